Background: an optimization exercise with open tools, aiming at a short achievable clock period and few clock cycles. Do not read the settings as production practice.
Where RTL was checked, it was by simulation tests only, not by an equivalence proof against the original.
Order is by start time. A run may have started before the one above it ended, and the first run may already hold edits.
Some runs may be left out. An edit can pass the tests and still lose a function that they never use.
Only the layout flow was run in runs 1 and 2; the RTL was not checked for function there.

<file path="flow/run.sh">
#!/bin/bash
# synth_recipe.tcl (not shown) runs the flow's synth.tcl, then flattens the netlist and writes it again
# the make line also repeats each setting of config.mk as NAME=value (left out here)
make -C /OpenROAD-flow-scripts/flow DESIGN_CONFIG=/design/flow/config.mk WORK_HOME=/design/flow/orfs CLKGATE_MAP_FILE= SYNTH_SCRIPT=/design/flow/synth_recipe.tcl finish
</file>
<file path="flow/config.mk">
export PLATFORM = sky130hd
export DESIGN_NAME = TopLevelProcessor
export DESIGN_NICKNAME = TopLevelProcessor
export VERILOG_FILES = /design/flow/design.v
export SDC_FILE = /design/flow/constraint.sdc
export NUM_CORES = 4
export LEC_CHECK = 0
export CAP_MARGIN = 20
export CORE_MARGIN = 2
export CORE_UTILIZATION = 20
export PLACE_DENSITY = 0.35
export SLEW_MARGIN = 20
</file>
<file path="flow/constraint.sdc">
create_clock -name core_clock -period 27.0 [get_ports {clk}]
set_input_delay 5.4000 -clock core_clock [delete_from_list [all_inputs] [get_ports {clk}]]
set_output_delay 5.4000 -clock core_clock [all_outputs]
set_load 0.01 [all_outputs]
</file>
<file path="flow/design.v">
`timescale 1ns / 1ps
module FullAdder(
    input  wire a,
    input  wire b,
    input  wire cin,
    output reg sum,
    output reg cout
);
    always @(*) begin
        sum = a ^ b ^ cin;
        cout = (a & b) | (a & cin) | (b & cin);
    end
endmodule
`timescale 1ns / 1ps
module ALU (
    input  wire [31:0] A,
    input  wire [31:0] B,
    input  wire [3:0]  ALUControl,
    output reg  [31:0] ALUResult,
    output wire        Zero,
    output wire        blt
);
    localparam AND_OP = 4'b0000;
    localparam OR_OP  = 4'b0001;
    localparam ADD_OP = 4'b0010;
    localparam SUB_OP = 4'b0110;
    localparam XOR_OP = 4'b0100;
    localparam SLL_OP = 4'b1000;
    localparam SRL_OP = 4'b1001;
    localparam SLT_OP = 4'b0111;
    wire [31:0] B_for_adder;
    wire [32:0] carry;
    wire [31:0] add_result;
    reg [31:0] B_temp;
    always @(*) begin
        if (ALUControl == SUB_OP)
            B_temp = ~B;
        else
            B_temp = B;
    end
    assign B_for_adder = B_temp;
    reg cin_lsb;
    always @(*) begin
        if (ALUControl == SUB_OP)
            cin_lsb = 1'b1;
        else
            cin_lsb = 1'b0;
    end
    assign carry[0] = cin_lsb;
    genvar i;
    generate
        for (i = 0; i < 32; i = i + 1) begin : ripple_adder
            FullAdder fa (
                .a   (A[i]),
                .b   (B_for_adder[i]),
                .cin (carry[i]),
                .sum (add_result[i]),
                .cout(carry[i+1])
            );
        end
    endgenerate
    wire [31:0] and_result = A & B;
    wire [31:0] or_result  = A | B;
    wire [31:0] xor_result = A ^ B;
    wire [31:0] sll_result = A << B[4:0];
    wire [31:0] srl_result = A >> B[4:0];
    wire [31:0] slt_result = ($signed(A) < $signed(B)) ? 32'd1 : 32'd0;
    always @(*) begin
        if      (ALUControl == AND_OP)                        ALUResult = and_result;
        else if (ALUControl == OR_OP)                         ALUResult = or_result;
        else if (ALUControl == XOR_OP)                        ALUResult = xor_result;
        else if (ALUControl == ADD_OP || ALUControl == SUB_OP) ALUResult = add_result;
        else if (ALUControl == SLL_OP)                        ALUResult = sll_result;
        else if (ALUControl == SRL_OP)                        ALUResult = srl_result;
        else if (ALUControl == SLT_OP)                        ALUResult = slt_result;
        else                                                   ALUResult = 32'b0;
    end
    assign Zero = (ALUResult == 32'b0);
    assign blt  = ($signed(A) < $signed(B));
endmodule
`timescale 1ns / 1ps
module ALUControl (
    input  wire [1:0] ALUOp,
    input  wire [2:0] funct3,
    input  wire [6:0] funct7,
    output reg  [3:0] ALUControl
);
    always @(*) begin
        case (ALUOp)
            2'b00: ALUControl = 4'b0010;   
            2'b01: ALUControl = 4'b0110;   
            2'b10: begin   
                case (funct3)
                    3'b000: begin
                        if (funct7[5] == 1'b1)
                            ALUControl = 4'b0110;   
                        else
                            ALUControl = 4'b0010;   
                    end
                    3'b001: ALUControl = 4'b1000;   
                    3'b100: ALUControl = 4'b0100;   
                    3'b101: ALUControl = 4'b1001;   
                    3'b110: ALUControl = 4'b0001;   
                    3'b111: ALUControl = 4'b0000;   
                    default: ALUControl = 4'b0010;
                endcase
            end
            2'b11: begin   
                case (funct3)
                    3'b000: ALUControl = 4'b0010;   
                    default: ALUControl = 4'b0010;
                endcase
            end
            default: ALUControl = 4'b0010;
        endcase
    end
endmodule
`timescale 1ns / 1ps
module MainControl (   
    input  wire [6:0] opcode,
    output reg        RegWrite,
    output reg        ALUSrc,
    output reg        MemRead,
    output reg        MemWrite,
    output reg        MemtoReg,
    output reg        Branch,
    output reg [1:0]  ALUOp
);
    localparam R_TYPE  = 7'b0110011;    
    localparam I_ARITH = 7'b0010011;    
    localparam LOAD    = 7'b0000011;    
    localparam STORE   = 7'b0100011;    
    localparam BRANCH  = 7'b1100011;    
    always @(*) begin  
        RegWrite = 1'b0;
        ALUSrc   = 1'b0;
        MemRead  = 1'b0;
        MemWrite = 1'b0;
        MemtoReg = 1'b0;
        Branch   = 1'b0;
        ALUOp    = 2'b00;
        case (opcode)  
            R_TYPE: begin
                RegWrite = 1'b1;
                ALUSrc   = 1'b0;
                MemRead  = 1'b0;
                MemWrite = 1'b0;
                MemtoReg = 1'b0;
                Branch   = 1'b0;
                ALUOp    = 2'b10;
            end  
            I_ARITH: begin  
                RegWrite = 1'b1;
                ALUSrc   = 1'b1;
                MemRead  = 1'b0;
                MemWrite = 1'b0;
                MemtoReg = 1'b0;
                Branch   = 1'b0;
                ALUOp    = 2'b11;
            end
            LOAD: begin    
                RegWrite = 1'b1;
                ALUSrc   = 1'b1;
                MemRead  = 1'b1;
                MemWrite = 1'b0;
                MemtoReg = 1'b1;
                Branch   = 1'b0;
                ALUOp    = 2'b00;
            end
            STORE: begin  
                RegWrite = 1'b0;
                ALUSrc   = 1'b1;
                MemRead  = 1'b0;
                MemWrite = 1'b1;
                MemtoReg = 1'b0;  
                Branch   = 1'b0;
                ALUOp    = 2'b00;
            end
            BRANCH: begin   
                RegWrite = 1'b0;
                ALUSrc   = 1'b0;
                MemRead  = 1'b0;
                MemWrite = 1'b0;
                MemtoReg = 1'b0;  
                Branch   = 1'b1;
                ALUOp    = 2'b01;
            end
            default: begin
                RegWrite = 1'b0;
                ALUSrc   = 1'b0;
                MemRead  = 1'b0;
                MemWrite = 1'b0;
                MemtoReg = 1'b0;
                Branch   = 1'b0;
                ALUOp    = 2'b00;
            end
        endcase
    end
endmodule
`timescale 1ns / 1ps
module RegisterFile (
    input  wire        clk,
    input  wire        rst,
    input  wire        WriteEnable,
    input  wire [4:0]  rs1,
    input  wire [4:0]  rs2,
    input  wire [4:0]  rd,
    input  wire [31:0] WriteData,
    output wire [31:0] ReadData1,    
    output wire [31:0] ReadData2     
);
    reg [31:0] regs [0:31];
    integer i;
    always @(posedge clk or posedge rst) begin
        if (rst) begin
            for (i = 0; i < 32; i = i + 1)
                regs[i] <= 32'b0;
        end
        else begin
            if (WriteEnable == 1'b1) begin
                if (rd != 5'b00000) begin
                    regs[rd] <= WriteData;
                end
            end
        end
    end
    assign ReadData1 = (rs1 == 5'b00000) ? 32'b0 : regs[rs1];
    assign ReadData2 = (rs2 == 5'b00000) ? 32'b0 : regs[rs2];
endmodule
`timescale 1ns / 1ps
module ProgramCounter (
    input  wire        clk,
    input  wire        rst,
    input  wire [31:0] PC_Next,  
    output reg  [31:0] PC    
);
    always @(posedge clk) begin
        if (rst)
            PC <= 32'h00000000;  
        else
            PC <= PC_Next;  
    end
endmodule
`timescale 1ns / 1ps
module pcAdder (
    input  wire [31:0] PC,           
    output wire [31:0] PC_Plus4      
);
    assign PC_Plus4 = PC + 32'd4;
endmodule
`timescale 1ns / 1ps
module immGen (
    input  wire [31:0] instruction,  
    output reg  [31:0] imm_out  
);
    wire [6:0] opcode = instruction[6:0];
    localparam LOAD    = 7'b0000011;  
    localparam I_ARITH = 7'b0010011;  
    localparam JALR    = 7'b1100111;  
    localparam STORE   = 7'b0100011;  
    localparam BRANCH  = 7'b1100011;  
    always @(*) begin
        case (opcode)
            LOAD, I_ARITH, JALR: begin
                imm_out = {{20{instruction[31]}}, instruction[31:20]};
            end
            STORE: begin
                imm_out = {{20{instruction[31]}},
                           instruction[31:25],
                           instruction[11:7]};
            end
            BRANCH: begin
                imm_out = {{20{instruction[31]}},
                           instruction[31],
                           instruction[7],
                           instruction[30:25],
                           instruction[11:8]};
            end
            default: begin
                imm_out = 32'd0;
            end
        endcase
    end
endmodule
`timescale 1ns / 1ps
module branchAdder (
    input  wire [31:0] PC,   
    input  wire [31:0] imm,  
    output wire [31:0] BranchTarget  
);
    assign BranchTarget = PC + (imm << 1);
endmodule
`timescale 1ns / 1ps
module mux2 (
    input  wire sel,  
    input  wire [31:0] in0,   
    input  wire [31:0] in1,  
    output reg  [31:0] out   
);
    always @(*) begin
        if (sel == 1'b0) begin
            out = in0;
        end
        else begin
            out = in1;
        end
    end
endmodule
`timescale 1ns / 1ps
module TopLevelProcessor (
    input  wire        clk,
    input  wire        rst,
    output wire [31:0] imem_addr,
    input  wire [31:0] imem_rdata,
    output wire        dmem_we,
    output wire        dmem_re,
    output wire [31:0] dmem_addr,
    output wire [31:0] dmem_wdata,
    input  wire [31:0] dmem_rdata
);
    wire [31:0] PC;
    wire [31:0] PC_Plus4;
    wire [31:0] BranchTarget;
    wire [31:0] PC_Next;
    wire        PCSrc;
    wire [31:0] instruction;
    wire [6:0]  opcode;
    wire [4:0]  rs1_addr;
    wire [4:0]  rs2_addr;
    wire [4:0]  rd_addr;
    wire [2:0]  funct3;
    wire [6:0]  funct7;
    assign opcode    = instruction[6:0];
    assign rd_addr   = instruction[11:7];
    assign funct3    = instruction[14:12];
    assign rs1_addr  = instruction[19:15];
    assign rs2_addr  = instruction[24:20];
    assign funct7    = instruction[31:25];
    wire        RegWrite;
    wire        ALUSrc;
    wire        MemRead;
    wire        MemWrite;
    wire        MemtoReg;
    wire        Branch;
    wire [1:0]  ALUOp;
    wire [3:0]  ALUControl;
    wire [31:0] ReadData1;
    wire [31:0] ReadData2;
    wire [31:0] WriteData;
    wire [31:0] imm_out;
    wire [31:0] ALU_B;
    wire [31:0] ALUResult;
    wire        Zero;
    wire [31:0] MemReadData;
    assign PCSrc = Branch & Zero;
    ProgramCounter u_pc (
        .clk     (clk),
        .rst     (rst),
        .PC_Next (PC_Next),
        .PC      (PC)
    );
    pcAdder u_pcAdder (
        .PC       (PC),
        .PC_Plus4 (PC_Plus4)
    );
    immGen u_immGen (
        .instruction (instruction),
        .imm_out     (imm_out)
    );
    branchAdder u_branchAdder (
        .PC           (PC),
        .imm          (imm_out),
        .BranchTarget (BranchTarget)
    );
    mux2 u_mux_pc (
        .sel (PCSrc),
        .in0 (PC_Plus4),
        .in1 (BranchTarget),
        .out (PC_Next)
    );
    assign imem_addr   = PC;
    assign instruction = imem_rdata;
    MainControl u_main_ctrl (
        .opcode   (opcode),
        .RegWrite (RegWrite),
        .ALUSrc   (ALUSrc),
        .MemRead  (MemRead),
        .MemWrite (MemWrite),
        .MemtoReg (MemtoReg),
        .Branch   (Branch),
        .ALUOp    (ALUOp)
    );
    ALUControl u_alu_ctrl (
        .ALUOp      (ALUOp),
        .funct3     (funct3),
        .funct7     (funct7),
        .ALUControl (ALUControl)
    );
    RegisterFile u_regfile (
        .clk         (clk),
        .rst         (rst),
        .WriteEnable (RegWrite),
        .rs1         (rs1_addr),
        .rs2         (rs2_addr),
        .rd          (rd_addr),
        .WriteData   (WriteData),
        .ReadData1   (ReadData1),
        .ReadData2   (ReadData2)
    );
    mux2 u_mux_alusrc (
        .sel (ALUSrc),
        .in0 (ReadData2),
        .in1 (imm_out),
        .out (ALU_B)
    );
    ALU u_alu (
        .A          (ReadData1),
        .B          (ALU_B),
        .ALUControl (ALUControl),
        .ALUResult  (ALUResult),
        .Zero       (Zero),
        .blt        ()
    );
    assign dmem_we     = MemWrite;
    assign dmem_re     = MemRead;
    assign dmem_addr   = ALUResult;
    assign dmem_wdata  = ReadData2;
    assign MemReadData = dmem_rdata;
    mux2 u_mux_wb (
        .sel (MemtoReg),
        .in0 (ALUResult),
        .in1 (MemReadData),
        .out (WriteData)
    );
endmodule
</file>
==> impl_metrics.yaml, run 1 <==
synthesis:
  netlist_instances: 6961
  synthArstFlopShare_pct: 97.0
  syn-cell-area_sq_um: 58900
  synth_top_area_share_pct: 42.2
  ys_seq_elements: 1023
  yosys-top-cells-area: "dfrtp_1 42%, nand2_1 9.1%, o21ai_0 9.0%"
  syn-num-nets: 7156
  synth.distinct_cells: 98
  syn_area_per_cell_sq_um: 8.46
  synthFlopType: "dfrtp_1"
  synth_top_area_cell: "dfrtp_1"
  ys_seq_area_share_pct: 43.2
  ys_warn_count: 9
  synth_edf_count: 0
floorplanning:
  fp-row-count: 199
  io_pins: 164
  design.core.area_sq_um: 293000
  die-width_um: 547
  start_util_pct: 20.1
  die_area_sq_um: 299000
  fp.dieH_um: 547
final_layout:
  synthToLayoutAreaGrowth_pct: 24.6
  stdcell_area_sq_um: 73400
  drive_above_1_share_pct: 14.4
  n_fill_cell: 32100
  final_cells: 11300
  nNetsFinal: 7405
routing:
  via_count: 63600
  m1WireLength_um: 187000
  drt_first_pass_iters: 8
  met2_length_um: 187000
  finalWirelength_um: 439000
  drc: 0
  vias_per_cell: 5.65
  met3_length_um: 42100
  top_layer_used: "met5"
  final_antenna_net_count: 0
  first_iter_violations: 9581
  wl_per_cell_um: 39.0
clock_tree:
  numCtsBuffers: 132
  cts.sinks: 1023
  cts.clk_slew.worst_paths_ps: 50
  clockBufferDepth: 3
  insertion_delay_ps: 830
  cts_root_buf: "clkbuf_16"
  htreeDepth: 4
  hold_buffers: 0
  cts_tree: "done"
place:
  dp_cells: 11000
  io_buffers: 162
  dp_hpwl_um: 298000
  place_congestion: 0.993
  placed_area_sq_um: 68600
global_routing:
  grt_antenna_before_repair: 55
  grt_pass1_wl_um: 581000
  grt_pass1_vias: 59900
  grt-ovfl-total: 0
  grt_max_degree: 137
  grt_use_total_pct: 28.5
critical_path:
  reg2reg_slack_ps: 9920
  arrival_ps: 21260
  rr_endpoint: "u_pc.PC[17]"
  critPathCaptureType: "output pin"
  worstSetupPathType: "input pin to output pin"
  crit_path_max_fanout: 11
  r2r-start: "u_regfile.regs[4][0]"
  cp_data_required_time_ps: 21600
  max_stage_delay_ps: 520
  r2r_cells: 52
  crit_slowest_cell: "a221oi_2"
  worst_setup_path_start_kind: "input pin"
  cp_common_cell: "fa_2"
timing:
  slew_headroom_pct: 16.8
  slew_violations: 0
  fmax_mhz: 37.5
  setup_viol: 0
  tightest_slew_ps: 1250
  skew_ps: 69.3
  period_share_pct: 98.7
  finalCriticalPeriod_ps: 26660
  final_hold_viol_count: 0
worst_hold_path:
  holdPathStages: 2
  hold_class: "flop to flop"
  hold-path-endpoint: "u_regfile.regs[8][1]"
  min_from: "u_regfile.regs[8][1]"
run:
  cap_violations: 0
status:
  status: "complete, no violations"
==> cells by family (layout without fill, tap and decap cells) <==
family | Yosys count | in the layout | synth area share (%)
buf+inv | 724 | 1070 | 4.84
compound gates | 2432 | 2432 | 26.3
other cells | 1 | 28 | 0.00637
flops | 1023 | 1023 | 43.2
mux | 162 | 162 | 2.91
xor+xnor | 86 | 86 | 1.28
fa+ha+maj | 129 | 129 | 3.14
simple gates | 2404 | 2404 | 18.4
==> how the worst max path moves through the flow <==
stage,startpoint,to,depth (start not counted)
after global routing,imem_rdata[23],dmem_addr[31],51
after floorplan,imem_rdata[21],dmem_addr[31],50
after global placement,imem_rdata[23],dmem_addr[31],50
final,imem_rdata[23],dmem_addr[31],51
after detailed placement,imem_rdata[23],dmem_addr[31],50
after CTS,imem_rdata[23],dmem_addr[31],48
==> routing by layer <==
layer	global-route usage (%)	up-vias
met5	0.475	-
met4	13.0	22
met3	7.45	1001
met2	42.2	4243
met1	38.4	32400
li1	-	25900
==> flip-flops by register name (all words and copies together) (netlist names) <==
| signal | flops |
|---|---|
| u_pc.PC | 31 |
| u_regfile.regs | 992 |
==> area by class of cell <==
class	instances	area (sq um)	share of cell area (%)
clock buffers	185	3760	5.13
repair buffers	742	6150	8.38
multi-input cells	5214	31900	43.5
diodes	27	67.6	0.0921
flip-flops and latches	1023	25400	34.7
inverters	97	372	0.506
clock inverters	46	766	1.04
well taps	3919	4900	6.68
==> cell usage after synthesis (all sizes together) (11+ instances only) <==
master and number:
nand2 1425, o21ai 1060, dfrtp 992, a22oi 681, clkbuf 530, a21oi 243
nor2 211, and3 187, nand3 167, mux2i 148, nand4 118, ha 98
buf 97, inv 95, nor3 95, a221oi 66, a2111oi 56, a22o 53
nor4 46, xor2 45, xnor2 41, a211oi 35, o22ai 34, a222oi 33
dfxtp 31, fa 31, nor2b 23, nand2b 21, or3 20, a21o 17
a31oi 17, nand3b 17, a32oi 12, and4 12, o211ai 11, or2 11
==> stage by stage <==
stage	utilization (%)	hold WS (ps)	TNS, ps	setup slack (ps)
2_1_floorplan	-	450	0	12.9
3_3_place_gp	23.4	469	-4490	-2010
3_5_place_dp	23.4	475	-4260	-1930
4_1_cts	25.0	487	0	53.1
5_1_grt	25.0	514	-6.49	-6.49
6_report	25.0	485	0	338
==> critical path, delay by kind of cell <==
family                   cells  cell delay [ps]
AND/OR/NAND/NOR              3              660
adder cells (fa/ha/maj)     30            11690
buffers and inverters        8             1490
XOR/XNOR                     4              570
AO/OA/AOI/OAI                6             1430
==> cell usage in the layout, fill, tap and decap left out, drive strengths merged, types with 154 or more instances in the layout <==
cell and n:
a21oi 243, a22oi 681, o21ai 1060, clkdlybuf4s50 154
dfrtp 992, buf 588, nand3 167, and3 187
nand2 1425, nor2 211, clkbuf 185
==> repair_timing <==
action / 4_1_cts / 5_1_grt
buffers inserted: 1 / 0
endpoints found under the setup margin: 4 / 3
hold endpoints to repair: 0 / 0
pin swaps: 17 / 24
gates resized for setup: 30 / 10
Power of run 1 is not shown: the default activity estimate is doubtful for this run.
==> run 2: changes to the inputs <==
==> flow/design.v (replaced) <==
`timescale 1ns / 1ps
module RegisterFile (
    input  wire        clk,
    input  wire        rst,
    input  wire        we,
    input  wire [4:0]  wa,
    input  wire [31:0] wd,
    input  wire [4:0]  ra1,
    input  wire [4:0]  ra2,
    output wire [31:0] rd1,
    output wire [31:0] rd2
);
    wire [31:0] q [0:31];
    assign q[0] = 32'b0;
    genvar i;
    generate
        for (i = 1; i < 32; i = i + 1) begin : g_reg
            reg [31:0] r;
            always @(posedge clk or posedge rst) begin
                if (rst)
                    r <= 32'b0;
                else if (we && wa == i)
                    r <= wd;
            end
            assign q[i] = r;
        end
    endgenerate
    assign rd1 = q[ra1];
    assign rd2 = q[ra2];
endmodule
`timescale 1ns / 1ps
module TopLevelProcessor (
    input  wire        clk,
    input  wire        rst,
    output wire [31:0] imem_addr,
    input  wire [31:0] imem_rdata,
    output wire        dmem_we,
    output wire        dmem_re,
    output wire [31:0] dmem_addr,
    output wire [31:0] dmem_wdata,
    input  wire [31:0] dmem_rdata
);
    reg  [31:0] pc_f;
    reg  [31:0] ir;
    reg  [31:0] pc_x;
    reg         v_x;
    reg         m_we, m_re, m_wen, m_ld;
    reg  [4:0]  m_rd;
    reg  [31:0] m_addr, m_wdata, m_res;
    wire [6:0] opcode = ir[6:0];
    wire [2:0] f3     = ir[14:12];
    wire [4:0] rs1    = ir[19:15];
    wire [4:0] rs2    = ir[24:20];
    wire [4:0] rd     = ir[11:7];
    wire is_op  = (opcode == 7'b0110011);
    wire is_imm = (opcode == 7'b0010011);
    wire is_ld  = (opcode == 7'b0000011);
    wire is_st  = (opcode == 7'b0100011);
    wire is_br  = (opcode == 7'b1100011);
    wire [31:0] imm_i = {{20{ir[31]}}, ir[31:20]};
    wire [31:0] imm_s = {{20{ir[31]}}, ir[31:25], ir[11:7]};
    wire [31:0] imm_b = {{19{ir[31]}}, ir[31], ir[7], ir[30:25], ir[11:8], 1'b0};
    wire use1 = is_op | is_imm | is_ld | is_st | is_br;
    wire use2 = is_op | is_st | is_br;
    wire [31:0] wb_data = m_ld ? dmem_rdata : m_res;
    wire [31:0] rf1, rf2;
    RegisterFile u_rf (
        .clk (clk), .rst (rst),
        .we  (m_wen), .wa (m_rd), .wd (wb_data),
        .ra1 (rs1), .ra2 (rs2),
        .rd1 (rf1), .rd2 (rf2)
    );
    wire hit1 = m_wen && (m_rd == rs1);
    wire hit2 = m_wen && (m_rd == rs2);
    wire stall = v_x && m_ld && ((hit1 && use1) || (hit2 && use2));
    wire [31:0] a = (hit1 && !m_ld) ? m_res : rf1;
    wire [31:0] b = (hit2 && !m_ld) ? m_res : rf2;
    wire        sub     = ir[30] && (f3 == 3'b000);
    wire [31:0] sum_rr  = a + (sub ? ~b : b) + {31'b0, sub};
    wire [31:0] sum_ri  = a + (is_st ? imm_s : imm_i);
    reg  [31:0] op_res;
    always @(*) begin
        case (f3)
            3'b001:  op_res = a << b[4:0];
            3'b100:  op_res = a ^ b;
            3'b101:  op_res = a >> b[4:0];
            3'b110:  op_res = a | b;
            3'b111:  op_res = a & b;
            default: op_res = sum_rr;
        endcase
    end
    wire [31:0] res = is_op ? op_res : sum_ri;
    wire go    = v_x && !stall;
    wire taken = go && is_br && (a == b);
    wire [31:0] target = pc_x + imm_b;
    always @(posedge clk or posedge rst) begin
        if (rst) begin
            pc_f  <= 32'b0;
            v_x   <= 1'b0;
            m_we  <= 1'b0;
            m_re  <= 1'b0;
            m_wen <= 1'b0;
            m_ld  <= 1'b0;
        end else begin
            if (taken)
                pc_f <= target;
            else if (!stall)
                pc_f <= pc_f + 32'd4;
            if (taken)
                v_x <= 1'b0;
            else if (!stall)
                v_x <= 1'b1;
            m_we  <= go && is_st;
            m_re  <= go && is_ld;
            m_wen <= go && (is_op || is_imm || is_ld) && (rd != 5'd0);
            m_ld  <= go && is_ld;
        end
    end
    always @(posedge clk) begin
        if (!stall) begin
            ir   <= imem_rdata;
            pc_x <= pc_f;
        end
        m_rd    <= rd;
        m_addr  <= sum_ri;
        m_wdata <= b;
        m_res   <= res;
    end
    assign imem_addr  = pc_f;
    assign dmem_we    = m_we;
    assign dmem_re    = m_re;
    assign dmem_addr  = m_addr;
    assign dmem_wdata = m_wdata;
endmodule
==> run 2 against run 1 <==
Effect of this change: clock-buffer cell count grew 38; wire length shrank 4.8%; hold slack lost 39 ps; synthesized cell count grew 7.4%.
==> impl_metrics.yaml, run 2 <==
global_routing:
  grt_pass1_vias: 61900
  grt_max_degree: 143
  grt_pass1_wl_um: 559000
  grt_use_total_pct: 24.3
  grt-ovfl-total: 0
  grt_antenna_before_repair: 40
timing:
  fmax_mhz: 112
  period_share_pct: 33.0
  skew_ps: 59.8
  setup_viol: 0
  final_hold_viol_count: 0
  finalSetupTns_ps: 0
  tightest_slew_ps: 1270
  rsz0062_at_grt: "false"
  slew_headroom_pct: 14.5
  finalCriticalPeriod_ps: 8900
  slew_violations: 0
critical_path:
  critPathCaptureType: "flop"
  worstSetupPathType: "flop to flop"
  crit_slowest_cell: "a31oi_1"
  r2r_cells: 23
  worst_setup_path_start_kind: "flop"
  cp_data_required_time_ps: 27760
  reg2reg_slack_ps: 18100
  max_stage_delay_ps: 710
  arrival_ps: 9660
  crit_chain: "buf_4 > nor3b_2 > buf_4 > and2_2 > buf_4 > a22oi_1 > and4_1 > a31oi_1 > a21oi_1 > inv_1 > ha_1 > o21ai_0 > a2111oi_0 > o21ai_0 > a21boi_0 > o211ai_1 > o211ai_1 > nand3_1 > nand3b_1 > xor2_1 > nor2_1 > or4_1 > o211ai_1"
  crit_path_max_fanout: 27
clock_tree:
  cts.sinks: 1193
  hold_buffers: 0
  cts.clk_slew.worst_paths_ps: 70
  clockBufferDepth: 3
  htreeDepth: 4
  cts_tree: "done"
  cts_resized: 0
  cts_root_buf: "clkbuf_16"
  insertion_delay_ps: 860
  numCtsBuffers: 154
  cts_setup_buffers: 0
final_layout:
  n_fill_cell: 35200
  regMostFlops: "u_rf.g.r"
  synthToLayoutAreaGrowth_pct: 20.2
  largest_register_ffs: 992
  layout_commonest_cell: "dfrtp_1"
  nNetsFinal: 7631
  stdcell_area_sq_um: 78700
  mostFrequentLayoutCells: "1027 x dfrtp_1, 812 x a21oi_1, 781 x nor2_1"
  final_util_pct: 24.1
  drive_above_1_share_pct: 10.2
synthesis:
  synth_top_area_cell: "dfrtp_1"
  syn-num-nets: 7699
  syn-cell-area_sq_um: 65500
  synth.distinct_cells: 104
  yosysMostFrequentCell: "dfrtp_1"
  synthFlopType: "dfrtp_1"
  synth_edf_count: 64
  ys_seq_elements: 1193
  netlist_top_cells_count: "1028 x dfrtp_1, 825 x nor2_1, 815 x a21oi_1"
  synth_top_area_share_pct: 39.3
  syn_area_per_cell_sq_um: 8.76
  ys_warn_count: 2
  yosys-top-cells-area: "dfrtp_1 39%, a21oi_1 6.2%, a22oi_1 5.8%"
  synthArstFlopShare_pct: 86.2
  netlist_instances: 7473
  ys_seq_area_share_pct: 45.3
routing:
  via_count: 65700
  final_antenna_net_count: 0
  wl_per_cell_um: 35.1
  first_iter_violations: 9917
  drc: 0
  drt_first_pass_iters: 9
  vias_per_cell: 5.52
  finalWirelength_um: 418000
floorplanning:
  start_util_pct: 20.1
  fp-row-count: 210
  fp.dieH_um: 576
  die-width_um: 576
  design.core.area_sq_um: 327000
  io_pins: 164
  die_area_sq_um: 332000
place:
  place_congestion: 0.917
  dp_hpwl_um: 268000
  io_buffers: 163
  placed_area_sq_um: 73100
worst_hold_path:
  holdPathStages: 2
  hold_class: "flop to flop"
run:
  cap_violations: 0
status:
  status: "complete, no violations"
run 2: metrics by stage:
stage          std cells  hold WS (ps)  setup WS (ps)
2_1_floorplan       7473           382           7430
3_3_place_gp       11600           427          17390
3_5_place_dp       11600           438          17360
4_1_cts            11900           446          18240
5_1_grt            11900           481          17760
6_report           11900           446          18100
run 2: final cells by class:
| class | count | area, sq um | area share (%) |
|---|---|---|---|
| Clock inverter | 65 | 942 | 1.20 |
| Sequential cell | 1193 | 29700 | 37.7 |
| Tap cell | 4346 | 5440 | 6.91 |
| Timing Repair Buffer | 446 | 3910 | 4.97 |
| Multi-Input combinational cell | 5496 | 33700 | 42.9 |
| Inverter | 114 | 437 | 0.555 |
| Clock buffer | 223 | 4510 | 5.73 |
| Antenna cell | 16 | 40.0 | 0.0509 |
run 2: critical path: cells and delay by family (launching register included):
| kind | cells | cell delay (ps) |
|---|---|---|
| AOI/OAI and AO/OA | 10 | 3780 |
| xor gates and xnor gates | 1 | 250 |
| adders and majority gates | 1 | 220 |
| buffers and inverters | 4 | 1780 |
| DFF | 1 | 330 |
| and+or+nand+nor | 7 | 2310 |
run 2: metal layers:
| layer | track usage [%] | up-vias | part of all wire, % |
|---|---|---|---|
| met5 | 0.387 | - | 0.064 |
| met4 | 11.4 | 18 | 5.3 |
| met3 | 5.72 | 856 | 9.1 |
| met2 | 35.4 | 3995 | 42 |
| met1 | 33.7 | 33500 | 44 |
| li1 | - | 27300 | - |
run 2: cells by family after synthesis:
kind of cell / count (synthesis) / synth area share (%)
flops: 1193 / 45.3
fa+ha+maj: 160 / 3.09
simple gates: 2597 / 18.6
compound gates: 2408 / 23.3
buf+inv: 784 / 4.74
mux: 219 / 3.54
xor+xnor: 112 / 1.50
run 2: final timing paths:
| kind | startpoint | end |
|---|---|---|
| hold reg to reg | pc_x[0] | pc_f[0] |
| setup / recovery | ir[19] | m_res[29] |
| setup reg to reg | ir[19] | m_res[29] |
| min in group asynchronous | rst | u_rf.g_reg[7].r[28] |
| hold / removal | pc_x[0] | pc_f[0] |
| max in group asynchronous | rst | u_rf.g_reg[3].r[0] |
Power of run 2 is not shown: the default activity estimate is doubtful for this run.
==> run 3: changes to the inputs <==
==> flow/design.v (replaced) <==
`timescale 1ns / 1ps
module RegisterFile (
    input  wire        clk,
    input  wire        clr,
    input  wire        we,
    input  wire [4:0]  wa,
    input  wire [31:0] wd,
    input  wire [31:1] sel1,
    input  wire [31:1] sel2,
    output reg  [31:0] rd1,
    output reg  [31:0] rd2
);
    reg [31:0] r [1:31];
    integer i;
    always @(posedge clk) begin
        for (i = 1; i < 32; i = i + 1) begin
            if (clr)
                r[i] <= 32'b0;
            else if (we && wa == i)
                r[i] <= wd;
        end
    end
    always @(*) begin
        rd1 = 32'b0;
        rd2 = 32'b0;
        for (i = 1; i < 32; i = i + 1) begin
            rd1 = rd1 | ({32{sel1[i]}} & r[i]);
            rd2 = rd2 | ({32{sel2[i]}} & r[i]);
        end
    end
endmodule
`timescale 1ns / 1ps
module TopLevelProcessor (
    input  wire        clk,
    input  wire        rst,
    output wire [31:0] imem_addr,
    input  wire [31:0] imem_rdata,
    output wire        dmem_we,
    output wire        dmem_re,
    output wire [31:0] dmem_addr,
    output wire [31:0] dmem_wdata,
    input  wire [31:0] dmem_rdata
);
    localparam NB = 4;    
    localparam NW = 2;    
    integer k;
    reg rst_q;
    always @(posedge clk) rst_q <= rst;
    reg  [31:0] pc_f;
    reg  [31:0]   ir;
    reg  [31:0]   pc_x;
    reg           v_x;
    reg           x_op, x_imm, x_ld, x_st, x_br, x_sub, x_wr;
    reg  [31:0]   x_immls;           
    reg  [31:1]   x_s1, x_s2;        
    reg           x_fw1, x_fw2;      
    reg           x_ldh;             
    reg           x_bh;              
    reg  [NW-1:0] x_bi;              
    reg         m_we, m_re, m_wen, m_ld;
    reg  [4:0]  m_rd;
    reg  [31:0] m_addr, m_wdata, m_res;
    reg            bv   [0:NB-1];
    reg  [9:0]     btag [0:NB-1];
    reg  [9:0]     btgt [0:NB-1];
    reg  [NW-1:0]  bptr;
    reg            u_v, u_set;
    reg  [NW-1:0]  u_idx;
    reg  [9:0]     u_tag, u_tgt;
    reg            p_hit;
    reg  [NW-1:0]  p_idx;
    reg  [9:0]     p_low;
    always @(*) begin
        p_hit = 1'b0;
        p_idx = {NW{1'b0}};
        p_low = 10'd0;
        for (k = 0; k < NB; k = k + 1) begin
            if (bv[k] && btag[k] == pc_f[11:2]) begin
                p_hit = 1'b1;
                p_idx = k[NW-1:0];
                p_low = p_low | btgt[k];
            end
        end
    end
    wire [31:0] p_tgt = {pc_f[31:12], p_low, pc_f[1:0]};
    wire [31:0] fi    = imem_rdata;
    wire [6:0]  f_opc = fi[6:0];
    wire [4:0]  f_rs1 = fi[19:15];
    wire [4:0]  f_rs2 = fi[24:20];
    wire f_op  = (f_opc == 7'b0110011);
    wire f_imm = (f_opc == 7'b0010011);
    wire f_ld  = (f_opc == 7'b0000011);
    wire f_st  = (f_opc == 7'b0100011);
    wire f_br  = (f_opc == 7'b1100011);
    wire f_use1 = f_op | f_imm | f_ld | f_st | f_br;
    wire f_use2 = f_op | f_st | f_br;
    wire f_wr  = (f_op | f_imm | f_ld) && (fi[11:7] != 5'd0);
    wire [31:0] f_immls = f_st ? {{20{fi[31]}}, fi[31:25], fi[11:7]}
                               : {{20{fi[31]}}, fi[31:20]};
    wire f_sub = fi[30] && (fi[14:12] == 3'b000);
    reg  [31:1] f_s1, f_s2;
    always @(*) begin
        for (k = 1; k < 32; k = k + 1) begin
            f_s1[k] = (f_rs1 == k);
            f_s2[k] = (f_rs2 == k);
        end
    end
    wire [2:0] f3 = ir[14:12];
    wire [4:0] rd = ir[11:7];
    wire [31:0] imm_b = {{19{ir[31]}}, ir[31], ir[7], ir[30:25], ir[11:8], 1'b0};
    wire [31:0] wb_data = m_ld ? dmem_rdata : m_res;
    wire [31:0] rf1, rf2;
    RegisterFile u_rf (
        .clk  (clk), .clr (rst_q),
        .we   (m_wen), .wa (m_rd), .wd (wb_data),
        .sel1 (x_s1), .sel2 (x_s2),
        .rd1  (rf1), .rd2 (rf2)
    );
    wire stall = v_x && x_ldh;
    wire go    = v_x && !x_ldh;
    wire [31:0] a = x_fw1 ? m_res : rf1;
    wire [31:0] b = x_fw2 ? m_res : rf2;
    wire [31:0] sum_rr = a + (x_sub ? ~b : b) + {31'b0, x_sub};
    wire [31:0] sum_ri = a + x_immls;
    reg  [31:0] op_res;
    always @(*) begin
        case (f3)
            3'b001:  op_res = a << b[4:0];
            3'b100:  op_res = a ^ b;
            3'b101:  op_res = a >> b[4:0];
            3'b110:  op_res = a | b;
            3'b111:  op_res = a & b;
            default: op_res = sum_rr;
        endcase
    end
    wire [31:0] res = x_op ? op_res : sum_ri;
    wire        taken  = x_br && (a == b);
    wire [31:0] target = pc_x + imm_b;
    wire [31:0] pc_x4  = pc_x + 32'd4;
    wire        bad_t  = go && (pc_f != target);    
    wire        bad_n  = go && (pc_f != pc_x4);     
    wire        redir  = taken ? bad_t : bad_n;
    wire [31:0] pred   = p_hit ? p_tgt : pc_f + 32'd4;
    wire [31:0] next_t = bad_t ? target : pred;
    wire [31:0] next_n = bad_n ? pc_x4  : pred;
    always @(posedge clk) begin
        if (rst) begin
            pc_f <= 32'b0;
            v_x  <= 1'b0;
            m_we <= 1'b0;
            m_re <= 1'b0;
            u_v  <= 1'b0;
            bptr <= {NW{1'b0}};
            for (k = 0; k < NB; k = k + 1) bv[k] <= 1'b0;
        end else begin
            if (!stall) begin
                pc_f <= taken ? next_t : next_n;
                v_x  <= !redir;
            end
            m_we <= go && x_st;
            m_re <= go && x_ld;
            u_v  <= redir && (taken || x_bh);
            if (redir && taken && !x_bh)
                bptr <= bptr + 1'b1;
            if (u_v)
                bv[u_idx] <= u_set;
        end
    end
    always @(posedge clk) begin
        u_set <= taken;
        u_idx <= x_bh ? x_bi : bptr;
        u_tag <= pc_x[11:2];
        u_tgt <= target[11:2];
        if (u_v && u_set) begin
            btag[u_idx] <= u_tag;
            btgt[u_idx] <= u_tgt;
        end
        if (!stall) begin
            ir      <= fi;
            pc_x    <= pc_f;
            x_op    <= f_op;
            x_imm   <= f_imm;
            x_ld    <= f_ld;
            x_st    <= f_st;
            x_br    <= f_br;
            x_sub   <= f_sub;
            x_wr    <= f_wr;
            x_immls <= f_immls;
            x_s1    <= f_s1;
            x_s2    <= f_s2;
            x_bh    <= p_hit;
            x_bi    <= p_idx;
        end
        x_fw1 <= go && x_wr && !x_ld && (rd == f_rs1);
        x_fw2 <= go && x_wr && !x_ld && (rd == f_rs2);
        x_ldh <= go && x_wr &&  x_ld && ((rd == f_rs1 && f_use1) || (rd == f_rs2 && f_use2));
        m_wen   <= go && x_wr;
        m_ld    <= go && x_ld;
        m_rd    <= rd;
        m_addr  <= sum_ri;
        m_wdata <= b;
        m_res   <= res;
    end
    assign imem_addr  = pc_f;
    assign dmem_we    = m_we;
    assign dmem_re    = m_re;
    assign dmem_addr  = m_addr;
    assign dmem_wdata = m_wdata;
endmodule
==> flow/flow/run.sh (new file) <==
#!/bin/bash
# The standard layout (standard.sh: standard synthesis, floorplan, place,
# CTS, route, finish), with the timing repair steps asked to leave extra setup
# slack so that they keep optimising the design's real paths. The SDC,
# clock period and every other setting are the standard flow's own.
set -euo pipefail
export SETUP_SLACK_MARGIN=${SETUP_MARGIN_NS:-20.5}
bash standard.sh > standard_flow.log 2>&1
==> flow/standard.sh (new file) <==
#!/bin/bash
# synth_recipe.tcl (not shown) runs the flow's synth.tcl, then flattens the netlist and writes it again
# the make line also repeats each setting of config.mk as NAME=value (left out here)
make -C /OpenROAD-flow-scripts/flow DESIGN_CONFIG=/design/flow/config.mk WORK_HOME=/design/flow/orfs CLKGATE_MAP_FILE= SYNTH_SCRIPT=/design/flow/synth_recipe.tcl "${@:-finish}"
--- a/flow/config.mk
+++ b/flow/config.mk
@@ -7,6 +7,8 @@
 export LEC_CHECK = 0
 export CAP_MARGIN = 20
 export CORE_MARGIN = 2
-export CORE_UTILIZATION = 20
-export PLACE_DENSITY = 0.35
+export CORE_UTILIZATION = 40
+export CTS_CLUSTER_DIAMETER = 100
+export CTS_CLUSTER_SIZE = 20
+export PLACE_DENSITY = 0.6
 export SLEW_MARGIN = 20
removed: flow/run.sh
==> run 3 against run 2 <==
Effect of this change: first-iteration DRC count up 49%; via count up 8.1%; flip-flop and latch count is 174 higher; critical path depth fell by 21; fmax grew 32%; non-clock buffer count is 2 higher; final area fell by 2.1%; hold slack improved by 32 ps; die area is 46% lower; global-route usage is 14 points higher.
==> impl_metrics.yaml, run 3 <==
status:
  status: "complete, no violations"
run:
  cap_violations: 0
final_layout:
  largest_register_ffs: 992
  mostFrequentLayoutCells: "1191 x nor2_1, 1081 x dfxtp_1, 1021 x a211oi_1"
  drive_above_1_share_pct: 9.53
  nNetsFinal: 7846
  regMostFlops: "u_rf.r"
  synthToLayoutAreaGrowth_pct: 9.81
  n_fill_cell: 17100
  layout_commonest_cell: "nor2_1"
  multi_input_area_sq_um: 37700
  reg_top3: "u_rf.r: 992 flops, btag: 40 flops, btgt: 40 flops"
  ff_latch_area_sq_um: 29600
global_routing:
  grt_pass1_wl_um: 495000
  grt_use_total_pct: 38.3
  grt_pass1_vias: 64600
  grt_max_degree: 188
  grt_antenna_before_repair: 16
  grt-ovfl-total: 0
synthesis:
  synth.distinct_cells: 100
  synth_xor_area_share_pct: 3.41
  syn-num-nets: 8085
  synth_top_family_by_area: "compound AO/OA/AOI/OAI gates"
  yosysMostFrequentCell: "nor2_1"
  synth_top_area_share_pct: 33.1
  syn-cell-area_sq_um: 70200
  synth_edf_count: 207
  synthMuxAreaShare_pct: 2.88
  synth_top_area_cell: "dfxtp_1"
  ys_seq_elements: 1367
  ys_warn_count: 3
  ys_seq_area_share_pct: 41.9
  synthArstFlopShare_pct: 0
  synthAdderAreaFrac_pct: 2.90
  synthFlopType: "dfxtp_1"
  syn_area_per_cell_sq_um: 8.93
  synthSimpleGateAreaFrac_pct: 14.0
  netlist_instances: 7858
  yosys-top-cells-area: "dfxtp_1 33%, a211oi_1 11%, edfxtp_1 8.9%"
  netlist_top_cells_count: "1224 x nor2_1, 1160 x dfxtp_1, 1021 x a211oi_1"
  synth-compound-area-share_pct: 29.9
critical_path:
  worst_setup_path_start_kind: "flop"
  crit_path_max_fanout: 2
  critPathCaptureType: "output pin"
  arrival_ps: 1330
  cp_data_required_time_ps: 21600
  worstSetupPathType: "flop to output pin"
  reg2reg_slack_ps: 20330
clock_tree:
  cts_tree: "done"
  hold_buffers: 0
  insertion_delay_ps: 780
  clockBufferDepth: 3
  cts.clk_slew.worst_paths_ps: 90
  numCtsBuffers: 82
  cts_root_buf: "clkbuf_16"
  htreeDepth: 3
  cts.sinks: 1367
routing:
  first_iter_violations: 14800
  final_antenna_net_count: 0
  wl_per_cell_um: 35.9
  finalWirelength_um: 359000
  vias_per_cell: 7.11
  via_count: 71000
  drt_first_pass_iters: 12
  drc: 0
floorplanning:
  die-width_um: 423
  start_util_pct: 40.3
  fp-row-count: 153
  fp.dieH_um: 423
  design.core.area_sq_um: 174000
  io_pins: 164
  die_area_sq_um: 179000
timing:
  fmax_mhz: 149
  tightest_slew_ps: 1260
  setup_viol: 0
  final_hold_viol_count: 0
  period_share_pct: 24.9
  finalSetupTns_ps: 0
  skew_ps: 70.2
  rsz0062_at_grt: "true"
  slew_violations: 0
  finalCriticalPeriod_ps: 6730
  slew_headroom_pct: 15.7
place:
  place_congestion: 1.00
  io_buffers: 163
  dp_hpwl_um: 212000
worst_hold_path:
  hold_class: "flop to flop"
[run 3: changes by cell type after synthesis, moves of 370 or more]
cell      before   now
a21oi_1      815   248
o21ai_0      529   159
a211oi_1      37  1021
dfrtp_1     1028     0
dfxtp_1      101  1160
nor2_1       825  1224
[run 3: repair_timing]
| item | CTS | global route |
|---|---|---|
| hold endpoints to repair | 0 | 0 |
| setup buffers | 39 | 7 |
| gates cloned | 0 | 1 |
| endpoints found under the setup margin | 132 | 125 |
| gates resized for setup | 545 | 61 |
| pin swaps | 0 | 1 |
[run 3: final timing paths]
| check | endpoint | startpoint | depth (start not counted) |
|---|---|---|---|
| worst max-delay path | imem_addr[22] | pc_f[22] | 2 |
| worst min-delay path | u_idx[0] | x_bi[0] | 2 |
| worst max register to register | pc_f[22] | x_s1[23] | 13 |
| worst min register to register | u_idx[0] | x_bi[0] | 2 |
[run 3: kinds of logic (layout without fill, tap and decap cells)]
group                      after synthesis  count (layout)
AOI/OAI and AO/OA                     2782            2782
and+or+nand+nor                       2188            2188
DFF                                   1367            1367
buffers and inverters                  902             696
xor gates and xnor gates               259             259
muxes                                  199             199
adders and majority gates              161             161
other                                    0              18
[run 3: critical path, stage by stage (launching register included)]
cell     delay [ps]
dfxtp_2         330
buf_8           120
buf_6           110
[run 3: metal layers]
layer / track usage [%] / share of wire [%] / vias to the layer above
met1: 49.2 / 37 / 33700
li1: - / - / 29400
met3: 15.1 / 16 / 1697
met4: 25.4 / 8.5 / 25
met2: 52.4 / 39 / 6269
met5: 0.591 / 0.11 / -
[run 3: final cells by class]
class                      count  share of cell area [%]
timing repair buffer         448                    5.04
antenna                       18                  0.0584
tap                         2325                    3.77
clock buffer                 104                    2.89
sequential                  1367                    38.4
inverter                     130                   0.653
clock inverter                13                   0.214
timing repair inverter         1                 0.00649
multi-input combinational   5589                    48.9
[run 3: through the flow]
stage | cell area (sq um) | hold WS (ps) | util (%) | worst slack, ps | cells
floorplan | 70200 | 371 | - | 20460 | 7858
global placement | 74000 | 429 | 42.5 | 19680 | 9812
detailed placement | 74000 | 452 | 42.5 | 19670 | 9812
CTS | 76700 | 481 | 44.0 | 20230 | 9968
global route | 77000 | 500 | 44.2 | 20230 | 9982
finish | 77100 | 478 | 44.2 | 20270 | 9995
Testbench counts for the RTL of run 3, summed over its fixed seeds: cycles 14,986.
Power of run 3 is not shown: the default activity estimate is doubtful for this run.
==> run 4: changes to the inputs <==
--- a/flow/design.v
+++ b/flow/design.v
@@ -1,33 +1,55 @@
 `timescale 1ns / 1ps
-module RegisterFile (
-    input  wire        clk,
-    input  wire        clr,
-    input  wire        we,
-    input  wire [4:0]  wa,
-    input  wire [31:0] wd,
-    input  wire [31:1] sel1,
-    input  wire [31:1] sel2,
-    output reg  [31:0] rd1,
-    output reg  [31:0] rd2
-);
-    reg [31:0] r [1:31];
-    integer i;
-    always @(posedge clk) begin
-        for (i = 1; i < 32; i = i + 1) begin
-            if (clr)
-                r[i] <= 32'b0;
-            else if (we && wa == i)
-                r[i] <= wd;
-        end
-    end
-    always @(*) begin
-        rd1 = 32'b0;
-        rd2 = 32'b0;
-        for (i = 1; i < 32; i = i + 1) begin
-            rd1 = rd1 | ({32{sel1[i]}} & r[i]);
-            rd2 = rd2 | ({32{sel2[i]}} & r[i]);
-        end
-    end
+module FastAdd #(parameter W = 13, parameter L = 4) (
+    input  wire [W-1:0] a,
+    input  wire [W-1:0] b,
+    output wire [W-1:0] s,
+    output wire         co
+);
+    wire [W-1:0] g [0:L];
+    wire [W-1:0] p [0:L];
+    assign g[0] = a & b;
+    assign p[0] = a ^ b;
+    genvar i, j;
+    generate
+        for (i = 0; i < L; i = i + 1) begin : lvl
+            for (j = 0; j < W; j = j + 1) begin : bit_
+                if (j >= (1 << i)) begin : m
+                    assign g[i+1][j] = g[i][j] | (p[i][j] & g[i][j - (1 << i)]);
+                    assign p[i+1][j] = p[i][j] & p[i][j - (1 << i)];
+                end else begin : c
+                    assign g[i+1][j] = g[i][j];
+                    assign p[i+1][j] = p[i][j];
+                end
+            end
+        end
+    endgenerate
+    assign s  = p[0] ^ {g[L][W-2:0], 1'b0};
+    assign co = g[L][W-1];
+endmodule
+module IncDec #(parameter W = 19) (
+    input  wire [W-1:0] x,
+    output wire [W-1:0] p1,
+    output wire [W-1:0] m1
+);
+    assign p1 = x + 1'b1;
+    assign m1 = x - 1'b1;
+endmodule
+module NextPc (
+    input  wire        late,
+    input  wire [31:0] late_pc,
+    input  wire        use_f,
+    input  wire        sign,
+    input  wire [12:0] f_lo,
+    input  wire        f_co,
+    input  wire [18:0] pc_hi,
+    input  wire [18:0] pc_hi_p1,
+    input  wire [18:0] pc_hi_m1,
+    input  wire [31:0] early_pc,
+    output wire [31:0] pc_next
+);
+    wire [18:0] f_hi  = (sign == f_co) ? pc_hi : (f_co ? pc_hi_p1 : pc_hi_m1);
+    wire [31:0] inner = use_f ? {f_hi, f_lo} : early_pc;
+    assign pc_next = late ? late_pc : inner;
 endmodule
 `timescale 1ns / 1ps
 module TopLevelProcessor (
@@ -105,17 +127,35 @@
             f_s2[k] = (f_rs2 == k);
         end
     end
+    wire f_jmp = f_br && (f_rs1 == f_rs2);
+    wire [31:0] f_immb = {{19{fi[31]}}, fi[31], fi[7], fi[30:25], fi[11:8], 1'b0};
+    wire [12:0] f_lo;
+    wire        f_co;
+    FastAdd #(.W(13), .L(4)) u_flo (.a(pc_f[12:0]), .b(f_immb[12:0]), .s(f_lo), .co(f_co));
+    wire [18:0] pc_hi_p1, pc_hi_m1;
+    IncDec #(.W(19)) u_fhi (.x(pc_f[31:13]), .p1(pc_hi_p1), .m1(pc_hi_m1));
     wire [2:0] f3 = ir[14:12];
     wire [4:0] rd = ir[11:7];
     wire [31:0] imm_b = {{19{ir[31]}}, ir[31], ir[7], ir[30:25], ir[11:8], 1'b0};
     wire [31:0] wb_data = m_ld ? dmem_rdata : m_res;
-    wire [31:0] rf1, rf2;
-    RegisterFile u_rf (
-        .clk  (clk), .clr (rst_q),
-        .we   (m_wen), .wa (m_rd), .wd (wb_data),
-        .sel1 (x_s1), .sel2 (x_s2),
-        .rd1  (rf1), .rd2 (rf2)
-    );
+    reg  [31:0] rf [1:31];
+    always @(posedge clk) begin
+        for (k = 1; k < 32; k = k + 1) begin
+            if (rst_q)
+                rf[k] <= 32'b0;
+            else if (m_wen && m_rd == k)
+                rf[k] <= wb_data;
+        end
+    end
+    reg  [31:0] rf1, rf2;
+    always @(*) begin
+        rf1 = 32'b0;
+        rf2 = 32'b0;
+        for (k = 1; k < 32; k = k + 1) begin
+            rf1 = rf1 | ({32{x_s1[k]}} & rf[k]);
+            rf2 = rf2 | ({32{x_s2[k]}} & rf[k]);
+        end
+    end
     wire stall = v_x && x_ldh;
     wire go    = v_x && !x_ldh;
     wire [31:0] a = x_fw1 ? m_res : rf1;
@@ -140,12 +180,22 @@
     wire        bad_t  = go && (pc_f != target);    
     wire        bad_n  = go && (pc_f != pc_x4);     
     wire        redir  = taken ? bad_t : bad_n;
-    wire [31:0] pred   = p_hit ? p_tgt : pc_f + 32'd4;
-    wire [31:0] next_t = bad_t ? target : pred;
-    wire [31:0] next_n = bad_n ? pc_x4  : pred;
+    wire [31:0] base   = p_hit ? p_tgt : pc_f + 32'd4;
+    wire        late   = rst || redir;
+    wire [31:0] late_pc = rst ? 32'b0 : (taken ? target : pc_x4);
+    wire        use_f  = f_jmp && !stall;
+    wire [31:0] early_pc = stall ? pc_f : base;
+    wire [31:0] pc_next;
+    NextPc u_npc (
+        .late (late), .late_pc (late_pc),
+        .use_f (use_f), .sign (fi[31]), .f_lo (f_lo), .f_co (f_co),
+        .pc_hi (pc_f[31:13]), .pc_hi_p1 (pc_hi_p1), .pc_hi_m1 (pc_hi_m1),
+        .early_pc (early_pc),
+        .pc_next (pc_next)
+    );
+    always @(posedge clk) pc_f <= pc_next;
     always @(posedge clk) begin
         if (rst) begin
-            pc_f <= 32'b0;
             v_x  <= 1'b0;
             m_we <= 1'b0;
             m_re <= 1'b0;
@@ -153,10 +203,8 @@
             bptr <= {NW{1'b0}};
             for (k = 0; k < NB; k = k + 1) bv[k] <= 1'b0;
         end else begin
-            if (!stall) begin
-                pc_f <= taken ? next_t : next_n;
+            if (!stall)
                 v_x  <= !redir;
-            end
             m_we <= go && x_st;
             m_re <= go && x_ld;
             u_v  <= redir && (taken || x_bh);
==> flow/flow/run.sh (replaced) <==
#!/bin/bash
# The standard layout (standard.sh: standard synthesis, floorplan, place,
# CTS, route, finish) with two changes to how it is made: the timing repair
# steps are asked to leave extra setup slack so that they keep optimising the
# design's real paths, and the port buffers are a plain buffer cell that the
# repair steps can size. The SDC, clock period and every other setting are
# the standard flow's own. The make output goes to standard_flow.log; each ORFS step logs
# to orfs/logs/.
set -euo pipefail
export SETUP_SLACK_MARGIN=${SETUP_MARGIN_NS:-20.4}
export BUFFER_PORTS_ARGS="-buffer_cell sky130_fd_sc_hd__buf_4"
bash standard.sh > standard_flow.log 2>&1
--- a/flow/config.mk
+++ b/flow/config.mk
@@ -7,8 +7,10 @@
 export LEC_CHECK = 0
 export CAP_MARGIN = 20
 export CORE_MARGIN = 2
-export CORE_UTILIZATION = 40
+export CORE_UTILIZATION = 25
 export CTS_CLUSTER_DIAMETER = 100
 export CTS_CLUSTER_SIZE = 20
-export PLACE_DENSITY = 0.6
+export PLACE_DENSITY = 0.45
 export SLEW_MARGIN = 20
+export SYNTH_HIERARCHICAL = 1
+export SYNTH_MINIMUM_KEEP_SIZE = 0
==> run 4 against run 3 <==
Effect of this change: critical path type is now flop to flop; first-iteration DRC count fell by 17%; hold slack better by 8.8 ps; worst setup slack lost 150 ps; largest cell class unchanged; non-clock buffer count increased by 155.
==> impl_metrics.yaml, run 4 <==
status:
  status: "complete, no violations"
global_routing:
  grt_max_degree: 97
  grt_antenna_before_repair: 25
  grt-ovfl-total: 0
  grt_pass1_wl_um: 551000
  grt_use_total_pct: 26.9
  grt_pass1_vias: 65700
critical_path:
  crit_chain: "inv_4 > buf_4 > o32a_1 > buf_4 > ha_4 > nor4_4 > nand4_1 > or3_4 > buf_16 > mux2i_4 > xor2_1 > nand3_1 > or4_4 > nor4_4 > nand4_1 > or4_4 > a211oi_4 > o21bai_4 > buf_12 > nor2_4 > buf_12 > a22oi_1 > o21ai_2"
  rr_endpoint: "pc_f[17]"
  crit_slowest_cell: "dfxtp_2"
  arrival_ps: 7590
  max_stage_delay_ps: 950
  reg2reg_slack_ps: 20130
  crit_buf_inv: 6
  critPathCaptureType: "flop"
  worstSetupPathType: "flop to flop"
  crit_path_max_fanout: 17
  worst_setup_path_start_kind: "flop"
  cp_data_required_time_ps: 27720
  r2r-start: "x_fw1"
  path_delay_family: "simple AND/OR/NAND/NOR gates"
  r2r_cells: 23
routing:
  via_count: 71300
  vias_per_cell: 6.11
  final_antenna_net_count: 0
  finalWirelength_um: 410000
  drt_first_pass_iters: 10
  first_iter_violations: 12200
  drc: 0
  wl_per_cell_um: 35.1
final_layout:
  drive_above_1_share_pct: 14.6
  synthToLayoutAreaGrowth_pct: 18.6
  nNetsFinal: 8103
  regMostFlops: "rf"
  largest_register_ffs: 992
  reg_top3: "rf: 992 flops, btag: 40 flops, btgt: 40 flops"
  mostFrequentLayoutCells: "1200 x nor2_1, 1058 x dfxtp_1, 1023 x a211oi_1"
  layout_commonest_cell: "nor2_1"
  stdcell_area_sq_um: 84200
timing:
  tightest_slew_ps: 1230
  skew_ps: 101
  finalSetupTns_ps: 0
  final_hold_viol_count: 0
  slew_headroom_pct: 17.9
  finalCriticalPeriod_ps: 6870
  slew_violations: 0
  fmax_mhz: 146
  rsz0062_at_grt: "true"
  period_share_pct: 25.5
  setup_viol: 0
worst_hold_path:
  holdPathStages: 0
  hold_class: "flop to flop"
  min_from: "u_tgt[0]"
  hold-path-endpoint: "btgt[2][0]"
run:
  cap_violations: 0
floorplanning:
  io_pins: 164
  start_util_pct: 25.2
  fp.dieH_um: 537
  die-width_um: 537
  fp-row-count: 195
  design.core.area_sq_um: 282000
  die_area_sq_um: 288000
synthesis:
  syn_area_per_cell_sq_um: 8.95
  syn-num-nets: 8173
  netlist_instances: 7930
  syn-cell-area_sq_um: 71000
  yosys-top-cells-area: "dfxtp_1 33%, a211oi_1 11%, edfxtp_1 8.8%"
  netlist_top_cells_count: "1237 x nor2_1, 1160 x dfxtp_1, 1025 x a211oi_1"
  synth_top_area_share_pct: 32.7
  synth_top_area_cell: "dfxtp_1"
  synth.distinct_cells: 114
  yosysMostFrequentCell: "nor2_1"
  ys_seq_area_share_pct: 41.5
  ys_warn_count: 9
  synth_edf_count: 207
  synthFlopType: "dfxtp_1"
  synthArstFlopShare_pct: 0
  ys_seq_elements: 1367
clock_tree:
  cts.clk_slew.worst_paths_ps: 90
  cts_root_buf: "clkbuf_16"
  numCtsBuffers: 91
  clockBufferDepth: 3
  htreeDepth: 3
  cts.sinks: 1367
  insertion_delay_ps: 820
  cts_tree: "done"
place:
  place_congestion: 0.983
  placed_area_sq_um: 76900
  dp_hpwl_um: 254000
  io_buffers: 163
run 4: changes by cell type in the layout (fill, tap and decap cells not counted), sizes merged, moves of 20 or more:
| cell | before | now |
|---|---|---|
| nand2 | 294 | 251 |
| nand4 | 179 | 155 |
| and2 | 48 | 28 |
| clkdlybuf4s50 | 64 | 0 |
| inv | 135 | 165 |
| buf | 383 | 582 |
| o32a | 62 | 36 |
| mux2i | 174 | 227 |
| nor3 | 72 | 110 |
run 4: how the worst max path moves through the flow:
stage	start	endpoint	slack, ps	cells past startpoint
after floorplan	imem_rdata[11]	pc_f[28]	19830	12
after global placement	x_s2[9]	pc_f[15]	17100	28
after detailed placement	x_s2[9]	pc_f[30]	17560	28
after CTS	m_wdata[22]	dmem_wdata[22]	20190	1
after global routing	imem_rdata[11]	pc_f[16]	20140	14
final	x_fw1	pc_f[17]	20130	23
run 4: Yosys stat by module, one instance, submodules excluded, excerpt:
module	cell area [sq um]	copies in the design
TopLevelProcessor	68300	1
NextPc	1300	1
run 4: final cells by class:
type / count / area [sq um]
clock inverters: 34 / 532
diodes: 10 / 25.0
clock buffers: 111 / 2410
inverters: 152 / 584
repair buffers: 603 / 6680
well taps: 3743 / 4680
multi-input cells: 5645 / 39600
flip-flops and latches: 1367 / 29700
fillers: 29400 / 198000
run 4: logic make-up (layout without fill, tap and decap cells):
| logic type | count (synthesis) | count (layout) | synth area share [%] |
|---|---|---|---|
| AO/OA/AOI/OAI | 2775 | 2776 | 29.5 |
| XOR/XNOR | 270 | 270 | 3.37 |
| buffers and inverters | 920 | 900 | 5.08 |
| flip-flops | 1367 | 1367 | 41.5 |
| multiplexers | 264 | 264 | 3.80 |
| adder cells (fa/ha/maj) | 177 | 177 | 3.16 |
| other | 1 | 11 | 0.00528 |
| AND/OR/NAND/NOR | 2156 | 2157 | 13.7 |
run 4: per-layer routing:
layer | GRT usage [%] | up-vias | share of wire, %
met2 | 38.1 | 5252 | 40
met3 | 9.38 | 1320 | 13
met5 | 0 | - | 0.070
met1 | 35.6 | 34800 | 40
li1 | - | 29900 | -
met4 | 14.6 | 30 | 7.1
run 4: metrics by stage:
step / util (%) / std cells / setup slack, ps / hold slack, ps
6_report: 29.8 / 11700 / 20130 / 487
5_1_grt: 29.8 / 11700 / 20140 / 502
4_1_cts: 29.2 / 11600 / 20190 / 487
3_5_place_dp: 27.2 / 11400 / 17560 / 461
3_3_place_gp: 27.2 / 11400 / 17100 / 449
2_1_floorplan: - / 7930 / 19830 / 422
run 4: what timing repair did:
| action | 4_1_cts | 5_1_grt |
|---|---|---|
| gates cloned | 21 | 9 |
| buffers inserted | 69 | 39 |
| hold buffers | 0 | 0 |
| gates resized for setup | 428 | 271 |
| pin swaps | 20 | 52 |
| endpoints found under the setup margin | 143 | 136 |
Testbench counts for the RTL of run 4, summed over its fixed seeds: cycles 14,746.
Power of run 4 is not shown: the default activity estimate is doubtful for this run.
==> run 5: changes to the inputs <==
--- a/flow/design.v
+++ b/flow/design.v
@@ -26,30 +26,24 @@
     assign s  = p[0] ^ {g[L][W-2:0], 1'b0};
     assign co = g[L][W-1];
 endmodule
-module IncDec #(parameter W = 19) (
-    input  wire [W-1:0] x,
-    output wire [W-1:0] p1,
-    output wire [W-1:0] m1
-);
-    assign p1 = x + 1'b1;
-    assign m1 = x - 1'b1;
-endmodule
 module NextPc (
     input  wire        late,
     input  wire [31:0] late_pc,
     input  wire        use_f,
-    input  wire        sign,
-    input  wire [12:0] f_lo,
-    input  wire        f_co,
-    input  wire [18:0] pc_hi,
-    input  wire [18:0] pc_hi_p1,
-    input  wire [18:0] pc_hi_m1,
+    input  wire [31:0] f_tgt,
     input  wire [31:0] early_pc,
     output wire [31:0] pc_next
 );
-    wire [18:0] f_hi  = (sign == f_co) ? pc_hi : (f_co ? pc_hi_p1 : pc_hi_m1);
-    wire [31:0] inner = use_f ? {f_hi, f_lo} : early_pc;
+    wire [31:0] inner = use_f ? f_tgt : early_pc;
     assign pc_next = late ? late_pc : inner;
+endmodule
+module Hold #(parameter W = 31) (
+    input  wire         hold,
+    input  wire [W-1:0] q,
+    input  wire [W-1:0] d,
+    output wire [W-1:0] o
+);
+    assign o = hold ? q : d;
 endmodule
 `timescale 1ns / 1ps
 module TopLevelProcessor (
@@ -132,8 +126,6 @@
     wire [12:0] f_lo;
     wire        f_co;
     FastAdd #(.W(13), .L(4)) u_flo (.a(pc_f[12:0]), .b(f_immb[12:0]), .s(f_lo), .co(f_co));
-    wire [18:0] pc_hi_p1, pc_hi_m1;
-    IncDec #(.W(19)) u_fhi (.x(pc_f[31:13]), .p1(pc_hi_p1), .m1(pc_hi_m1));
     wire [2:0] f3 = ir[14:12];
     wire [4:0] rd = ir[11:7];
     wire [31:0] imm_b = {{19{ir[31]}}, ir[31], ir[7], ir[30:25], ir[11:8], 1'b0};
@@ -157,6 +149,9 @@
         end
     end
     wire stall = v_x && x_ldh;
+    wire [31:1] s1_n, s2_n;
+    Hold #(.W(31)) u_h1 (.hold(stall), .q(x_s1), .d(f_s1), .o(s1_n));
+    Hold #(.W(31)) u_h2 (.hold(stall), .q(x_s2), .d(f_s2), .o(s2_n));
     wire go    = v_x && !x_ldh;
     wire [31:0] a = x_fw1 ? m_res : rf1;
     wire [31:0] b = x_fw2 ? m_res : rf2;
@@ -174,7 +169,11 @@
         endcase
     end
     wire [31:0] res = x_op ? op_res : sum_ri;
-    wire        taken  = x_br && (a == b);
+    wire        e_rr   = (rf1 == rf2);
+    wire        e_mr   = (m_res == rf2);
+    wire        e_rm   = (rf1 == m_res);
+    wire        eq     = x_fw1 ? (x_fw2 || e_mr) : (x_fw2 ? e_rm : e_rr);
+    wire        taken  = x_br && eq;
     wire [31:0] target = pc_x + imm_b;
     wire [31:0] pc_x4  = pc_x + 32'd4;
     wire        bad_t  = go && (pc_f != target);    
@@ -188,8 +187,7 @@
     wire [31:0] pc_next;
     NextPc u_npc (
         .late (late), .late_pc (late_pc),
-        .use_f (use_f), .sign (fi[31]), .f_lo (f_lo), .f_co (f_co),
-        .pc_hi (pc_f[31:13]), .pc_hi_p1 (pc_hi_p1), .pc_hi_m1 (pc_hi_m1),
+        .use_f (use_f), .f_tgt ({pc_f[31:13], f_lo}),
         .early_pc (early_pc),
         .pc_next (pc_next)
     );
@@ -234,11 +232,11 @@
             x_sub   <= f_sub;
             x_wr    <= f_wr;
             x_immls <= f_immls;
-            x_s1    <= f_s1;
-            x_s2    <= f_s2;
             x_bh    <= p_hit;
             x_bi    <= p_idx;
         end
+        x_s1 <= s1_n;
+        x_s2 <= s2_n;
         x_fw1 <= go && x_wr && !x_ld && (rd == f_rs1);
         x_fw2 <= go && x_wr && !x_ld && (rd == f_rs2);
         x_ldh <= go && x_wr &&  x_ld && ((rd == f_rs1 && f_use1) || (rd == f_rs2 && f_use2));
==> run 5 against run 4 <==
Effect of this change: still clean on timing, DRC and antenna; non-clock buffer count is 151 lower; die area is 0.44% lower; clock skew is 29 ps lower; hold slack worse by 25 ps; utilization is 1.3 points lower; synthesized cell count is 2.1% higher; area after synthesis is 0.44% lower.
==> impl_metrics.yaml, run 5 <==
final_layout:
  mostFrequentLayoutCells: "1264 x nor2_1, 1062 x dfxtp_1, 1010 x a211oi_1"
  largest_register_ffs: 992
  reg_top3: "rf: 992 flops, btag: 40 flops, btgt: 40 flops"
  drive_above_1_share_pct: 12.8
  layout_commonest_cell: "nor2_1"
  regMostFlops: "rf"
  nNetsFinal: 8106
  synthToLayoutAreaGrowth_pct: 13.5
  n_fill_cell: 29800
  final_cells: 11600
timing:
  finalCriticalPeriod_ps: 6710
  setup_viol: 0
  final_hold_viol_count: 0
  skew_ps: 71.5
  period_share_pct: 24.8
  rsz0062_at_grt: "true"
  fmax_mhz: 149
  slew_headroom_pct: 21.5
  slew_violations: 0
  tightest_slew_ps: 1150
  finalSetupTns_ps: 0
routing:
  wl_per_cell_um: 35.0
  vias_per_cell: 6.13
  drt_first_pass_iters: 12
  drc: 0
  final_antenna_net_count: 0
  via_count: 71400
  finalWirelength_um: 408000
  first_iter_violations: 12400
floorplanning:
  fp-row-count: 195
  die_area_sq_um: 287000
  fp.dieH_um: 536
  io_pins: 164
  start_util_pct: 25.1
  die-width_um: 536
  design.core.area_sq_um: 282000
global_routing:
  grt_max_degree: 93
  grt_pass1_vias: 65900
  grt-ovfl-total: 0
  grt_antenna_before_repair: 22
  grt_pass1_wl_um: 554000
  grt_use_total_pct: 27.3
place:
  io_buffers: 163
  dp_cells: 11500
  dp_hpwl_um: 263000
  place_congestion: 0.990
run:
  cap_violations: 0
worst_hold_path:
  hold_class: "flop to flop"
clock_tree:
  cts_tree: "done"
  cts.clk_slew.worst_paths_ps: 100
  insertion_delay_ps: 780
  hold_buffers: 0
  cts_root_buf: "clkbuf_16"
  clockBufferDepth: 3
  numCtsBuffers: 83
  htreeDepth: 3
  cts.sinks: 1367
critical_path:
  cp_data_required_time_ps: 21600
  arrival_ps: 1310
  critPathCaptureType: "output pin"
  worstSetupPathType: "flop to output pin"
  path_delay_family: "flip-flops"
  worst_setup_path_start_kind: "flop"
  crit_chain: "buf_6"
  crit_slowest_cell: "dfxtp_4"
  crit_buf_inv: 1
  max_stage_delay_ps: 420
  crit_path_max_fanout: 1
  reg2reg_slack_ps: 20430
synthesis:
  syn_area_per_cell_sq_um: 8.73
  syn-cell-area_sq_um: 70700
  netlist_instances: 8098
  syn-num-nets: 8339
  ys_warn_count: 9
status:
  status: "complete, no violations"
## run 5: cell types whose count changed in the layout (fill, tap and decap cells not counted), moves of 71 or more
cell / change
a21oi_1: -71
nand2_1: +123
mux2_2: +91
a221oi_1: -189
a22oi_1: +346
a22o_1: -202
## run 5: final cells by class
cell class                 instances  area (sq um)  share of cell area (%)
timing repair buffer             452          4220                    5.26
antenna                           14          35.0                  0.0437
tap                             3743          4680                    5.84
sequential                      1367         29200                    36.3
clock buffer                      98          2180                    2.71
inverter                         128           492                   0.613
multi-input combinational       5833         39300                    48.9
clock inverter                    14           224                   0.279
## run 5: layer usage
layer | up-vias | track usage (%) | part of all wire, %
li1 | 29900 | - | -
met1 | 35000 | 37.3 | 42
met2 | 5129 | 38.9 | 40
met3 | 1273 | 7.86 | 11
met4 | 28 | 13.1 | 6.1
met5 | - | 0.183 | 0.061
## run 5: repair_timing
item / in CTS / in global routing
gates resized for setup: 315 / 85
setup endpoints to repair: 150 / 145
pin swaps: 1 / 7
setup buffers: 23 / 3
## run 5: through the flow
step                      util, %  hold slack, ps  area, sq um  worst slack (ps)
final                        28.5             462        80200             20290
after global routing         28.5             496        80200             20250
after CTS                    28.3             475        79700             20250
after detailed placement     27.0             453        76100             19400
after global placement       27.0             453        76000             19370
after floorplan                 -             409        70700             20080
## run 5: worst paths after layout
path | start | to | depth (start not counted)
hold / removal | x_bi[1] | u_idx[1] | 2
setup reg to reg | x_s2[1] | pc_f[26] | 22
hold reg to reg | x_bi[1] | u_idx[1] | 2
setup / recovery | m_wdata[15] | dmem_wdata[15] | 1
Testbench counts for the RTL of run 5, summed over its fixed seeds: cycles 14,746.
Power of run 5 is not shown: the default activity estimate is doubtful for this run.
==> run 6: changes to the inputs <==
--- a/flow/design.v
+++ b/flow/design.v
@@ -139,22 +139,22 @@
                 rf[k] <= wb_data;
         end
     end
-    reg  [31:0] rf1, rf2;
-    always @(*) begin
-        rf1 = 32'b0;
-        rf2 = 32'b0;
+    reg  [31:0] a, b;
+    always @(*) begin
+        a = {32{x_fw1}} & m_res;
+        b = {32{x_fw2}} & m_res;
         for (k = 1; k < 32; k = k + 1) begin
-            rf1 = rf1 | ({32{x_s1[k]}} & rf[k]);
-            rf2 = rf2 | ({32{x_s2[k]}} & rf[k]);
+            a = a | ({32{x_s1[k]}} & rf[k]);
+            b = b | ({32{x_s2[k]}} & rf[k]);
         end
     end
     wire stall = v_x && x_ldh;
+    wire go    = v_x && !x_ldh;
+    wire fw1_n = go && x_wr && !x_ld && (rd == f_rs1);
+    wire fw2_n = go && x_wr && !x_ld && (rd == f_rs2);
     wire [31:1] s1_n, s2_n;
-    Hold #(.W(31)) u_h1 (.hold(stall), .q(x_s1), .d(f_s1), .o(s1_n));
-    Hold #(.W(31)) u_h2 (.hold(stall), .q(x_s2), .d(f_s2), .o(s2_n));
-    wire go    = v_x && !x_ldh;
-    wire [31:0] a = x_fw1 ? m_res : rf1;
-    wire [31:0] b = x_fw2 ? m_res : rf2;
+    Hold #(.W(31)) u_h1 (.hold(stall), .q(x_s1), .d(f_s1 & {31{!fw1_n}}), .o(s1_n));
+    Hold #(.W(31)) u_h2 (.hold(stall), .q(x_s2), .d(f_s2 & {31{!fw2_n}}), .o(s2_n));
     wire [31:0] sum_rr = a + (x_sub ? ~b : b) + {31'b0, x_sub};
     wire [31:0] sum_ri = a + x_immls;
     reg  [31:0] op_res;
@@ -169,10 +169,7 @@
         endcase
     end
     wire [31:0] res = x_op ? op_res : sum_ri;
-    wire        e_rr   = (rf1 == rf2);
-    wire        e_mr   = (m_res == rf2);
-    wire        e_rm   = (rf1 == m_res);
-    wire        eq     = x_fw1 ? (x_fw2 || e_mr) : (x_fw2 ? e_rm : e_rr);
+    wire        eq     = (a == b);
     wire        taken  = x_br && eq;
     wire [31:0] target = pc_x + imm_b;
     wire [31:0] pc_x4  = pc_x + 32'd4;
@@ -237,8 +234,8 @@
         end
         x_s1 <= s1_n;
         x_s2 <= s2_n;
-        x_fw1 <= go && x_wr && !x_ld && (rd == f_rs1);
-        x_fw2 <= go && x_wr && !x_ld && (rd == f_rs2);
+        x_fw1 <= fw1_n;
+        x_fw2 <= fw2_n;
         x_ldh <= go && x_wr &&  x_ld && ((rd == f_rs1 && f_use1) || (rd == f_rs2 && f_use2));
         m_wen   <= go && x_wr;
         m_ld    <= go && x_ld;
--- a/flow/config.mk
+++ b/flow/config.mk
@@ -7,10 +7,10 @@
 export LEC_CHECK = 0
 export CAP_MARGIN = 20
 export CORE_MARGIN = 2
-export CORE_UTILIZATION = 25
+export CORE_UTILIZATION = 35
 export CTS_CLUSTER_DIAMETER = 100
 export CTS_CLUSTER_SIZE = 20
-export PLACE_DENSITY = 0.45
+export PLACE_DENSITY = 0.55
 export SLEW_MARGIN = 20
 export SYNTH_HIERARCHICAL = 1
 export SYNTH_MINIMUM_KEEP_SIZE = 0
==> run 6 against run 5 <==
Effect of this change: still clean on timing, DRC and antenna; global-route usage grew 9.8 points; register-to-register slack worse by 30 ps; hold slack better by 26 ps; sequential share of layout area up 0.80 points; final cell count decreased by 10%.
==> impl_metrics.yaml, run 6 <==
status:
  status: "complete, no violations"
place:
  place_congestion: 0.989
  placed_area_sq_um: 73700
  io_buffers: 163
  dp_hpwl_um: 248000
run:
  cap_violations: 0
floorplanning:
  die-width_um: 450
  start_util_pct: 35.3
  fp-row-count: 163
  fp.dieH_um: 450
  die_area_sq_um: 203000
  io_pins: 164
  design.core.area_sq_um: 198000
timing:
  finalSetupTns_ps: 0
  final_hold_viol_count: 0
  slew_violations: 0
  rsz0062_at_grt: "true"
  finalCriticalPeriod_ps: 6740
  skew_ps: 62.4
  slew_headroom_pct: 21.3
  setup_viol: 0
  fmax_mhz: 148
  tightest_slew_ps: 1180
  period_share_pct: 25.0
routing:
  final_antenna_net_count: 0
  finalWirelength_um: 392000
  wl_per_cell_um: 37.6
  vias_per_cell: 6.73
  drt_first_pass_iters: 8
  drc: 0
  via_count: 70200
  first_iter_violations: 12500
critical_path:
  path_depth: 2
  r2r_cells: 21
  arrival_ps: 1340
  crit_path_max_fanout: 2
  crit_slowest_cell: "dfxtp_2"
  critPathLaunch: "pc_f[3]"
  cp-endpoint: "imem_addr[3]"
  critPathCaptureType: "output pin"
  crit_chain: "buf_8 > buf_6"
  worstSetupPathType: "flop to output pin"
  worst_setup_path_start_kind: "flop"
  path_delay_family: "flip-flops"
  max_stage_delay_ps: 330
  rr_endpoint: "pc_f[24]"
  crit_buf_inv: 2
  cp_data_required_time_ps: 21600
  r2r-start: "x_s1[24]"
  reg2reg_slack_ps: 20400
final_layout:
  synthToLayoutAreaGrowth_pct: 12.9
  regMostFlops: "rf"
  largest_register_ffs: 992
  stdcell_area_sq_um: 78700
  mostFrequentLayoutCells: "1190 x nor2_1, 1059 x dfxtp_1, 1024 x a211oi_1"
  reg_top3: "rf: 992 flops, btag: 40 flops, btgt: 40 flops"
  layout_commonest_cell: "nor2_1"
  drive_above_1_share_pct: 13.3
  nNetsFinal: 7973
  n_fill_cell: 19700
clock_tree:
  insertion_delay_ps: 810
  htreeDepth: 3
  cts_root_buf: "clkbuf_16"
  clockBufferDepth: 3
  cts.sinks: 1367
  cts.clk_slew.worst_paths_ps: 90
  cts_tree: "done"
  numCtsBuffers: 88
global_routing:
  grt_use_total_pct: 37.1
  grt_pass1_vias: 65200
  grt_max_degree: 91
  grt_antenna_before_repair: 7
  grt-ovfl-total: 0
  grt_pass1_wl_um: 536000
synthesis:
  syn-cell-area_sq_um: 69700
  syn_area_per_cell_sq_um: 8.80
  syn-num-nets: 8166
  ys_warn_count: 9
  netlist_instances: 7925
worst_hold_path:
  min_from: "x_bi[0]"
  hold_class: "flop to flop"
## run 6: cell count changes in the layout (fill, tap and decap cells not counted), moves of 65 or more
cell,change
a221oi_1,-76
a22o_1,-73
nand4_1,+81
nor2_1,-74
nand2_1,-104
mux2i_1,+65
a22oi_1,+243
a222oi_1,-67
## run 6: worst min-delay path by stage
stage / to / slack [ps] / cells after the start
floorplan: u_tag[5] / 370 / 0
global placement: btgt[2][1] / 450 / 0
detailed placement: x_s2[6] / 460 / 1
CTS: x_s2[6] / 480 / 1
global route: btgt[0][0] / 500 / 0
finish: u_idx[0] / 490 / 1
## run 6: timing repair
item                       CTS  global route
buffers inserted            34            35
gates resized for setup    394            88
hold buffers                 0             0
pin swaps                    5            10
cloned                       1             1
setup endpoints to repair  138           133
## run 6: metal layers
layer	vias to the layer above	GRT usage, %	wire, um
li1	29600	-	-
met1	34300	49.9	160000
met2	5029	53.8	162000
met3	1294	9.61	44500
met4	0	20.1	26600
met5	-	0.142	0
## run 6: layout make-up
| class | instances | area [sq um] | area share, % |
|---|---|---|---|
| multi-input combinational | 5686 | 38400 | 48.8 |
| antenna | 14 | 35.0 | 0.0445 |
| clock inverter | 28 | 365 | 0.464 |
| inverter | 121 | 500 | 0.636 |
| clock buffer | 106 | 2350 | 2.99 |
| timing repair inverter | 1 | 8.76 | 0.0111 |
| tap | 2640 | 3300 | 4.20 |
| sequential | 1367 | 29200 | 37.1 |
| timing repair buffer | 467 | 4480 | 5.69 |
## run 6: metrics by stage
| step | hold slack, ps | setup slack (ps) | util, % | cells |
|---|---|---|---|---|
| 4_1_cts | 481 | 20210 | 39.5 | 10400 |
| 6_report | 487 | 20260 | 39.8 | 10400 |
| 3_3_place_gp | 450 | 18890 | 37.3 | 10200 |
| 2_1_floorplan | 371 | 20080 | - | 7925 |
| 5_1_grt | 498 | 20220 | 39.8 | 10400 |
| 3_5_place_dp | 461 | 18770 | 37.3 | 10200 |
Testbench counts for the RTL of run 6, summed over its fixed seeds: cycles 14,746.
Power of run 6 is not shown: the default activity estimate is doubtful for this run.
==> run 7: changes to the inputs <==
--- a/flow/config.mk
+++ b/flow/config.mk
@@ -7,10 +7,10 @@
 export LEC_CHECK = 0
 export CAP_MARGIN = 20
 export CORE_MARGIN = 2
-export CORE_UTILIZATION = 35
+export CORE_UTILIZATION = 40
 export CTS_CLUSTER_DIAMETER = 100
 export CTS_CLUSTER_SIZE = 20
-export PLACE_DENSITY = 0.55
+export PLACE_DENSITY = 0.6
 export SLEW_MARGIN = 20
 export SYNTH_HIERARCHICAL = 1
 export SYNTH_MINIMUM_KEEP_SIZE = 0
==> run 7 against run 6 <==
Effect of this change: synthesized cell count unchanged; worst setup slack improved by 1.6 ps; hold slack about the same; area after synthesis unchanged; flip-flop and latch count is the same; final cell count shrank 3.0%; final area shrank 0.34%; non-clock buffer count grew 27; sequential share of layout area increased by 0.098 points; critical endpoint is now imem_addr[4]; largest cell class unchanged; global-route usage rose by 2.0 points.
==> impl_metrics.yaml, run 7 <==
floorplanning:
  fp-row-count: 153
  fp.dieH_um: 422
  start_util_pct: 40.2
  io_pins: 164
  die_area_sq_um: 178000
  design.core.area_sq_um: 173000
  die-width_um: 422
critical_path:
  critPathCaptureType: "output pin"
  rr_endpoint: "pc_f[30]"
  crit_chain: "buf_12 > buf_6"
  worstSetupPathType: "flop to output pin"
  r2r_cells: 22
  cp_data_required_time_ps: 21600
  cp-endpoint: "imem_addr[4]"
  worst_setup_path_start_kind: "flop"
  arrival_ps: 1340
  max_stage_delay_ps: 340
  crit_slowest_cell: "dfxtp_2"
  reg2reg_slack_ps: 20490
  r2r-start: "x_s2[28]"
  critPathLaunch: "pc_f[4]"
  crit_path_max_fanout: 2
timing:
  finalSetupTns_ps: 0
  fmax_mhz: 148
  finalCriticalPeriod_ps: 6740
  setup_viol: 0
  skew_ps: 87.6
  tightest_slew_ps: 1210
  rsz0062_at_grt: "true"
  period_share_pct: 25.0
  slew_headroom_pct: 19.6
  slew_violations: 0
  final_hold_viol_count: 0
synthesis:
  syn-num-nets: 8166
  ys_warn_count: 9
  syn-cell-area_sq_um: 69700
  syn_area_per_cell_sq_um: 8.80
  netlist_instances: 7925
final_layout:
  drive_above_1_share_pct: 13.4
  layout_commonest_cell: "nor2_1"
  largest_register_ffs: 992
  synthToLayoutAreaGrowth_pct: 12.5
  final_cells: 10100
  final_util_pct: 45.2
  ff_latch_area_sq_um: 29200
  reg_top3: "rf: 992 flops, btag: 40 flops, btgt: 40 flops"
  multi_input_area_sq_um: 38500
  nNetsFinal: 7994
  mostFrequentLayoutCells: "1192 x nor2_1, 1062 x dfxtp_1, 1024 x a211oi_1"
  n_fill_cell: 16700
  regMostFlops: "rf"
clock_tree:
  numCtsBuffers: 81
  cts_tree: "done"
  cts.clk_slew.worst_paths_ps: 90
  insertion_delay_ps: 790
  htreeDepth: 3
  hold_buffers: 0
  cts.sinks: 1367
  clockBufferDepth: 3
  cts_root_buf: "clkbuf_16"
routing:
  final_antenna_net_count: 0
  drt_first_pass_iters: 13
  first_iter_violations: 13100
  finalWirelength_um: 365000
  vias_per_cell: 7.03
  drc: 0
  wl_per_cell_um: 36.1
  via_count: 71100
worst_hold_path:
  hold_class: "flop to flop"
place:
  dp_cells: 9886
  io_buffers: 163
  place_congestion: 1.02
  dp_hpwl_um: 225000
run:
  cap_violations: 0
global_routing:
  grt_pass1_vias: 64800
  grt_pass1_wl_um: 505000
  grt_use_total_pct: 39.1
  grt_max_degree: 103
  grt-ovfl-total: 0
  grt_antenna_before_repair: 12
status:
  status: "complete, no violations"
-- run 7: how the worst min path moves through the flow --
stage	start	endpoint	cells after the start	slack, ps
floorplan	pc_x[7]	u_tag[5]	0	370
global placement	u_tgt[5]	btgt[2][5]	0	460
detailed placement	x_bi[1]	u_idx[1]	1	460
CTS	x_s1[31]	x_s1[31]	1	480
global route	pc_f[9]	pc_x[9]	0	500
finish	x_st	m_we	1	490
-- run 7: worst max-delay path: cells and delay by family (launching register included) --
family                 cells  cell delay, ps
DFF                        1             340
buffers and inverters      2             240
-- run 7: per-layer routing --
metal	part of all wire (%)	vias to the layer above	global-route usage (%)
li1	-	29600	-
met1	39	34000	51.3
met2	40	5799	55.2
met3	13	1692	12.4
met4	8.6	14	24.5
met5	0.041	-	0.591
-- run 7: what timing repair did --
item                       in CTS  in global routing
buffers inserted               35                 67
resized for setup             325                218
cloned                          0                  6
pin swaps                       5                 20
setup endpoints to repair     135                157
-- run 7: stage by stage --
step	hold WS [ps]	cell area (sq um)	worst slack, ps
6_report	487	78400	20260
3_3_place_gp	457	73200	19180
4_1_cts	484	76900	20240
3_5_place_dp	462	73200	19000
5_1_grt	497	78400	20240
2_1_floorplan	371	69800	20080
-- run 7: area by class of cell --
class,count,area share (%)
multi-input cells,5686,49.1
clock inverters,14,0.270
clock buffers,95,2.74
well taps,2325,3.71
diodes,16,0.0510
flip-flops and latches,1367,37.2
repair inverters,2,0.0223
inverters,121,0.633
repair buffers,494,6.21
Power of run 7 is not shown: the default activity estimate is doubtful for this run.
==> run 8: changes to the inputs <==
--- a/flow/design.v
+++ b/flow/design.v
@@ -67,7 +67,7 @@
     reg  [31:0]   pc_x;
     reg           v_x;
     reg           x_op, x_imm, x_ld, x_st, x_br, x_sub, x_wr;
-    reg  [31:0]   x_immls;           
+    reg  [10:0]   x_immls;           
     reg  [31:1]   x_s1, x_s2;        
     reg           x_fw1, x_fw2;      
     reg           x_ldh;             
@@ -111,8 +111,7 @@
     wire f_use1 = f_op | f_imm | f_ld | f_st | f_br;
     wire f_use2 = f_op | f_st | f_br;
     wire f_wr  = (f_op | f_imm | f_ld) && (fi[11:7] != 5'd0);
-    wire [31:0] f_immls = f_st ? {{20{fi[31]}}, fi[31:25], fi[11:7]}
-                               : {{20{fi[31]}}, fi[31:20]};
+    wire [10:0] f_immls = f_st ? {fi[30:25], fi[11:7]} : fi[30:20];
     wire f_sub = fi[30] && (fi[14:12] == 3'b000);
     reg  [31:1] f_s1, f_s2;
     always @(*) begin
@@ -152,11 +151,17 @@
     wire go    = v_x && !x_ldh;
     wire fw1_n = go && x_wr && !x_ld && (rd == f_rs1);
     wire fw2_n = go && x_wr && !x_ld && (rd == f_rs2);
+    localparam XW = 32 + 32 + 7 + 11 + 1 + NW;
+    wire [XW-1:0] xn;
+    Hold #(.W(XW)) u_hx (.hold(stall),
+        .q({ir, pc_x, x_op, x_imm, x_ld, x_st, x_br, x_sub, x_wr, x_immls, x_bh, x_bi}),
+        .d({fi, pc_f, f_op, f_imm, f_ld, f_st, f_br, f_sub, f_wr, f_immls, p_hit, p_idx}),
+        .o(xn));
     wire [31:1] s1_n, s2_n;
     Hold #(.W(31)) u_h1 (.hold(stall), .q(x_s1), .d(f_s1 & {31{!fw1_n}}), .o(s1_n));
     Hold #(.W(31)) u_h2 (.hold(stall), .q(x_s2), .d(f_s2 & {31{!fw2_n}}), .o(s2_n));
     wire [31:0] sum_rr = a + (x_sub ? ~b : b) + {31'b0, x_sub};
-    wire [31:0] sum_ri = a + x_immls;
+    wire [31:0] sum_ri = a + {{21{ir[31]}}, x_immls};
     reg  [31:0] op_res;
     always @(*) begin
         case (f3)
@@ -218,20 +223,7 @@
             btag[u_idx] <= u_tag;
             btgt[u_idx] <= u_tgt;
         end
-        if (!stall) begin
-            ir      <= fi;
-            pc_x    <= pc_f;
-            x_op    <= f_op;
-            x_imm   <= f_imm;
-            x_ld    <= f_ld;
-            x_st    <= f_st;
-            x_br    <= f_br;
-            x_sub   <= f_sub;
-            x_wr    <= f_wr;
-            x_immls <= f_immls;
-            x_bh    <= p_hit;
-            x_bi    <= p_idx;
-        end
+        {ir, pc_x, x_op, x_imm, x_ld, x_st, x_br, x_sub, x_wr, x_immls, x_bh, x_bi} <= xn;
         x_s1 <= s1_n;
         x_s2 <= s2_n;
         x_fw1 <= fw1_n;
--- a/flow/config.mk
+++ b/flow/config.mk
@@ -7,10 +7,10 @@
 export LEC_CHECK = 0
 export CAP_MARGIN = 20
 export CORE_MARGIN = 2
-export CORE_UTILIZATION = 40
+export CORE_UTILIZATION = 25
 export CTS_CLUSTER_DIAMETER = 100
 export CTS_CLUSTER_SIZE = 20
-export PLACE_DENSITY = 0.6
+export PLACE_DENSITY = 0.45
 export SLEW_MARGIN = 20
 export SYNTH_HIERARCHICAL = 1
 export SYNTH_MINIMUM_KEEP_SIZE = 0
==> run 8 against run 7 <==
Effect of this change: flip-flop and latch count grew 6; final area grew 4.9%; synthesized cell count grew 0.43%; first-iteration DRC count shrank 6.2%; non-clock buffer count grew 113; clock-buffer cell count grew 14; clock skew is essentially flat; area after synthesis is essentially flat; sequential share of layout area shrank 2.4 points; hold slack lost 29 ps; utilization shrank 16 points.
==> impl_metrics.yaml, run 8 <==
timing:
  slew_violations: 0
  slew_headroom_pct: 10.7
  skew_ps: 87.6
  fmax_mhz: 149
  final_hold_viol_count: 0
  period_share_pct: 24.9
  finalSetupTns_ps: 0
  setup_viol: 0
  finalWorstSetupSlack_ps: 20270
  rsz0062_at_grt: "true"
  tightest_slew_ps: 1330
  finalCriticalPeriod_ps: 6730
place:
  dp_hpwl_um: 280000
  place_congestion: 1.02
  dp_slack_ps: 18250
  dp_cells: 11400
  io_buffers: 163
clock_tree:
  cts_tree: "done"
  cts_root_buf: "clkbuf_16"
  cts.sinks: 1373
  hold_buffers: 0
  clockBufferDepth: 3
  cts.clk_slew.worst_paths_ps: 90
  numCtsBuffers: 92
  insertion_delay_ps: 820
  htreeDepth: 3
final_layout:
  n_fill_cell: 29200
  final_util_pct: 29.7
  synthToLayoutAreaGrowth_pct: 18.0
  regMostFlops: "rf"
  layout_commonest_cell: "nor2_1"
  ff_latch_area_sq_um: 28700
  nNetsFinal: 8154
  mostFrequentLayoutCells: "1199 x nor2_1, 1123 x dfxtp_1, 1015 x a211oi_1"
  reg_top3: "rf: 992 flops, btag: 40 flops, btgt: 40 flops"
  drive_above_1_share_pct: 15.9
  multi_input_area_sq_um: 39400
  final_cells: 11700
  largest_register_ffs: 992
critical_path:
  reg2reg_slack_ps: 20300
  critPathLaunch: "pc_f[1]"
  critPathCaptureType: "output pin"
  arrival_ps: 1330
  r2r-start: "x_s1[28]"
  path_delay_family: "flip-flops"
  max_stage_delay_ps: 410
  crit_slowest_cell: "dfxtp_4"
  cp-endpoint: "imem_addr[1]"
  cp_data_required_time_ps: 21600
  rr_endpoint: "pc_f[23]"
  worst_setup_path_start_kind: "flop"
  crit_chain: "buf_6"
  crit_buf_inv: 1
  worstSetupPathType: "flop to output pin"
  path_depth: 1
  r2r_cells: 23
  crit_path_max_fanout: 2
run:
  cap_violations: 0
synthesis:
  syn_area_per_cell_sq_um: 8.75
  netlist_instances: 7959
  syn-cell-area_sq_um: 69700
  ys_warn_count: 9
  syn-num-nets: 8200
floorplanning:
  fp.dieH_um: 532
  die_area_sq_um: 283000
  start_util_pct: 25.2
  design.core.area_sq_um: 277000
  fp-row-count: 193
  die-width_um: 532
  io_pins: 164
routing:
  drc: 0
  wl_per_cell_um: 36.6
  vias_per_cell: 6.16
  final_antenna_net_count: 0
  drt_first_pass_iters: 11
  finalWirelength_um: 428000
  first_iter_violations: 12200
  via_count: 72000
global_routing:
  grt_use_total_pct: 28.5
  grt_pass1_vias: 65600
  grt_pass1_wl_um: 571000
  grt_max_degree: 210
  grt_antenna_before_repair: 23
  grt-ovfl-total: 0
worst_hold_path:
  hold_class: "flop to flop"
status:
  status: "complete, no violations"
-- run 8: cell type report --
| cell class | instances | share of cell area [%] |
|---|---|---|
| diodes | 12 | 0.0365 |
| multi-input cells | 5720 | 47.9 |
| well taps | 3705 | 5.64 |
| clock inverters | 36 | 0.580 |
| flip-flops and latches | 1373 | 34.9 |
| clock buffers | 109 | 2.98 |
| inverters | 119 | 0.563 |
| repair buffers | 607 | 7.48 |
-- run 8: per-stage QoR --
step | hold slack [ps] | area (sq um)
detailed placement | 436 | 75600
floorplan | 380 | 69800
finish | 458 | 82200
CTS | 458 | 80500
global placement | 437 | 75500
global route | 460 | 82200
-- run 8: timing repair --
action | CTS | global route
pin swaps | 19 | 39
endpoints found under the setup margin | 165 | 157
gates resized for setup | 432 | 183
setup buffers | 54 | 89
gates cloned | 3 | 7
-- run 8: worst register-to-register path: cells and delay by family (launching register included) --
family	cells	cell delay, ps
AND/OR/NAND/NOR	11	3210
AO/OA/AOI/OAI	6	1240
buffers and inverters	5	1140
flip-flops	1	820
adder cells (fa/ha/maj)	1	250
-- run 8: layer usage --
metal / vias to the layer above / global-route usage, % / share of wire, %
met5: - / 0.253 / 0.035
met4: 16 / 16.0 / 7.3
met3: 1422 / 8.68 / 12
met2: 5442 / 40.4 / 40
met1: 35200 / 38.2 / 41
li1: 30000 / - / -
-- run 8: how the worst min path moves through the flow --
stage | slack [ps] | end | cells after the start | from
after floorplan | 380 | u_tag[1] | 0 | pc_x[3]
after global placement | 440 | u_tag[6] | 0 | pc_x[8]
after detailed placement | 440 | u_tag[6] | 0 | pc_x[8]
after CTS | 460 | u_tag[6] | 0 | pc_x[8]
after global routing | 460 | u_tag[6] | 0 | pc_x[8]
final | 460 | u_tag[6] | 0 | pc_x[8]
Testbench counts for the RTL of run 8, summed over its fixed seeds: cycles 14,746.
Power of run 8 is not shown: the default activity estimate is doubtful for this run.
==> run 9: changes to the inputs <==
--- a/flow/design.v
+++ b/flow/design.v
@@ -29,11 +29,15 @@
 module NextPc (
     input  wire        late,
     input  wire [31:0] late_pc,
-    input  wire        use_f,
+    input  wire        stall,
+    input  wire        f_jmp,
+    input  wire        f_zjmp,
+    input  wire        x_zero,
     input  wire [31:0] f_tgt,
     input  wire [31:0] early_pc,
     output wire [31:0] pc_next
 );
+    wire        use_f = (f_jmp || (f_zjmp && x_zero)) && !stall;
     wire [31:0] inner = use_f ? f_tgt : early_pc;
     assign pc_next = late ? late_pc : inner;
 endmodule
@@ -44,6 +48,13 @@
     output wire [W-1:0] o
 );
     assign o = hold ? q : d;
+endmodule
+module SumZero (
+    input  wire [31:0] a,
+    input  wire [31:0] b,
+    output wire        z
+);
+    assign z = (((a ^ b) ^ {(a[30:0] | b[30:0]), 1'b0}) == 32'd0);
 endmodule
 `timescale 1ns / 1ps
 module TopLevelProcessor (
@@ -67,7 +78,7 @@
     reg  [31:0]   pc_x;
     reg           v_x;
     reg           x_op, x_imm, x_ld, x_st, x_br, x_sub, x_wr;
-    reg  [10:0]   x_immls;           
+    reg  [31:0]   x_immls;           
     reg  [31:1]   x_s1, x_s2;        
     reg           x_fw1, x_fw2;      
     reg           x_ldh;             
@@ -111,7 +122,8 @@
     wire f_use1 = f_op | f_imm | f_ld | f_st | f_br;
     wire f_use2 = f_op | f_st | f_br;
     wire f_wr  = (f_op | f_imm | f_ld) && (fi[11:7] != 5'd0);
-    wire [10:0] f_immls = f_st ? {fi[30:25], fi[11:7]} : fi[30:20];
+    wire [31:0] f_immls = f_st ? {{20{fi[31]}}, fi[31:25], fi[11:7]}
+                               : {{20{fi[31]}}, fi[31:20]};
     wire f_sub = fi[30] && (fi[14:12] == 3'b000);
     reg  [31:1] f_s1, f_s2;
     always @(*) begin
@@ -138,30 +150,24 @@
                 rf[k] <= wb_data;
         end
     end
-    reg  [31:0] a, b;
-    always @(*) begin
-        a = {32{x_fw1}} & m_res;
-        b = {32{x_fw2}} & m_res;
+    reg  [31:0] rf1, rf2;
+    always @(*) begin
+        rf1 = 32'b0;
+        rf2 = 32'b0;
         for (k = 1; k < 32; k = k + 1) begin
-            a = a | ({32{x_s1[k]}} & rf[k]);
-            b = b | ({32{x_s2[k]}} & rf[k]);
+            rf1 = rf1 | ({32{x_s1[k]}} & rf[k]);
+            rf2 = rf2 | ({32{x_s2[k]}} & rf[k]);
         end
     end
     wire stall = v_x && x_ldh;
+    wire [31:1] s1_n, s2_n;
+    Hold #(.W(31)) u_h1 (.hold(stall), .q(x_s1), .d(f_s1), .o(s1_n));
+    Hold #(.W(31)) u_h2 (.hold(stall), .q(x_s2), .d(f_s2), .o(s2_n));
     wire go    = v_x && !x_ldh;
-    wire fw1_n = go && x_wr && !x_ld && (rd == f_rs1);
-    wire fw2_n = go && x_wr && !x_ld && (rd == f_rs2);
-    localparam XW = 32 + 32 + 7 + 11 + 1 + NW;
-    wire [XW-1:0] xn;
-    Hold #(.W(XW)) u_hx (.hold(stall),
-        .q({ir, pc_x, x_op, x_imm, x_ld, x_st, x_br, x_sub, x_wr, x_immls, x_bh, x_bi}),
-        .d({fi, pc_f, f_op, f_imm, f_ld, f_st, f_br, f_sub, f_wr, f_immls, p_hit, p_idx}),
-        .o(xn));
-    wire [31:1] s1_n, s2_n;
-    Hold #(.W(31)) u_h1 (.hold(stall), .q(x_s1), .d(f_s1 & {31{!fw1_n}}), .o(s1_n));
-    Hold #(.W(31)) u_h2 (.hold(stall), .q(x_s2), .d(f_s2 & {31{!fw2_n}}), .o(s2_n));
+    wire [31:0] a = x_fw1 ? m_res : rf1;
+    wire [31:0] b = x_fw2 ? m_res : rf2;
     wire [31:0] sum_rr = a + (x_sub ? ~b : b) + {31'b0, x_sub};
-    wire [31:0] sum_ri = a + {{21{ir[31]}}, x_immls};
+    wire [31:0] sum_ri = a + x_immls;
     reg  [31:0] op_res;
     always @(*) begin
         case (f3)
@@ -174,7 +180,10 @@
         endcase
     end
     wire [31:0] res = x_op ? op_res : sum_ri;
-    wire        eq     = (a == b);
+    wire        e_rr   = (rf1 == rf2);
+    wire        e_mr   = (m_res == rf2);
+    wire        e_rm   = (rf1 == m_res);
+    wire        eq     = x_fw1 ? (x_fw2 || e_mr) : (x_fw2 ? e_rm : e_rr);
     wire        taken  = x_br && eq;
     wire [31:0] target = pc_x + imm_b;
     wire [31:0] pc_x4  = pc_x + 32'd4;
@@ -184,12 +193,16 @@
     wire [31:0] base   = p_hit ? p_tgt : pc_f + 32'd4;
     wire        late   = rst || redir;
     wire [31:0] late_pc = rst ? 32'b0 : (taken ? target : pc_x4);
-    wire        use_f  = f_jmp && !stall;
+    wire sum_zero;
+    SumZero u_sz (.a(a), .b(x_immls), .z(sum_zero));
+    wire x_zero = go && x_wr && x_imm && sum_zero;
+    wire f_zjmp = f_br && ((f_rs2 == 5'd0 && f_rs1 == rd) || (f_rs1 == 5'd0 && f_rs2 == rd));
     wire [31:0] early_pc = stall ? pc_f : base;
     wire [31:0] pc_next;
     NextPc u_npc (
         .late (late), .late_pc (late_pc),
-        .use_f (use_f), .f_tgt ({pc_f[31:13], f_lo}),
+        .stall (stall), .f_jmp (f_jmp), .f_zjmp (f_zjmp), .x_zero (x_zero),
+        .f_tgt ({pc_f[31:13], f_lo}),
         .early_pc (early_pc),
         .pc_next (pc_next)
     );
@@ -223,11 +236,24 @@
             btag[u_idx] <= u_tag;
             btgt[u_idx] <= u_tgt;
         end
-        {ir, pc_x, x_op, x_imm, x_ld, x_st, x_br, x_sub, x_wr, x_immls, x_bh, x_bi} <= xn;
+        if (!stall) begin
+            ir      <= fi;
+            pc_x    <= pc_f;
+            x_op    <= f_op;
+            x_imm   <= f_imm;
+            x_ld    <= f_ld;
+            x_st    <= f_st;
+            x_br    <= f_br;
+            x_sub   <= f_sub;
+            x_wr    <= f_wr;
+            x_immls <= f_immls;
+            x_bh    <= p_hit;
+            x_bi    <= p_idx;
+        end
         x_s1 <= s1_n;
         x_s2 <= s2_n;
-        x_fw1 <= fw1_n;
-        x_fw2 <= fw2_n;
+        x_fw1 <= go && x_wr && !x_ld && (rd == f_rs1);
+        x_fw2 <= go && x_wr && !x_ld && (rd == f_rs2);
         x_ldh <= go && x_wr &&  x_ld && ((rd == f_rs1 && f_use1) || (rd == f_rs2 && f_use2));
         m_wen   <= go && x_wr;
         m_ld    <= go && x_ld;
==> run 9 against run 8 <==
Effect of this change: still clean; largest cell class unchanged; final area decreased by 1.1%; wire length decreased by 3.2%; utilization decreased by 0.82 points; synthesized cell count increased by 1.1%.
==> impl_metrics.yaml, run 9 <==
status:
  status: "complete, no violations"
final_layout:
  n_fill_cell: 29900
  regMostFlops: "rf"
  layout_commonest_cell: "nor2_1"
  reg_top3: "rf: 992 flops, btag: 40 flops, btgt: 40 flops"
  drive_above_1_share_pct: 13.6
  largest_register_ffs: 992
  synthToLayoutAreaGrowth_pct: 15.0
  mostFrequentLayoutCells: "1267 x nor2_1, 1060 x dfxtp_1, 1022 x a211oi_1"
  nNetsFinal: 8139
global_routing:
  grt_pass1_wl_um: 560000
  grt_use_total_pct: 27.7
  grt-ovfl-total: 0
  grt_max_degree: 190
  grt_antenna_before_repair: 22
  grt_pass1_vias: 65100
synthesis:
  syn-num-nets: 8315
  syn-cell-area_sq_um: 70800
  netlist_instances: 8043
  syn_area_per_cell_sq_um: 8.80
  ys_warn_count: 9
timing:
  tightest_slew_ps: 1230
  finalSetupTns_ps: 0
  slew_headroom_pct: 17.4
  finalCriticalPeriod_ps: 6780
  period_share_pct: 25.1
  slew_violations: 0
  rsz0062_at_grt: "true"
  setup_viol: 0
  skew_ps: 98.9
  final_hold_viol_count: 0
  fmax_mhz: 147
routing:
  finalWirelength_um: 414000
  drt_first_pass_iters: 13
  final_antenna_net_count: 0
  via_count: 70200
  drc: 0
  vias_per_cell: 6.02
  first_iter_violations: 11300
  wl_per_cell_um: 35.5
critical_path:
  critPathCaptureType: "output pin"
  reg2reg_slack_ps: 20430
  crit_path_max_fanout: 2
  rr_endpoint: "pc_f[8]"
  worstSetupPathType: "flop to output pin"
  r2r_cells: 21
  critPathLaunch: "pc_f[6]"
  arrival_ps: 1380
  r2r-start: "x_s2[23]"
  cp-endpoint: "imem_addr[6]"
  worst_setup_path_start_kind: "flop"
  cp_data_required_time_ps: 21600
clock_tree:
  numCtsBuffers: 91
  cts.sinks: 1368
  insertion_delay_ps: 840
  cts_tree: "done"
  cts.clk_slew.worst_paths_ps: 90
  clockBufferDepth: 3
  htreeDepth: 3
  cts_root_buf: "clkbuf_16"
floorplanning:
  start_util_pct: 25.1
  design.core.area_sq_um: 282000
  die-width_um: 536
  die_area_sq_um: 287000
  io_pins: 164
  fp.dieH_um: 536
  fp-row-count: 195
place:
  place_congestion: 0.971
  io_buffers: 163
  dp_hpwl_um: 273000
run:
  cap_violations: 0
worst_hold_path:
  hold_class: "flop to flop"
==> run 9: worst min path at each step <==
stage	to	from	depth (start not counted)
6_report	u_idx[0]	x_bi[0]	2
5_1_grt	btgt[3][9]	u_tgt[9]	0
4_1_cts	u_idx[0]	x_bi[0]	2
3_5_place_dp	u_idx[0]	x_bi[0]	2
3_3_place_gp	u_idx[0]	x_bi[0]	2
2_1_floorplan	u_tag[1]	pc_x[3]	0
==> run 9: through the flow <==
step / instances / area (sq um) / setup slack (ps) / utilization (%) / hold slack, ps
after global routing: 11700 / 81400 / 20160 / 28.9 / 489
after detailed placement: 11400 / 76400 / 18220 / 27.1 / 456
after floorplan: 8043 / 70900 / 19800 / - / 395
final: 11700 / 81400 / 20220 / 28.9 / 468
after CTS: 11600 / 80600 / 20160 / 28.6 / 476
after global placement: 11400 / 76100 / 18020 / 27.0 / 453
==> run 9: repair_timing <==
action	CTS	global route
hold buffers	0	0
gates cloned	4	0
pin swaps	10	14
gates resized for setup	344	128
setup endpoints to repair	149	141
setup buffers	38	24
==> run 9: final cells by class <==
cell class                 count  area, sq um  area share [%]
clock inverter                38          529           0.650
sequential                  1368        29200            35.9
antenna                        8         20.0          0.0246
timing repair buffer         461         4420            5.44
tap                         3743         4680            5.75
multi-input combinational   5752        39400            48.4
clock buffer                 103         2340            2.88
inverter                     193          726           0.892
==> run 9: worst max-delay path, cell delays in order (launching register included) <==
cell and delay [ps]:
dfxtp_2 330, buf_8 120, buf_6 110
==> run 9: layer usage <==
metal	vias to the layer above	share of wire [%]	global-route usage, %
li1	29800	-	-
met1	34400	42	37.6
met2	4769	42	40.8
met3	1171	10	6.49
met4	8	6.1	13.6
met5	-	0.014	0
Testbench counts for the RTL of run 9, summed over its fixed seeds: cycles 14,566.
Power of run 9 is not shown: the default activity estimate is doubtful for this run.

-- afterwards: timing with drivers on the ports --
Ports are ideal in the flow. The routed layouts listed here were re-timed in OpenROAD. Step 1 assumes that a clkbuf_16 drives the clock port and a buf_2 every other input. Step 2 adds t to the input delays and takes it off the output delays; t is the mean of the earliest and latest rising clock arrival at the registers after step 1. Input paths then give back, and output paths get back, about the clock's delay inside the block. Three values: ideal ports, drivers, drivers and shift; two values: the first two.
run	shift t [ns]	slack for setup (ns)	worst hold slack (ns)	latest minus earliest clock arrival (ns)	slew at the worst register clock pin (ns)
run 1	0.910	0.338 / 0.307 / 0.307	0.485 / 0.485 / 0.485	0.069 / 0.070	0.07 / 0.07
run 2	0.929	18.103 / 18.103 / 17.351	0.446 / 0.446 / 0.446	0.063 / 0.063	0.07 / 0.07
run 3	0.835	20.274 / 20.189 / 19.815	0.478 / 0.478 / 0.478	0.072 / 0.071	0.10 / 0.10
run 4	0.876	20.128 / 20.128 / 19.369	0.487 / 0.487 / 0.487	0.118 / 0.118	0.10 / 0.10
run 5	0.853	20.293 / 20.192 / 19.700	0.462 / 0.462 / 0.462	0.079 / 0.079	0.10 / 0.10
run 6	0.867	20.260 / 20.170 / 19.661	0.487 / 0.487 / 0.487	0.077 / 0.077	0.10 / 0.10
run 7	0.841	20.262 / 20.167 / 19.653	0.487 / 0.487 / 0.487	0.089 / 0.089	0.10 / 0.10
run 8	0.891	20.268 / 20.154 / 19.546	0.458 / 0.458 / 0.458	0.093 / 0.094	0.09 / 0.09
run 9	0.885	20.220 / 20.121 / 19.555	0.468 / 0.468 / 0.468	0.101 / 0.102	0.10 / 0.10
After both steps every run listed still meets setup and hold. The setup slack of run 4, which loses most, moves by 0.000 ns with the drivers and by -0.759 ns with both steps. The worst setup slack also covers recovery checks on asynchronous resets.
